From an optimization exercise on the open Yosys and OpenROAD flow, aimed at small area; shortcuts taken in it are not production practice. In this exercise RTL edits were held to simulation tests only and were not proved equivalent to the original. Runs are listed by start time; runs that overlapped did not see each other's results, and the first one shown may already differ from the original design. Some runs may be left out. An edit can pass the tests and still lose a function that they never use. Power figures rest on the tool's default switching activity, not on a simulated workload.

==> design/flow/design.v <==
module conv_neuron
  #
  (
   parameter FEATURE_WIDTH    = 8,
   parameter WEIGHT_WIDTH     = 8,
   parameter WEIGHT_MEM_ORDER = 5,
   parameter OUTPUT_WIDTH     = 8,
   parameter OUTPUT_SHIFT     = 0,
   parameter BIAS_SHIFT       = 0,
   parameter ReLU             = "TRUE"
   )   
  (
   input logic                     clk,
   input logic [FEATURE_WIDTH-1:0] feature_stream,
   input logic                     feature_first,
   input logic                     feature_last,
   input logic [WEIGHT_WIDTH-1:0]  weight_stream,
   input logic                     weight_first,
   input logic                     weight_last,
   output logic [OUTPUT_WIDTH-1:0] output_stream,
   output logic                    output_valid
   );
   localparam WEIGHT_MEM_SIZE = 2**WEIGHT_MEM_ORDER;
   localparam ACC_SIZE        = FEATURE_WIDTH + WEIGHT_WIDTH + WEIGHT_MEM_ORDER;
   localparam P_SIZE          = FEATURE_WIDTH + WEIGHT_WIDTH + 1;
   logic [WEIGHT_MEM_SIZE-1:0][WEIGHT_WIDTH-1:0] wmem;
   logic [WEIGHT_MEM_ORDER-1:0] 		 wmem_waddr;
   logic [WEIGHT_MEM_ORDER-1:0] 		 wmem_raddr;
   logic [WEIGHT_WIDTH-1:0] 			 bias;
   logic 					 wmem_writing;
   logic signed [P_SIZE-1:0] 			 p;
   logic [3:0][FEATURE_WIDTH-1:0] 		 feature_stream_reg;
   logic [2:0][WEIGHT_WIDTH-1:0] 		 weight_reg;
   logic signed [ACC_SIZE-1:0] 			 acc;
   logic [4:0] 					 feature_first_reg;
   logic [6:0] 					 feature_last_reg;
   logic signed [ACC_SIZE-1:0] 			 acc_slv;
   always @(posedge clk) begin
      if (weight_first) begin
         wmem_writing <= '1;
         wmem_waddr   <= '0;
         bias         <= weight_stream;
      end else if (wmem_writing) begin
         if (weight_last) wmem_writing <= '0;
         wmem[wmem_waddr] <= weight_stream;
         wmem_waddr       <= wmem_waddr + 1'b1;
      end
      for (int i = 0; i < 3; i++) begin
	 if (i == 0) weight_reg[i] <= wmem[wmem_raddr];
	 else        weight_reg[i] <= weight_reg[i-1];
      end
      if (feature_first) 
        wmem_raddr <= '0;
      else
        wmem_raddr <= wmem_raddr + 1'b1;  
      for (int i = 0; i < 4; i++) begin
	 if (i == 0) feature_stream_reg[i] <= feature_stream;
	 else        feature_stream_reg[i] <= feature_stream_reg[i-1];
      end
      for (int i = 0; i < 5; i++) begin
	 if (i == 0) feature_first_reg[i] <= feature_first;
	 else        feature_first_reg[i] <= feature_first_reg[i-1];
      end
      for (int i = 0; i < 7; i++) begin
	 if (i == 0) feature_last_reg[i] <= feature_last;
	 else        feature_last_reg[i] <= feature_last_reg[i-1];
      end
      p <= $signed(weight_reg[2]) * $signed({1'b0, feature_stream_reg[3]});  
      if (feature_first_reg[4])      
        acc <= ($signed(bias) << BIAS_SHIFT) + $signed(p);
      else        
        acc <= acc + p;
      acc_slv <= acc;
      if (feature_last_reg[6]) begin
         if (ReLU == "TRUE") begin
            if (acc_slv[ACC_SIZE-1]) begin
               output_stream <= '0;
            end else begin
               if (ACC_SIZE == OUTPUT_WIDTH+OUTPUT_SHIFT) begin
		  output_stream <= acc_slv[ACC_SIZE-1:OUTPUT_SHIFT];
               end else begin
		  if (|acc_slv[ACC_SIZE-1:OUTPUT_WIDTH+OUTPUT_SHIFT-1]) begin
                     output_stream[OUTPUT_WIDTH-1] <= '0;
                     output_stream[OUTPUT_WIDTH-2:0] <= '1;
                  end else begin
                     output_stream <= acc_slv[OUTPUT_WIDTH+OUTPUT_SHIFT-1:OUTPUT_SHIFT];
		  end
               end
            end 
	 end else begin
            output_stream <= acc_slv[OUTPUT_WIDTH+OUTPUT_SHIFT-1:OUTPUT_SHIFT];
	 end  
         output_valid <= '1;
      end else begin
         output_valid <= '0;
      end  
   end  
endmodule  
module conv_neuron_layer_ffanout
  #
  (
   parameter LAYER_SIZE       = 10,
   parameter LAYER_SIZE_ORDER = 4,
   parameter FEATURE_WIDTH    = 8,
   parameter WEIGHT_WIDTH     = 8,
   parameter WEIGHT_MEM_ORDER = 5,
   parameter OUTPUT_WIDTH     = 8,
   parameter OUTPUT_SHIFT     = 0,
   parameter BIAS_SHIFT       = 0,
   parameter ReLU             = "TRUE"
   )
  (
   input logic                         clk,
   input logic [FEATURE_WIDTH-1:0]     feature_stream,
   input logic                         feature_first,
   input logic                         feature_last,
   input logic [WEIGHT_WIDTH-1:0]      weight_stream,
   input logic [LAYER_SIZE_ORDER-1:0]  weight_id,
   input logic                         weight_first,
   input logic                         weight_last,
   output logic [OUTPUT_WIDTH-1:0]     output_stream,
   output logic [LAYER_SIZE_ORDER-1:0] output_id,
   output logic                        output_valid
   );
  logic [0:LAYER_SIZE][FEATURE_WIDTH-1:0]    feature_fanout_sr;
  logic [0:LAYER_SIZE][WEIGHT_WIDTH-1:0]     weight_fanout_sr;
  logic [0:LAYER_SIZE][LAYER_SIZE_ORDER-1:0] weight_id_fanout_sr;
  logic [0:LAYER_SIZE][LAYER_SIZE_ORDER-1:0] output_id_fanin_sr;
  logic [0:LAYER_SIZE][OUTPUT_WIDTH-1:0]     output_fanin_sr;
  logic [0:LAYER_SIZE][OUTPUT_WIDTH-1:0]     output_sig;
  logic [LAYER_SIZE:0]                       feature_first_sr;
  logic [LAYER_SIZE:0]                       feature_last_sr;
  logic [LAYER_SIZE:0]                       weight_first_sr;
  logic [LAYER_SIZE:0]                       weight_last_sr;
  logic [LAYER_SIZE:0]                       output_valid_sr;
  logic [LAYER_SIZE:0]                       weight_first_valid;
  logic [LAYER_SIZE:0]                       weight_last_valid;
  logic [LAYER_SIZE:0]                       output_valid_sig;
  always_ff @(posedge clk) begin
    feature_fanout_sr[0]   <= feature_stream;
    feature_first_sr[0]    <= feature_first;
    feature_last_sr[0]     <= feature_last;
    weight_fanout_sr[0]    <= weight_stream;
    weight_id_fanout_sr[0] <= weight_id;
    weight_first_sr[0]     <= weight_first;
    weight_last_sr[0]      <= weight_last;
    output_valid_sr[LAYER_SIZE]    <= '0;
    output_fanin_sr[LAYER_SIZE]    <= '0;
    output_id_fanin_sr[LAYER_SIZE] <= '0;
    for (int i=1; i <= LAYER_SIZE; i++) begin
      feature_fanout_sr[i]   <= feature_fanout_sr[0];
      feature_first_sr[i]    <= feature_first_sr[0];
      feature_last_sr[i]     <= feature_last_sr[0];
      weight_fanout_sr[i]    <= weight_fanout_sr[i-1];
      weight_first_sr[i]     <= weight_first_sr[i-1];
      weight_last_sr[i]      <= weight_last_sr[i-1];
      weight_id_fanout_sr[i] <= weight_id_fanout_sr[i-1];
      if (weight_id_fanout_sr[i-1] == i) begin
        weight_first_valid[i] <= weight_first_sr[i-1];
        weight_last_valid[i]  <= weight_last_sr[i-1];
      end else begin
        weight_first_valid[i] <= '0;
        weight_last_valid[i]  <= '0;
      end
      if (output_valid_sig[i]) begin
        output_valid_sr[i-1]    <= '1;
        output_fanin_sr[i-1]    <= output_sig[i];
        output_id_fanin_sr[i-1] <= i;
      end else begin
        output_valid_sr[i-1]    <= output_valid_sr[i];
        output_fanin_sr[i-1]    <= output_fanin_sr[i];
        output_id_fanin_sr[i-1] <= output_id_fanin_sr[i];
      end
    end  
  end  
  assign output_valid  = output_valid_sr[0];
  assign output_id     = output_id_fanin_sr[0];
  assign output_stream = output_fanin_sr[0];
  generate
    for (genvar i_g = 1; i_g <= LAYER_SIZE; i_g++) begin : g_NEURONS
      conv_neuron
        #
        (
         .FEATURE_WIDTH    (FEATURE_WIDTH),
         .WEIGHT_WIDTH     (WEIGHT_WIDTH),
         .WEIGHT_MEM_ORDER (WEIGHT_MEM_ORDER),
         .OUTPUT_WIDTH     (OUTPUT_WIDTH),
         .OUTPUT_SHIFT     (OUTPUT_SHIFT),
         .BIAS_SHIFT       (BIAS_SHIFT),
         .ReLU             (ReLU)
         )
      u_conv_neuron
        (
         .clk              (clk),
         .feature_stream   (feature_fanout_sr[i_g]),
         .feature_first    (feature_first_sr[i_g]),
         .feature_last     (feature_last_sr[i_g]),
         .weight_stream    (weight_fanout_sr[i_g]),
         .weight_first     (weight_first_valid[i_g]),
         .weight_last      (weight_last_valid[i_g]),
         .output_stream    (output_sig[i_g]),
         .output_valid     (output_valid_sig[i_g])
         );
    end  
  endgenerate
endmodule  
==> design/flow/run.sh <==
#!/bin/bash
# synth_recipe.tcl (not shown) runs the flow's synth.tcl, then flattens the netlist and writes it again
# the make line also repeats each setting of config.mk as NAME=value (left out here)
make -C /OpenROAD-flow-scripts/flow DESIGN_CONFIG=/design/flow/config.mk WORK_HOME=/design/flow/orfs CLKGATE_MAP_FILE= SYNTH_SCRIPT=/design/flow/synth_recipe.tcl finish
==> design/flow/config.mk <==
export PLATFORM = sky130hd
export DESIGN_NAME = conv_neuron_layer_ffanout
export DESIGN_NICKNAME = conv_neuron_layer_ffanout
export VERILOG_FILES = /design/flow/design.v
export SDC_FILE = /design/flow/constraint.sdc
export NUM_CORES = 4
export LEC_CHECK = 0
export CAP_MARGIN = 20
export CORE_MARGIN = 2
export CORE_UTILIZATION = 40
export SLEW_MARGIN = 20
==> design/flow/constraint.sdc <==
create_clock -name core_clock -period 6.0 [get_ports {clk}]
set_input_delay 1.2000 -clock core_clock [delete_from_list [all_inputs] [get_ports {clk}]]
set_output_delay 1.2000 -clock core_clock [all_outputs]
set_load 0.01 [all_outputs]
==> results_dict.tcl, run 1 <==
set metrics [dict create \
    outcome "finished clean" \
    layout.nets 15700 \
    reg2reg_depth 17 \
    start_kind "flop" \
    ant_nets 0 \
    yosysTopAreaCell "edfxtp_1" \
    fmax_mhz 186 \
    grt_max_degree 191 \
    layout_setup_ws_ns 0.629 \
    cts_hold_buffers 0 \
    clk_pin_slew_ns 0.06 \
    synth.top_cell.area_share 0.397 \
    worstSkewPairLatency_ns 1.00 \
    place_hpwl_um 296000 \
    synth_edf_count 2720 \
    topRoutingLayerUsed "met5" \
    drt_iter0_markers 7691 \
    avgSynthCellArea_um2 14.2 \
    die-area_um2 520000 \
    crit_slowest_cell "dfxtp_4" \
    maxSlewHeadroom 0.154 \
    peakVddDrop_mv 0.391 \
    drive_gt1_frac 0.316 \
    maxSlewViolCount 0 \
    clock-sinks 4014 \
    final.fill_count 45500 \
    wl_met1_um 215000 \
    start_util 0.401 \
    grt_pass1_vias 117000 \
    htreeDepth 5 \
    path_class "flop to flop" \
    path_delay_family "adder cells" \
    path_common_cell "fa_1" \
    synth_async_sr_flop_share 0 \
    track_usage 0.171 \
    cts_setup_buffers 0 \
    r2r_start "g_NEURONS[10].u_conv_neuron.feature_stream_reg[24]$_DFF_P_" \
    post_cts_resize_count 0 \
    final_util 0.445 \
    tritoncts "done" \
    final_common_cell "mux2_2" \
    period_needed_ns 5.37 \
    synth_seq_cells 4014 \
    wl_met2_um 213000 \
    cts_buffers 433 \
    synthesis.area_um2 206000 \
    end_kind "flop" \
    rows 263 \
    startpoint "g_NEURONS[10].u_conv_neuron.feature_stream_reg[24]$_DFF_P_" \
    path_max_fanout 54 \
    viasPerCell 5.37 \
    r2r_setup_slack_ns 0.63 \
    synth-warning-count 2 \
    syn_to_final_growth_pct 10.9 \
    crit_arrival_ns 6.22 \
    syn_inst 14500 \
    finalClockSkew_ns 0.100 \
    worstPathRequired_ns 6.85 \
    vias 116000 \
    hold_viol 0 \
    antenna_found_initial 11 \
    root_buffer "clkbuf_16" \
    largest_reg_flops 2560 \
    worst-path-stages 17 \
    drc 0 \
    critical_path_buf_inv_count 3 \
    die_y_um 721 \
    grt_pass1_wl_um 709000 \
    core-area_um2 512000 \
    overflow 0 \
    seqCellArea_um2 108000 \
    rsz0062_at_grt "no" \
    multi_input_area_um2 92500 \
    p_per_area_nw_per_um2 555 \
    leakage_nw 83.8 \
    worst_slew_pin_slew_ns 1.27 \
    path_cells "nand2b_1, fa_1, fa_1, inv_1, fa_1, inv_1, fa_1, inv_1, ha_1, o21ai_0, a21boi_0, o21ai_0, a21boi_0, o21bai_1, a21boi_0, nor4_1, a311oi_1" \
    endpoint "g_NEURONS[9].u_conv_neuron.p[16]$_DFF_P_" \
    synth-seq-area-share 0.523 \
    finalCritPeriodShare 0.895 \
    wl_um 455000 \
    port_buffers 37 \
    r2r_end "g_NEURONS[9].u_conv_neuron.p[16]$_DFF_P_" \
    met3_wirelength_um 17200 \
    layout_common_cells "2723 x mux2_2, 2720 x edfxtp_1, 1262 x dfxtp_1" \
    wire_per_inst_um 21.1 \
    clock_path_buffers 4 \
    yosys-top-cells-area "edfxtp_1 40%, mux2_2 15%, dfxtp_1 13%" \
    setup_viol 0 \
    pre_cts_ws_ns 0.660 \
    drv_cap 0 \
    hold_path.class "flop to flop" \
    die_w_um 721 \
    ios 38 \
    gp_congestion 0.822 \
    drt_pass1_iterations 6 \
    synth-main-ff-cell "edfxtp_1" \
    ys_types 106 \
    cp_slowest_stage_delay_ns 0.88 \
    p_total_mw 126 \
]
==> per-layer routing <==
layer | global-route usage | vias to the layer above
li1 | - | 53900
met5 | 0 | -
met2 | 0.281 | 1972
met1 | 0.245 | 59200
met3 | 0.0192 | 578
met4 | 0.0380 | 2
==> worst register-to-register path, cell delays in order, from the launching register on <==
cell and delay [ns]:
dfxtp_4 0.88, nand2b_1 0.33, fa_1 0.43, fa_1 0.49, inv_1 0.05, fa_1 0.47
inv_1 0.05, fa_1 0.47, inv_1 0.04, ha_1 0.31, o21ai_0 0.13, a21boi_0 0.27
o21ai_0 0.15, a21boi_0 0.33, o21bai_1 0.12, a21boi_0 0.35, nor4_1 0.09, a311oi_1 0.25
==> cells by family after synthesis <==
logic type                 share of synthesized area
muxes                                          0.239
AOI/OAI and AO/OA                             0.0380
adders and majority gates                     0.0891
and+or+nand+nor                               0.0638
buffers and inverters                         0.0271
DFF                                            0.523
xor gates and xnor gates                      0.0195
other                                      0.0000182
==> metrics by stage <==
| stage | std cells | hold WS (ns) | cell area (um2) | setup TNS (ns) |
|---|---|---|---|---|
| final | 21600 | 0.274 | 228000 | 0 |
| after global routing | 21600 | 0.277 | 228000 | 0 |
| after CTS | 21600 | 0.265 | 228000 | 0 |
| after detailed placement | 20700 | 0.312 | 213000 | 0 |
| after global placement | 20700 | 0.310 | 213000 | 0 |
| after floorplan | 14500 | 0.310 | 206000 | -1758.74 |
==> worst min path at each step <==
stage	from	end	slack (ns)	cells after the start
CTS	g_NEURONS[10].u_conv_neuron.feature_stream_reg[18]$_DFF_P_	g_NEURONS[10].u_conv_neuron.feature_stream_reg[26]$_DFF_P_	0.27	0
global placement	g_NEURONS[10].u_conv_neuron.feature_stream_reg[17]$_DFF_P_	g_NEURONS[10].u_conv_neuron.feature_stream_reg[25]$_DFF_P_	0.31	0
detailed placement	g_NEURONS[10].u_conv_neuron.weight_reg[9]$_DFF_P_	g_NEURONS[10].u_conv_neuron.weight_reg[17]$_DFF_P_	0.31	0
finish	g_NEURONS[10].u_conv_neuron.feature_stream_reg[18]$_DFF_P_	g_NEURONS[10].u_conv_neuron.feature_stream_reg[26]$_DFF_P_	0.27	0
global route	g_NEURONS[10].u_conv_neuron.feature_stream_reg[18]$_DFF_P_	g_NEURONS[10].u_conv_neuron.feature_stream_reg[26]$_DFF_P_	0.28	0
floorplan	feature_fanout_sr[80]$_DFF_P_	feature_fanout_sr[72]$_DFF_P_	0.31	0
==> where the power goes <==
group,internal [mW],total [mW],leakage [nW],switching [mW]
clock,16.0,27.5,7.30,11.5
sequential,41.2,46.4,37.1,5.22
combinational,25.2,52.6,39.4,27.4
total,82.4,126,83.8,44.1
==> synthesized netlist by cell type (13+ instances only) <==
library cell     n
mux2_2        2723
edfxtp_1      2720
dfxtp_1       1294
ha_1           840
mux4_2         800
inv_1          699
nand2_1        621
nor2_1         569
clkbuf_1       528
fa_1           390
and2_1         379
a21oi_1        338
o21ai_0        276
xnor2_1        253
xor2_1         205
nand2b_1       169
a21o_1         162
nor2b_1        142
nand3_1        132
buf_2          130
nor3_1         108
nor2_2         106
nand4_1         69
or2_2           52
buf_1           51
or3_1           50
mux2i_1         47
a211oi_1        46
nor4_1          46
o21a_1          46
a31oi_1         42
and3_1          38
a21boi_0        35
o21bai_1        35
o21ai_1         28
o31ai_1         25
a211o_1         23
nor3b_1         14
o2111ai_1       14
buf_4           13
nand3b_1        13
==> cell type report <==
cell class / count / area share
timing repair buffer: 221 / 0.00834
clock buffer: 630 / 0.0568
inverter: 699 / 0.0115
multi-input combinational: 9057 / 0.406
clock inverter: 188 / 0.00839
antenna: 4 / 0.0000439
sequential: 4014 / 0.472
tap: 6757 / 0.0371
==> inputs of run 2 (changes only) <==
==> design/flow/design.v (replaced) <==
module conv_neuron
  (
   input  logic        clk,
   input  logic [7:0]  wdx,         
   input  logic [7:0]  wdy,         
   input  logic [7:0]  ins_x,       
   input  logic [7:0]  ins_y,       
   input  logic [7:0]  ins_k,       
   input  logic [7:0]  bdata,       
   input  logic        bias_we,     
   input  logic [31:0] rsel,        
   input  logic        rpol,        
   input  logic [7:0]  feat,        
   input  logic        first,       
   output logic [6:0]  result       
   );
   logic [31:0][7:0] ring;      
   logic [7:0]       bias;
   logic [7:0]       w, w_r;
   logic [20:0]      acc, ain, sum;
   logic [1:0]       cr, cin, cout;
   logic [13:0]      acc_hi;
   always_ff @(posedge clk)
      if (bias_we) bias <= bdata;
   genvar gr;
   generate
      for (gr = 0; gr < 8; gr++) begin : g_RING
         always_ff @(posedge clk) begin
            ring[4*gr+0] <= ring[4*gr+1];
            ring[4*gr+1] <= ring[4*gr+2];
            ring[4*gr+2] <= ring[4*gr+3];
            ring[4*gr+3] <= ~(({8{ins_x[gr]}} & wdx) | ({8{ins_y[gr]}} & wdy) |
                             ({8{ins_k[gr]}} & ring[4*gr+0]));
         end
      end
   endgenerate
   always_comb begin
      w = '0;
      for (int k = 0; k < 32; k++)
        w = w | (ring[k] & {8{rsel[k]}});
   end
   assign ain = first ? {{13{bias[7]}}, bias} : acc;
   assign cin = first ? 2'b00 : cr;
   conv_mac u_mac (.w(w_r), .f(feat), .ain(ain), .cin(cin), .sum(sum), .cout(cout));
   always_ff @(posedge clk) begin
      w_r <= w ^ {8{rpol}};
      acc <= sum;
      cr  <= cout;
   end
   assign acc_hi = acc[20:7] + {cr[1], 4'd0, cr[0], 1'b0};
   assign result = acc_hi[13] ? 7'd0 : (|acc_hi) ? 7'h7f : acc[6:0];
endmodule  
module conv_mac (
  input  logic [7:0]  w,
  input  logic [7:0]  f,
  input  logic [20:0] ain,
  input  logic [1:0]  cin,
  output logic [20:0] sum,
  output logic [1:0]  cout);
  logic t1;
  logic t2;
  logic t3;
  logic t4;
  logic t5;
  logic t6;
  logic t7;
  logic t8;
  logic t9;
  logic t10;
  logic t11;
  logic t12;
  logic t13;
  logic t14;
  logic t15;
  logic t16;
  logic t17;
  logic t18;
  logic t19;
  logic t20;
  logic t21;
  logic t22;
  logic t23;
  logic t24;
  logic t25;
  logic t26;
  logic t27;
  logic t28;
  logic t29;
  logic t30;
  logic t31;
  logic t32;
  logic t33;
  logic t34;
  logic t35;
  logic t36;
  logic t37;
  logic t38;
  logic t39;
  logic t40;
  logic t41;
  logic t42;
  logic t43;
  logic t44;
  logic t45;
  logic t46;
  logic t47;
  logic t48;
  logic t49;
  logic t50;
  logic t51;
  logic t52;
  logic t53;
  logic t54;
  logic t55;
  logic t56;
  logic t57;
  logic t58;
  logic t59;
  logic t60;
  logic t61;
  logic t62;
  logic t63;
  logic t64;
  logic t65;
  logic t66;
  logic t67;
  logic t68;
  logic t69;
  logic t70;
  logic t71;
  logic t72;
  logic t73;
  logic t74;
  logic t75;
  logic t76;
  logic t77;
  logic t78;
  logic t79;
  logic t80;
  logic t81;
  logic t82;
  logic t83;
  logic t84;
  logic t85;
  logic t86;
  logic t87;
  logic t88;
  logic t89;
  logic t90;
  logic t91;
  logic t92;
  logic t93;
  logic t94;
  logic t95;
  logic t96;
  logic t97;
  logic t98;
  logic t99;
  logic t100;
  logic t101;
  logic t102;
  logic t103;
  logic t104;
  logic t105;
  logic t106;
  logic t107;
  logic t108;
  logic t109;
  logic t110;
  logic t111;
  logic t112;
  logic t113;
  logic t114;
  logic t115;
  logic t116;
  logic t117;
  logic t118;
  logic t119;
  logic t120;
  logic t121;
  logic t122;
  logic t123;
  logic t124;
  logic t125;
  logic t126;
  logic t127;
  logic t128;
  logic t129;
  logic t130;
  logic t131;
  logic t132;
  logic t133;
  logic t134;
  logic t135;
  logic t136;
  logic t137;
  logic t138;
  logic t139;
  logic t140;
  logic t141;
  logic t142;
  logic t143;
  logic t144;
  logic t145;
  logic t146;
  logic t147;
  logic t148;
  logic t149;
  logic t150;
  logic t151;
  logic t152;
  logic t153;
  logic t154;
  logic t155;
  logic t156;
  logic t157;
  logic t158;
  logic t159;
  logic t160;
  logic t161;
  logic t162;
  logic t163;
  logic t164;
  logic t165;
  logic t166;
  conv_ha u_t1 (.a(ain[0]), .b((w[0] & f[0])), .s(t1), .co(t2));
  assign sum[0] = t1;
  conv_fa u_t3 (.a(ain[1]), .b((w[0] & f[1])), .c((w[1] & f[0])), .s(t3), .co(t4));
  conv_ha u_t5 (.a(t2), .b(t3), .s(t5), .co(t6));
  assign sum[1] = t5;
  conv_fa u_t7 (.a(ain[2]), .b((w[0] & f[2])), .c((w[1] & f[1])), .s(t7), .co(t8));
  conv_fa u_t9 (.a((w[2] & f[0])), .b(t4), .c(t7), .s(t9), .co(t10));
  conv_ha u_t11 (.a(t6), .b(t9), .s(t11), .co(t12));
  assign sum[2] = t11;
  conv_fa u_t13 (.a(ain[3]), .b((w[0] & f[3])), .c((w[1] & f[2])), .s(t13), .co(t14));
  conv_fa u_t15 (.a((w[2] & f[1])), .b((w[3] & f[0])), .c(t8), .s(t15), .co(t16));
  conv_fa u_t17 (.a(t13), .b(t10), .c(t15), .s(t17), .co(t18));
  conv_ha u_t19 (.a(t12), .b(t17), .s(t19), .co(t20));
  assign sum[3] = t19;
  conv_fa u_t21 (.a(ain[4]), .b((w[0] & f[4])), .c((w[1] & f[3])), .s(t21), .co(t22));
  conv_fa u_t23 (.a((w[2] & f[2])), .b((w[3] & f[1])), .c((w[4] & f[0])), .s(t23), .co(t24));
  conv_fa u_t25 (.a(t14), .b(t21), .c(t23), .s(t25), .co(t26));
  conv_fa u_t27 (.a(t16), .b(t25), .c(t18), .s(t27), .co(t28));
  conv_ha u_t29 (.a(t20), .b(t27), .s(t29), .co(t30));
  assign sum[4] = t29;
  conv_fa u_t31 (.a(ain[5]), .b((w[0] & f[5])), .c((w[1] & f[4])), .s(t31), .co(t32));
  conv_fa u_t33 (.a((w[2] & f[3])), .b((w[3] & f[2])), .c((w[4] & f[1])), .s(t33), .co(t34));
  conv_fa u_t35 (.a((w[5] & f[0])), .b(t22), .c(t24), .s(t35), .co(t36));
  conv_fa u_t37 (.a(t31), .b(t33), .c(t26), .s(t37), .co(t38));
  conv_fa u_t39 (.a(t35), .b(t37), .c(t28), .s(t39), .co(t40));
  conv_ha u_t41 (.a(t30), .b(t39), .s(t41), .co(t42));
  assign sum[5] = t41;
  conv_fa u_t43 (.a(ain[6]), .b((w[0] & f[6])), .c((w[1] & f[5])), .s(t43), .co(t44));
  conv_fa u_t45 (.a((w[2] & f[4])), .b((w[3] & f[3])), .c((w[4] & f[2])), .s(t45), .co(t46));
  conv_fa u_t47 (.a((w[5] & f[1])), .b((w[6] & f[0])), .c(t32), .s(t47), .co(t48));
  conv_fa u_t49 (.a(t34), .b(t43), .c(t45), .s(t49), .co(t50));
  conv_fa u_t51 (.a(t36), .b(t47), .c(t49), .s(t51), .co(t52));
  conv_fa u_t53 (.a(t38), .b(t51), .c(t40), .s(t53), .co(t54));
  conv_ha u_t55 (.a(t42), .b(t53), .s(t55), .co(t56));
  assign sum[6] = t55;
  conv_fa u_t57 (.a(ain[7]), .b(w[7]), .c((w[0] & f[7])), .s(t57), .co(t58));
  conv_fa u_t59 (.a((w[1] & f[6])), .b((w[2] & f[5])), .c((w[3] & f[4])), .s(t59), .co(t60));
  conv_fa u_t61 (.a((w[4] & f[3])), .b((w[5] & f[2])), .c((w[6] & f[1])), .s(t61), .co(t62));
  conv_fa u_t63 (.a((w[7] & ~f[0])), .b(t44), .c(t46), .s(t63), .co(t64));
  conv_fa u_t65 (.a(t57), .b(t59), .c(t61), .s(t65), .co(t66));
  conv_fa u_t67 (.a(t48), .b(t50), .c(t63), .s(t67), .co(t68));
  conv_fa u_t69 (.a(t65), .b(t52), .c(t67), .s(t69), .co(t70));
  conv_fa u_t71 (.a(t69), .b(t54), .c(t56), .s(t71), .co(t72));
  assign sum[7] = t71;
  conv_fa u_t73 (.a(cin[0]), .b(ain[8]), .c((w[1] & f[7])), .s(t73), .co(t74));
  conv_fa u_t75 (.a((w[2] & f[6])), .b((w[3] & f[5])), .c((w[4] & f[4])), .s(t75), .co(t76));
  conv_fa u_t77 (.a((w[5] & f[3])), .b((w[6] & f[2])), .c((w[7] & ~f[1])), .s(t77), .co(t78));
  conv_fa u_t79 (.a(t58), .b(t60), .c(t62), .s(t79), .co(t80));
  conv_fa u_t81 (.a(t73), .b(t75), .c(t77), .s(t81), .co(t82));
  conv_fa u_t83 (.a(t64), .b(t66), .c(t79), .s(t83), .co(t84));
  conv_fa u_t85 (.a(t81), .b(t68), .c(t83), .s(t85), .co(t86));
  conv_ha u_t87 (.a(t70), .b(t85), .s(t87), .co(t88));
  assign sum[8] = t87;
  conv_fa u_t89 (.a(ain[9]), .b((w[2] & f[7])), .c((w[3] & f[6])), .s(t89), .co(t90));
  conv_fa u_t91 (.a((w[4] & f[5])), .b((w[5] & f[4])), .c((w[6] & f[3])), .s(t91), .co(t92));
  conv_fa u_t93 (.a((w[7] & ~f[2])), .b(t74), .c(t76), .s(t93), .co(t94));
  conv_fa u_t95 (.a(t78), .b(t89), .c(t91), .s(t95), .co(t96));
  conv_fa u_t97 (.a(t80), .b(t82), .c(t93), .s(t97), .co(t98));
  conv_fa u_t99 (.a(t95), .b(t84), .c(t97), .s(t99), .co(t100));
  conv_fa u_t101 (.a(t86), .b(t99), .c(t88), .s(t101), .co(t102));
  assign sum[9] = t101;
  conv_fa u_t103 (.a(ain[10]), .b((w[3] & f[7])), .c((w[4] & f[6])), .s(t103), .co(t104));
  conv_fa u_t105 (.a((w[5] & f[5])), .b((w[6] & f[4])), .c((w[7] & ~f[3])), .s(t105), .co(t106));
  conv_fa u_t107 (.a(t90), .b(t92), .c(t103), .s(t107), .co(t108));
  conv_fa u_t109 (.a(t105), .b(t94), .c(t96), .s(t109), .co(t110));
  conv_fa u_t111 (.a(t107), .b(t98), .c(t109), .s(t111), .co(t112));
  conv_fa u_t113 (.a(t100), .b(t111), .c(t102), .s(t113), .co(t114));
  assign sum[10] = t113;
  conv_fa u_t115 (.a(ain[11]), .b((w[4] & f[7])), .c((w[5] & f[6])), .s(t115), .co(t116));
  conv_fa u_t117 (.a((w[6] & f[5])), .b((w[7] & ~f[4])), .c(t104), .s(t117), .co(t118));
  conv_fa u_t119 (.a(t106), .b(t115), .c(t108), .s(t119), .co(t120));
  conv_fa u_t121 (.a(t117), .b(t110), .c(t119), .s(t121), .co(t122));
  conv_fa u_t123 (.a(t112), .b(t121), .c(t114), .s(t123), .co(t124));
  assign sum[11] = t123;
  conv_fa u_t125 (.a(ain[12]), .b((w[5] & f[7])), .c((w[6] & f[6])), .s(t125), .co(t126));
  conv_fa u_t127 (.a((w[7] & ~f[5])), .b(t116), .c(t125), .s(t127), .co(t128));
  conv_fa u_t129 (.a(t118), .b(t127), .c(t120), .s(t129), .co(t130));
  conv_fa u_t131 (.a(t122), .b(t129), .c(t124), .s(t131), .co(t132));
  assign sum[12] = t131;
  conv_fa u_t133 (.a(cin[1]), .b(ain[13]), .c((w[6] & f[7])), .s(t133), .co(t134));
  conv_fa u_t135 (.a((w[7] & ~f[6])), .b(t126), .c(t133), .s(t135), .co(t136));
  conv_fa u_t137 (.a(t128), .b(t135), .c(t130), .s(t137), .co(t138));
  assign sum[13] = t137;
  conv_fa u_t139 (.a(ain[14]), .b((w[7] & ~f[7])), .c(t134), .s(t139), .co(t140));
  conv_fa u_t141 (.a(t136), .b(t139), .c(t138), .s(t141), .co(t142));
  assign sum[14] = t141;
  conv_fa u_t143 (.a(ain[15]), .b(w[7]), .c(t140), .s(t143), .co(t144));
  conv_ha u_t145 (.a(t143), .b(t142), .s(t145), .co(t146));
  assign sum[15] = t145;
  conv_fa u_t147 (.a(ain[16]), .b(w[7]), .c(t144), .s(t147), .co(t148));
  conv_ha u_t149 (.a(t147), .b(t146), .s(t149), .co(t150));
  assign sum[16] = t149;
  conv_fa u_t151 (.a(ain[17]), .b(w[7]), .c(t148), .s(t151), .co(t152));
  conv_ha u_t153 (.a(t151), .b(t150), .s(t153), .co(t154));
  assign sum[17] = t153;
  conv_fa u_t155 (.a(ain[18]), .b(w[7]), .c(t152), .s(t155), .co(t156));
  conv_ha u_t157 (.a(t155), .b(t154), .s(t157), .co(t158));
  assign sum[18] = t157;
  conv_fa u_t159 (.a(ain[19]), .b(w[7]), .c(t156), .s(t159), .co(t160));
  conv_ha u_t161 (.a(t159), .b(t158), .s(t161), .co(t162));
  assign sum[19] = t161;
  conv_fa u_t163 (.a(ain[20]), .b(w[7]), .c(t160), .s(t163), .co(t164));
  conv_ha u_t165 (.a(t163), .b(t162), .s(t165), .co(t166));
  assign sum[20] = t165;
  assign cout[0] = t72;
  assign cout[1] = t132;
endmodule
module conv_fa (input logic a, b, c, output logic s, co);
  assign s  = a ^ b ^ c;
  assign co = (a & b) | (a & c) | (b & c);
endmodule
module conv_ha (input logic a, b, output logic s, co);
  assign s  = a ^ b;
  assign co = a & b;
endmodule
module conv_neuron_layer_ffanout
  #
  (
   parameter LAYER_SIZE       = 10,
   parameter LAYER_SIZE_ORDER = 4,
   parameter FEATURE_WIDTH    = 8,
   parameter WEIGHT_WIDTH     = 8,
   parameter WEIGHT_MEM_ORDER = 5,
   parameter OUTPUT_WIDTH     = 8,
   parameter OUTPUT_SHIFT     = 0,
   parameter BIAS_SHIFT       = 0,
   parameter ReLU             = "TRUE"
   )
  (
   input logic                         clk,
   input logic [FEATURE_WIDTH-1:0]     feature_stream,
   input logic                         feature_first,
   input logic                         feature_last,
   input logic [WEIGHT_WIDTH-1:0]      weight_stream,
   input logic [LAYER_SIZE_ORDER-1:0]  weight_id,
   input logic                         weight_first,
   input logic                         weight_last,
   output logic [OUTPUT_WIDTH-1:0]     output_stream,
   output logic [LAYER_SIZE_ORDER-1:0] output_id,
   output logic                        output_valid
   );
  logic [2:0]  tc;                    
  logic [1:0]  ph;
  logic        ld_active;
  logic        word_v;
  logic        bcur;                  
  logic [3:0]  tv, tb;                
  logic [3:0][7:0] td;                
  logic [1:0]  xd, yd;                
  logic [3:0]  xid, yid;              
  logic [4:0]  xk, yk;                
  logic        xv, yv;                
  logic [7:0]  xdat, ydat;
  logic [LAYER_SIZE:1] xn, yn;        
  logic [7:0]  xr, yr;                
  logic        yfirst;                
  logic        clash;                 
  logic        xw, yw;                
  assign ph     = tc[1:0];
  assign word_v = ld_active && !weight_first;
  always_comb begin
    tv[0] = word_v;
    tb[0] = bcur;
    td[0] = weight_stream;
  end
  always_ff @(posedge clk) begin
    tc <= tc + 1'b1;
    if (weight_first) begin
      ld_active <= 1'b1;
      bcur      <= !bcur;
      if (bcur) begin
        xd  <= 2'd3 - ph;
        xid <= weight_id;
      end else begin
        yd  <= 2'd3 - ph;
        yid <= weight_id;
      end
    end else if (ld_active && weight_last) begin
      ld_active <= 1'b0;
    end
    for (int i = 1; i < 4; i++) begin
      tv[i] <= tv[i-1];
      tb[i] <= tb[i-1];
      td[i] <= td[i-1];
    end
    if (weight_first && bcur) xk <= '0;
    else if (xv)              xk <= xk + 1'b1;
    if (weight_first && !bcur) yk <= '0;
    else if (yv)               yk <= yk + 1'b1;
  end
  assign xv   = tv[xd] && !tb[xd];
  assign yv   = tv[yd] &&  tb[yd];
  assign xdat = td[xd] ^ {8{tc[2]}};
  assign ydat = td[yd] ^ {8{tc[2]}};
  assign yfirst = bcur;
  assign clash = xv && yv && (xid == yid) && (xk[4:2] == yk[4:2]);
  assign xw = xv && !(clash && yfirst);
  assign yw = yv && !(clash && !yfirst);
  always_comb begin
    for (int n = 1; n <= LAYER_SIZE; n++) begin
      xn[n] = xw && (xid == n);
      yn[n] = yw && (yid == n);
    end
    for (int r = 0; r < 8; r++) begin
      xr[r] = (xk[4:2] == r);
      yr[r] = (yk[4:2] == r);
    end
  end
  logic [7:0]  feat_r;
  logic        first_r, last_r, last_r2;
  logic [4:0]  rcnt, raddr;
  logic [1:0]  rpos;
  logic [2:0]  rpt;
  logic        rpol;
  logic [31:0] rsel;
  assign raddr = feature_first ? 5'd0 : rcnt;
  assign rpos  = raddr[1:0] - ph;
  assign rpt   = tc + {1'b0, rpos};
  assign rpol  = rpt[2];
  always_ff @(posedge clk) begin
    feat_r  <= feature_stream;
    first_r <= feature_first;
    last_r  <= feature_last;
    last_r2 <= last_r;
    rcnt    <= raddr + 1'b1;
  end
  always_comb
    for (int r = 0; r < 8; r++)
      for (int p = 0; p < 4; p++)
        rsel[4*r+p] = (raddr[4:2] == r) && (rpos == p);
  logic [7*LAYER_SIZE-1:0] result;
  genvar gi;
  generate
    for (gi = 1; gi <= LAYER_SIZE; gi++) begin : g_NEURONS
      logic [7:0] hx, hy;
      assign hx = {8{xn[gi]}} & xr;
      assign hy = {8{yn[gi]}} & yr;
      conv_neuron u_conv_neuron
        (
         .clk     (clk),
         .wdx     (xdat),
         .wdy     (ydat),
         .ins_x   (hx),
         .ins_y   (hy),
         .ins_k   (~(hx | hy)),
         .bdata   (weight_stream),
         .bias_we (weight_first && weight_id == gi),
         .rsel    (rsel),
         .rpol    (rpol),
         .feat    (feat_r),
         .first   (first_r),
         .result  (result[7*(gi-1) +: 7])
         );
    end
  endgenerate
  logic [6:0] out_sr [1:LAYER_SIZE];
  logic [3:0]               out_id;
  logic                     out_valid;
  always_ff @(posedge clk) begin
    if (last_r2) begin
      for (int j = 1; j <= LAYER_SIZE; j++) out_sr[j] <= result[7*(j-1) +: 7];
      out_id    <= 4'd1;
      out_valid <= 1'b1;
    end else begin
      for (int j = 1; j < LAYER_SIZE; j++) out_sr[j] <= out_sr[j+1];
      out_sr[LAYER_SIZE] <= result[7*(LAYER_SIZE-1) +: 7];
      if (out_valid) begin
        out_id <= out_id + 1'b1;
        if (out_id == LAYER_SIZE) out_valid <= 1'b0;
      end
    end
  end
  assign output_stream = {1'b0, out_sr[1]};
  assign output_id     = out_id;
  assign output_valid  = out_valid;
endmodule  
--- a/design/flow/config.mk
+++ b/design/flow/config.mk
@@ -10,2 +10,7 @@
 export CORE_UTILIZATION = 40
+export CTS_BUF_LIST = sky130_fd_sc_hd__clkbuf_16
+export CTS_CLUSTER_DIAMETER = 80
+export CTS_CLUSTER_SIZE = 30
 export SLEW_MARGIN = 20
+export SYNTH_HIERARCHICAL = 1
+export SYNTH_MINIMUM_KEEP_SIZE = 0
==> run 2 against run 1 <==
Synthesized area decreased by 43%. Combinational power decreased by about 80%. Highest routed layer unchanged. Largest cell class unchanged. Non-clock buffer count increased by 335. Largest power group is now sequential cells.
==> results_dict.tcl, run 2 <==
set metrics [dict create \
    grt_max_degree 81 \
    p_per_area_nw_per_um2 368 \
    worst_slew_pin_slew_ns 1.32 \
    crit_arrival_ns 6.14 \
    grt_pass1_wl_um 613000 \
    p_total_mw 47.0 \
    port_buffers 36 \
    track_usage 0.283 \
    pre_cts_ws_ns 0.640 \
    gp_congestion 0.945 \
    layout_setup_ws_ns 0.566 \
    ys_types 66 \
    synth_common_cells "3005 x dfxtp_1, 744 x clkbuf_1, 690 x fa_1" \
    path_class "flop to flop" \
    wl_um 428000 \
    clk_pin_slew_ns 0.11 \
    final_common_cell "dfxtp_1" \
    maxSlewHeadroom 0.117 \
    outcome "finished clean" \
    largest-register "g_NEURONS.u_conv_neuron.ring" \
    antenna_found_initial 24 \
    clock_path_buffers 3 \
    drt_iter0_markers 14200 \
    ant_nets 0 \
    period_needed_ns 5.43 \
    hold_path.class "flop to flop" \
    start_util 0.401 \
    layout_common_cells "2994 x dfxtp_1, 690 x fa_1, 640 x a222oi_1, 640 x a22oi_1, 523 x and2_1" \
    synth-main-ff-cell "dfxtp_1" \
    cts_setup_buffers 0 \
    peakVddDrop_mv 0.319 \
    clock-sinks 3098 \
    yosys-top-cells-area "dfxtp_1 52%, fa_1 12%, a222oi_1 5.5%" \
    drt_pass1_iterations 11 \
    synthesis.area_um2 117000 \
    critical_path_buf_inv_count 1 \
    drive_gt1_frac 0.131 \
    synth_async_sr_flop_share 0 \
    die_w_um 544 \
    crit_slowest_cell "dfxtp_4" \
    fmax_mhz 184 \
    die-area_um2 296000 \
    overflow 0 \
    vias 84000 \
    drv_cap 0 \
    hold_viol 0 \
    cp_slowest_stage_delay_ns 0.62 \
    die_y_um 544 \
    core-area_um2 290000 \
    syn_to_final_growth_pct 9.54 \
    finalClockSkew_ns 0.0735 \
    start_kind "flop" \
    avgSynthCellArea_um2 12.5 \
    synth-warning-count 9 \
    yosysMostFrequentCell "dfxtp_1" \
    synth_seq_cells 3098 \
    viasPerCell 6.49 \
    post_cts_resize_count 0 \
    maxSlewViolCount 0 \
    path_cells "buf_4, nand2_1, o21ai_0, fa_1, fa_1, fa_1, fa_1, ha_1, fa_1, fa_1, fa_1, fa_1" \
    finalCritPeriodShare 0.906 \
    syn_inst 9333 \
    cts_buffers 143 \
    grt_pass1_vias 86300 \
    rows 198 \
    htreeDepth 4 \
    path_max_fanout 25 \
    end_kind "flop" \
    place_hpwl_um 275000 \
    drc 0 \
    tritoncts "done" \
    cts_hold_buffers 0 \
    path_common_cell "fa_1" \
    layout.nets 9854 \
    path_delay_family "adder cells" \
    worstPathRequired_ns 6.70 \
    worstSkewPairLatency_ns 0.88 \
    wire_per_inst_um 33.1 \
    setup_viol 0 \
    rsz0062_at_grt "no" \
    root_buffer "clkbuf_16" \
    synth.top_cell.area_share 0.516 \
    synth-seq-area-share 0.540 \
    largest_reg_flops 2560 \
    yosysTopAreaCell "dfxtp_1" \
    leakage_nw 48.5 \
    finalSetupTns_ns 0 \
    synth_edf_count 93 \
    ios 38 \
]
==> run 2: cell types whose count changed after synthesis, sizes merged, moves of 304 or more <==
cell	delta
a21oi	-304
a221oi	+317
a222oi	+640
a22o	+318
a22oi	+639
dfxtp	+1711
edfxtp	-2627
ha	-661
inv	-540
mux2	-2580
mux4	-784
nand2	-571
nor2	-515
==> run 2: cell type report <==
cell class / instances / area [um2]
multi-input cells: 5002 / 49600
well taps: 3900 / 4880
clock inverters: 70 / 957
flip-flops and latches: 3098 / 63000
fillers: 26300 / 163000
diodes: 8 / 20.0
inverters: 159 / 597
clock buffers: 145 / 3630
repair buffers: 556 / 5000
==> run 2: path summary, 6_finish.rpt <==
kind,to,from,cells after the start,slack [ns]
setup / recovery,g_NEURONS[5].u_conv_neuron.acc[12]$_DFF_P_,first_r$_DFF_P_,12,0.57
hold / removal,g_NEURONS[4].u_conv_neuron.ring[230]$_DFF_P_,g_NEURONS[4].u_conv_neuron.ring[238]$_DFF_P_,0,0.33
setup reg to reg,g_NEURONS[5].u_conv_neuron.acc[12]$_DFF_P_,first_r$_DFF_P_,12,0.57
hold reg to reg,g_NEURONS[4].u_conv_neuron.ring[230]$_DFF_P_,g_NEURONS[4].u_conv_neuron.ring[238]$_DFF_P_,0,0.33
==> run 2: metrics by stage <==
stage	cells	instance area, um2	util	hold slack, ns
after global placement	12700	123000	0.424	0.320
after floorplan	9333	117000	-	0.310
final	12900	128000	0.440	0.326
after CTS	12900	128000	0.440	0.328
after detailed placement	12700	123000	0.424	0.319
after global routing	12900	128000	0.440	0.322
==> run 2: layer usage <==
metal,GRT usage,share of wire,up-vias
li1,-,-,33900
met4,0.137,0.058,6
met1,0.374,0.38,42300
met5,0,0.00011,-
met2,0.425,0.42,6265
met3,0.0818,0.13,1504
==> run 2: logic make-up after synthesis <==
group | synth area share
flops | 0.540
compound gates | 0.166
simple gates | 0.0778
buf+inv | 0.0479
fa+ha+maj | 0.138
xor+xnor | 0.0129
mux | 0.0172
other cells | 0.0000322
==> run 2: worst register-to-register path: cells and delay by family (launching register included) <==
kind            cells  cell delay (ns)
compound gates      1             0.21
fa+ha+maj           9             3.75
buf+inv             1             0.38
flops               1             0.62
simple gates        1             0.30
==> run 2: power by group <==
group          leakage (nW)  switching (mW)  total, mW  internal, mW
combinational          20.2            5.75       10.7          4.99
clock                  2.25            7.15       11.9          4.78
sequential             26.0            1.86       24.3          22.5
==> run 2: Yosys stat by module, one instance, submodules excluded <==
module                     cells inside  cell area, um2  flip-flops and latches  copies in the design
conv_neuron_layer_ffanout           793            7410                     148                     1
conv_mac                             87             579                       0                    10
conv_fa                               1            20.0                       0                   690
conv_neuron                         684            8780                     295                    10
conv_ha                               1            12.5                       0                   140
==> inputs of run 3 (changes only) <==
--- a/design/flow/config.mk
+++ b/design/flow/config.mk
@@ -10,5 +10,5 @@
 export CORE_UTILIZATION = 40
-export CTS_BUF_LIST = sky130_fd_sc_hd__clkbuf_16
-export CTS_CLUSTER_DIAMETER = 80
-export CTS_CLUSTER_SIZE = 30
+export CTS_BUF_LIST = sky130_fd_sc_hd__clkbuf_8
+export CTS_CLUSTER_DIAMETER = 50
+export CTS_CLUSTER_SIZE = 16
 export SLEW_MARGIN = 20
==> run 3 against run 2 <==
Global-route usage increased by 0.24 points. Sequential share of layout area down 0.76 points. Clock skew increased by 0.058 ns. Flip-flop and latch count is the same. Die area is the same. Total power is 5.4% higher. Sequential power is essentially flat. Still clean on timing, DRC and antenna. Non-clock buffer count stayed put. Critical path depth stayed put. Combinational power about the same.
==> results_dict.tcl, run 3 <==
set metrics [dict create \
    largest_reg_flops 2560 \
    clk_pin_slew_ns 0.10 \
    tritoncts "done" \
    final_util 0.447 \
    peakVddDrop_mv 0.254 \
    r2r_setup_slack_ns 0.53 \
    avgSynthCellArea_um2 12.5 \
    grt_pass1_vias 88200 \
    place_hpwl_um 275000 \
    clock_path_buffers 4 \
    layout_common_cells "2993 x dfxtp_1, 690 x fa_1, 640 x a222oi_1, 640 x a22oi_1, 523 x and2_1" \
    hold_viol 0 \
    startpoint "first_r$_DFF_P_" \
    cts_buffers 307 \
    post_cts_resize_count 0 \
    finalCritPeriodShare 0.912 \
    worstPathRequired_ns 6.83 \
    worst-path-stages 12 \
    layout.nets 10000 \
    final_common_cell "dfxtp_1" \
    ys_types 66 \
    path_class "flop to flop" \
    path_delay_family "adder cells" \
    crit_arrival_ns 6.30 \
    maxSlewHeadroom 0.121 \
    rows 198 \
    drc 0 \
    die_y_um 544 \
    overflow 0 \
    yosys-top-cells-area "dfxtp_1 52%, fa_1 12%, a222oi_1 5.5%" \
    maxSlewViolCount 0 \
    final.fill_count 26300 \
    setup_viol 0 \
    holdWs_ns 0.284 \
    die_w_um 544 \
    synthesis.area_um2 117000 \
    grt_pass1_wl_um 620000 \
    synth-seq-area-share 0.540 \
    root_buffer "clkbuf_8" \
    cts_hold_buffers 0 \
    synth-main-ff-cell "dfxtp_1" \
    ios 38 \
    start_util 0.401 \
    die-area_um2 296000 \
    viasPerCell 6.43 \
    critical_path_buf_inv_count 1 \
    drt_iter0_markers 14500 \
    crit_slowest_cell "dfxtp_4" \
    path_max_fanout 25 \
    end_kind "flop" \
    worstSkewPairLatency_ns 1.06 \
    r2r_start "first_r$_DFF_P_" \
    r2r_end "g_NEURONS[5].u_conv_neuron.acc[12]$_DFF_P_" \
    cts_setup_buffers 0 \
    path_common_cell "fa_1" \
    drv_cap 0 \
    clock-sinks 3098 \
    wl_um 433000 \
    synth.top_cell.area_share 0.516 \
    p_per_area_nw_per_um2 382 \
    hp-start "g_NEURONS[9].u_conv_neuron.ring[237]$_DFF_P_" \
    yosysTopAreaCell "dfxtp_1" \
    syn_inst 9333 \
    cp_slowest_stage_delay_ns 0.61 \
    endpoint "g_NEURONS[5].u_conv_neuron.acc[12]$_DFF_P_" \
    fmax_mhz 183 \
    vias 85100 \
    synth_common_cells "3005 x dfxtp_1, 744 x clkbuf_1, 690 x fa_1" \
    seqCellArea_um2 63000 \
    syn_to_final_growth_pct 11.2 \
    yosysMostFrequentCell "dfxtp_1" \
    port_buffers 36 \
    period_needed_ns 5.47 \
    drive_gt1_frac 0.157 \
    largest-register "g_NEURONS.u_conv_neuron.ring" \
    outcome "finished clean" \
    finalSetupTns_ns 0 \
    synth_edf_count 93 \
    grt_max_degree 81 \
    wire_per_inst_um 32.7 \
    multi_input_area_um2 49600 \
    rsz0062_at_grt "no" \
    track_usage 0.286 \
    antenna_found_initial 22 \
    synth-warning-count 9 \
    gp_congestion 0.945 \
    path_cells "buf_4, nand2_1, o21ai_0, fa_1, fa_1, fa_1, fa_1, ha_1, fa_1, fa_1, fa_1, fa_1" \
    leakage_nw 49.7 \
    finalClockSkew_ns 0.132 \
    drt_pass1_iterations 14 \
    synth_seq_cells 3098 \
    ant_nets 0 \
    core-area_um2 290000 \
    reg2reg_depth 12 \
    synth_async_sr_flop_share 0 \
    start_kind "flop" \
    worst_slew_pin_slew_ns 1.31 \
    hold_path.class "flop to flop" \
    htreeDepth 5 \
]
## run 3: changes by cell type in the layout (fill, tap and decap cells not counted), moves of 2 or more
cell and delta:
clkbuf_8 +328, clkbuf_16 -145, inv_6 +27, bufinv_16 +23
clkinvlp_4 +20, inv_1 +19, clkinv_4 +15, clkinv_2 +14
clkinv_16 -9, inv_16 -9, inv_8 +9, clkinv_8 +6
clkinv_1 -3, diode_2 +2
## run 3: per-module statistics from Yosys, one instance, submodules excluded
module                     cell area, um2  flip-flops and latches  cells inside  times used
conv_neuron                          8780                     295           684          10
conv_mac                              579                       0            87          10
conv_fa                              20.0                       0             1         690
conv_neuron_layer_ffanout            7410                     148           793           1
conv_ha                              12.5                       0             1         140
## run 3: metal layers
metal | vias to the layer above | track usage | part of all wire
li1 | 34300 | - | -
met1 | 42600 | 0.371 | 0.38
met2 | 6473 | 0.425 | 0.42
met3 | 1697 | 0.0878 | 0.14
met4 | 8 | 0.152 | 0.063
met5 | - | 0 | 0.00014
## run 3: report_power, final
| group | internal [mW] | total, mW | switching [mW] |
|---|---|---|---|
| sequential | 22.5 | 24.3 | 1.86 |
| combinational | 4.99 | 10.8 | 5.77 |
| clock | 6.44 | 14.5 | 8.01 |
## run 3: cell type report
class                   instances  area share
well taps                    3900      0.0376
clock buffers                 328      0.0348
clock inverters               182      0.0158
repair buffers                556      0.0386
multi-input cells            5002       0.383
flip-flops and latches       3098       0.486
inverters                     159     0.00460
diodes                         10    0.000193
## run 3: through the flow
stage                     setup slack [ns]  total power [mW]  std cells  area, um2
after floorplan                      0.807              35.7       9333     117000
after global placement               0.595              35.2      12700     123000
after detailed placement             0.640              35.6      12700     123000
after CTS                            0.551              49.7      13200     130000
after global routing                 0.289              52.3      13200     130000
final                                0.528              49.6      13200     130000
## run 3: kinds of logic after synthesis
| kind of cell | Yosys count | synth area share |
|---|---|---|
| compound gates | 2274 | 0.166 |
| xor+xnor | 171 | 0.0129 |
| fa+ha+maj | 869 | 0.138 |
| buf+inv | 1233 | 0.0479 |
| flops | 3098 | 0.540 |
| mux | 161 | 0.0172 |
| other cells | 1 | 0.0000322 |
| simple gates | 1526 | 0.0778 |
## run 3: how the worst min path moves through the flow
stage / end / depth (start not counted)
final: g_NEURONS[9].u_conv_neuron.ring[229]$_DFF_P_ / 0
after global routing: g_NEURONS[4].u_conv_neuron.ring[79]$_DFF_P_ / 0
after CTS: g_NEURONS[2].u_conv_neuron.ring[16]$_DFF_P_ / 0
after detailed placement: last_r2$_DFF_P_ / 0
after global placement: last_r2$_DFF_P_ / 0
after floorplan: last_r2$_DFF_P_ / 0
==> inputs of run 4 (changes only) <==
--- a/design/flow/design.v
+++ b/design/flow/design.v
@@ -13,2 +13,3 @@
    input  logic [7:0]  feat,        
+   input  logic [7:0]  feat_n,      
    input  logic        first,       
@@ -18,3 +19,3 @@
    logic [7:0]       bias;
-   logic [7:0]       w, w_r;
+   logic [7:0]       w, w_rn;
    logic [20:0]      acc, ain, sum;
@@ -43,5 +44,5 @@
    assign cin = first ? 2'b00 : cr;
-   conv_mac u_mac (.w(w_r), .f(feat), .ain(ain), .cin(cin), .sum(sum), .cout(cout));
+   conv_mac u_mac (.wn(w_rn), .f(feat), .fn(feat_n), .ain(ain), .cin(cin), .sum(sum), .cout(cout));
    always_ff @(posedge clk) begin
-      w_r <= w ^ {8{rpol}};
+      w_rn <= ~(w ^ {8{rpol}});
       acc <= sum;
@@ -53,4 +54,5 @@
 module conv_mac (
-  input  logic [7:0]  w,
-  input  logic [7:0]  f,
+  input  logic [7:0]  wn,      
+  input  logic [7:0]  f,       
+  input  logic [7:0]  fn,      
   input  logic [20:0] ain,
@@ -59,2 +61,3 @@
   output logic [1:0]  cout);
+  logic w7;
   logic t1;
@@ -225,13 +228,14 @@
   logic t166;
-  conv_ha u_t1 (.a(ain[0]), .b((w[0] & f[0])), .s(t1), .co(t2));
+  assign w7 = ~wn[7];
+  conv_ha u_t1 (.a(ain[0]), .b(~(wn[0] | fn[0])), .s(t1), .co(t2));
   assign sum[0] = t1;
-  conv_fa u_t3 (.a(ain[1]), .b((w[0] & f[1])), .c((w[1] & f[0])), .s(t3), .co(t4));
+  conv_fa u_t3 (.a(ain[1]), .b(~(wn[0] | fn[1])), .c(~(wn[1] | fn[0])), .s(t3), .co(t4));
   conv_ha u_t5 (.a(t2), .b(t3), .s(t5), .co(t6));
   assign sum[1] = t5;
-  conv_fa u_t7 (.a(ain[2]), .b((w[0] & f[2])), .c((w[1] & f[1])), .s(t7), .co(t8));
-  conv_fa u_t9 (.a((w[2] & f[0])), .b(t4), .c(t7), .s(t9), .co(t10));
+  conv_fa u_t7 (.a(ain[2]), .b(~(wn[0] | fn[2])), .c(~(wn[1] | fn[1])), .s(t7), .co(t8));
+  conv_fa u_t9 (.a(~(wn[2] | fn[0])), .b(t4), .c(t7), .s(t9), .co(t10));
   conv_ha u_t11 (.a(t6), .b(t9), .s(t11), .co(t12));
   assign sum[2] = t11;
-  conv_fa u_t13 (.a(ain[3]), .b((w[0] & f[3])), .c((w[1] & f[2])), .s(t13), .co(t14));
-  conv_fa u_t15 (.a((w[2] & f[1])), .b((w[3] & f[0])), .c(t8), .s(t15), .co(t16));
+  conv_fa u_t13 (.a(ain[3]), .b(~(wn[0] | fn[3])), .c(~(wn[1] | fn[2])), .s(t13), .co(t14));
+  conv_fa u_t15 (.a(~(wn[2] | fn[1])), .b(~(wn[3] | fn[0])), .c(t8), .s(t15), .co(t16));
   conv_fa u_t17 (.a(t13), .b(t10), .c(t15), .s(t17), .co(t18));
@@ -239,4 +243,4 @@
   assign sum[3] = t19;
-  conv_fa u_t21 (.a(ain[4]), .b((w[0] & f[4])), .c((w[1] & f[3])), .s(t21), .co(t22));
-  conv_fa u_t23 (.a((w[2] & f[2])), .b((w[3] & f[1])), .c((w[4] & f[0])), .s(t23), .co(t24));
+  conv_fa u_t21 (.a(ain[4]), .b(~(wn[0] | fn[4])), .c(~(wn[1] | fn[3])), .s(t21), .co(t22));
+  conv_fa u_t23 (.a(~(wn[2] | fn[2])), .b(~(wn[3] | fn[1])), .c(~(wn[4] | fn[0])), .s(t23), .co(t24));
   conv_fa u_t25 (.a(t14), .b(t21), .c(t23), .s(t25), .co(t26));
@@ -245,5 +249,5 @@
   assign sum[4] = t29;
-  conv_fa u_t31 (.a(ain[5]), .b((w[0] & f[5])), .c((w[1] & f[4])), .s(t31), .co(t32));
-  conv_fa u_t33 (.a((w[2] & f[3])), .b((w[3] & f[2])), .c((w[4] & f[1])), .s(t33), .co(t34));
-  conv_fa u_t35 (.a((w[5] & f[0])), .b(t22), .c(t24), .s(t35), .co(t36));
+  conv_fa u_t31 (.a(ain[5]), .b(~(wn[0] | fn[5])), .c(~(wn[1] | fn[4])), .s(t31), .co(t32));
+  conv_fa u_t33 (.a(~(wn[2] | fn[3])), .b(~(wn[3] | fn[2])), .c(~(wn[4] | fn[1])), .s(t33), .co(t34));
+  conv_fa u_t35 (.a(~(wn[5] | fn[0])), .b(t22), .c(t24), .s(t35), .co(t36));
   conv_fa u_t37 (.a(t31), .b(t33), .c(t26), .s(t37), .co(t38));
@@ -252,5 +256,5 @@
   assign sum[5] = t41;
-  conv_fa u_t43 (.a(ain[6]), .b((w[0] & f[6])), .c((w[1] & f[5])), .s(t43), .co(t44));
-  conv_fa u_t45 (.a((w[2] & f[4])), .b((w[3] & f[3])), .c((w[4] & f[2])), .s(t45), .co(t46));
-  conv_fa u_t47 (.a((w[5] & f[1])), .b((w[6] & f[0])), .c(t32), .s(t47), .co(t48));
+  conv_fa u_t43 (.a(ain[6]), .b(~(wn[0] | fn[6])), .c(~(wn[1] | fn[5])), .s(t43), .co(t44));
+  conv_fa u_t45 (.a(~(wn[2] | fn[4])), .b(~(wn[3] | fn[3])), .c(~(wn[4] | fn[2])), .s(t45), .co(t46));
+  conv_fa u_t47 (.a(~(wn[5] | fn[1])), .b(~(wn[6] | fn[0])), .c(t32), .s(t47), .co(t48));
   conv_fa u_t49 (.a(t34), .b(t43), .c(t45), .s(t49), .co(t50));
@@ -260,6 +264,6 @@
   assign sum[6] = t55;
-  conv_fa u_t57 (.a(ain[7]), .b(w[7]), .c((w[0] & f[7])), .s(t57), .co(t58));
-  conv_fa u_t59 (.a((w[1] & f[6])), .b((w[2] & f[5])), .c((w[3] & f[4])), .s(t59), .co(t60));
-  conv_fa u_t61 (.a((w[4] & f[3])), .b((w[5] & f[2])), .c((w[6] & f[1])), .s(t61), .co(t62));
-  conv_fa u_t63 (.a((w[7] & ~f[0])), .b(t44), .c(t46), .s(t63), .co(t64));
+  conv_fa u_t57 (.a(ain[7]), .b(w7), .c(~(wn[0] | fn[7])), .s(t57), .co(t58));
+  conv_fa u_t59 (.a(~(wn[1] | fn[6])), .b(~(wn[2] | fn[5])), .c(~(wn[3] | fn[4])), .s(t59), .co(t60));
+  conv_fa u_t61 (.a(~(wn[4] | fn[3])), .b(~(wn[5] | fn[2])), .c(~(wn[6] | fn[1])), .s(t61), .co(t62));
+  conv_fa u_t63 (.a(~(wn[7] | f[0])), .b(t44), .c(t46), .s(t63), .co(t64));
   conv_fa u_t65 (.a(t57), .b(t59), .c(t61), .s(t65), .co(t66));
@@ -269,5 +273,5 @@
   assign sum[7] = t71;
-  conv_fa u_t73 (.a(cin[0]), .b(ain[8]), .c((w[1] & f[7])), .s(t73), .co(t74));
-  conv_fa u_t75 (.a((w[2] & f[6])), .b((w[3] & f[5])), .c((w[4] & f[4])), .s(t75), .co(t76));
-  conv_fa u_t77 (.a((w[5] & f[3])), .b((w[6] & f[2])), .c((w[7] & ~f[1])), .s(t77), .co(t78));
+  conv_fa u_t73 (.a(cin[0]), .b(ain[8]), .c(~(wn[1] | fn[7])), .s(t73), .co(t74));
+  conv_fa u_t75 (.a(~(wn[2] | fn[6])), .b(~(wn[3] | fn[5])), .c(~(wn[4] | fn[4])), .s(t75), .co(t76));
+  conv_fa u_t77 (.a(~(wn[5] | fn[3])), .b(~(wn[6] | fn[2])), .c(~(wn[7] | f[1])), .s(t77), .co(t78));
   conv_fa u_t79 (.a(t58), .b(t60), .c(t62), .s(t79), .co(t80));
@@ -278,5 +282,5 @@
   assign sum[8] = t87;
-  conv_fa u_t89 (.a(ain[9]), .b((w[2] & f[7])), .c((w[3] & f[6])), .s(t89), .co(t90));
-  conv_fa u_t91 (.a((w[4] & f[5])), .b((w[5] & f[4])), .c((w[6] & f[3])), .s(t91), .co(t92));
-  conv_fa u_t93 (.a((w[7] & ~f[2])), .b(t74), .c(t76), .s(t93), .co(t94));
+  conv_fa u_t89 (.a(ain[9]), .b(~(wn[2] | fn[7])), .c(~(wn[3] | fn[6])), .s(t89), .co(t90));
+  conv_fa u_t91 (.a(~(wn[4] | fn[5])), .b(~(wn[5] | fn[4])), .c(~(wn[6] | fn[3])), .s(t91), .co(t92));
+  conv_fa u_t93 (.a(~(wn[7] | f[2])), .b(t74), .c(t76), .s(t93), .co(t94));
   conv_fa u_t95 (.a(t78), .b(t89), .c(t91), .s(t95), .co(t96));
@@ -286,4 +290,4 @@
   assign sum[9] = t101;
-  conv_fa u_t103 (.a(ain[10]), .b((w[3] & f[7])), .c((w[4] & f[6])), .s(t103), .co(t104));
-  conv_fa u_t105 (.a((w[5] & f[5])), .b((w[6] & f[4])), .c((w[7] & ~f[3])), .s(t105), .co(t106));
+  conv_fa u_t103 (.a(ain[10]), .b(~(wn[3] | fn[7])), .c(~(wn[4] | fn[6])), .s(t103), .co(t104));
+  conv_fa u_t105 (.a(~(wn[5] | fn[5])), .b(~(wn[6] | fn[4])), .c(~(wn[7] | f[3])), .s(t105), .co(t106));
   conv_fa u_t107 (.a(t90), .b(t92), .c(t103), .s(t107), .co(t108));
@@ -293,4 +297,4 @@
   assign sum[10] = t113;
-  conv_fa u_t115 (.a(ain[11]), .b((w[4] & f[7])), .c((w[5] & f[6])), .s(t115), .co(t116));
-  conv_fa u_t117 (.a((w[6] & f[5])), .b((w[7] & ~f[4])), .c(t104), .s(t117), .co(t118));
+  conv_fa u_t115 (.a(ain[11]), .b(~(wn[4] | fn[7])), .c(~(wn[5] | fn[6])), .s(t115), .co(t116));
+  conv_fa u_t117 (.a(~(wn[6] | fn[5])), .b(~(wn[7] | f[4])), .c(t104), .s(t117), .co(t118));
   conv_fa u_t119 (.a(t106), .b(t115), .c(t108), .s(t119), .co(t120));
@@ -299,4 +303,4 @@
   assign sum[11] = t123;
-  conv_fa u_t125 (.a(ain[12]), .b((w[5] & f[7])), .c((w[6] & f[6])), .s(t125), .co(t126));
-  conv_fa u_t127 (.a((w[7] & ~f[5])), .b(t116), .c(t125), .s(t127), .co(t128));
+  conv_fa u_t125 (.a(ain[12]), .b(~(wn[5] | fn[7])), .c(~(wn[6] | fn[6])), .s(t125), .co(t126));
+  conv_fa u_t127 (.a(~(wn[7] | f[5])), .b(t116), .c(t125), .s(t127), .co(t128));
   conv_fa u_t129 (.a(t118), .b(t127), .c(t120), .s(t129), .co(t130));
@@ -304,25 +308,25 @@
   assign sum[12] = t131;
-  conv_fa u_t133 (.a(cin[1]), .b(ain[13]), .c((w[6] & f[7])), .s(t133), .co(t134));
-  conv_fa u_t135 (.a((w[7] & ~f[6])), .b(t126), .c(t133), .s(t135), .co(t136));
+  conv_fa u_t133 (.a(cin[1]), .b(ain[13]), .c(~(wn[6] | fn[7])), .s(t133), .co(t134));
+  conv_fa u_t135 (.a(~(wn[7] | f[6])), .b(t126), .c(t133), .s(t135), .co(t136));
   conv_fa u_t137 (.a(t128), .b(t135), .c(t130), .s(t137), .co(t138));
   assign sum[13] = t137;
-  conv_fa u_t139 (.a(ain[14]), .b((w[7] & ~f[7])), .c(t134), .s(t139), .co(t140));
+  conv_fa u_t139 (.a(ain[14]), .b(~(wn[7] | f[7])), .c(t134), .s(t139), .co(t140));
   conv_fa u_t141 (.a(t136), .b(t139), .c(t138), .s(t141), .co(t142));
   assign sum[14] = t141;
-  conv_fa u_t143 (.a(ain[15]), .b(w[7]), .c(t140), .s(t143), .co(t144));
+  conv_fa u_t143 (.a(ain[15]), .b(w7), .c(t140), .s(t143), .co(t144));
   conv_ha u_t145 (.a(t143), .b(t142), .s(t145), .co(t146));
   assign sum[15] = t145;
-  conv_fa u_t147 (.a(ain[16]), .b(w[7]), .c(t144), .s(t147), .co(t148));
+  conv_fa u_t147 (.a(ain[16]), .b(w7), .c(t144), .s(t147), .co(t148));
   conv_ha u_t149 (.a(t147), .b(t146), .s(t149), .co(t150));
   assign sum[16] = t149;
-  conv_fa u_t151 (.a(ain[17]), .b(w[7]), .c(t148), .s(t151), .co(t152));
+  conv_fa u_t151 (.a(ain[17]), .b(w7), .c(t148), .s(t151), .co(t152));
   conv_ha u_t153 (.a(t151), .b(t150), .s(t153), .co(t154));
   assign sum[17] = t153;
-  conv_fa u_t155 (.a(ain[18]), .b(w[7]), .c(t152), .s(t155), .co(t156));
+  conv_fa u_t155 (.a(ain[18]), .b(w7), .c(t152), .s(t155), .co(t156));
   conv_ha u_t157 (.a(t155), .b(t154), .s(t157), .co(t158));
   assign sum[18] = t157;
-  conv_fa u_t159 (.a(ain[19]), .b(w[7]), .c(t156), .s(t159), .co(t160));
+  conv_fa u_t159 (.a(ain[19]), .b(w7), .c(t156), .s(t159), .co(t160));
   conv_ha u_t161 (.a(t159), .b(t158), .s(t161), .co(t162));
   assign sum[19] = t161;
-  conv_fa u_t163 (.a(ain[20]), .b(w[7]), .c(t160), .s(t163), .co(t164));
+  conv_fa u_t163 (.a(ain[20]), .b(w7), .c(t160), .s(t163), .co(t164));
   conv_ha u_t165 (.a(t163), .b(t162), .s(t165), .co(t166));
@@ -433,3 +437,3 @@
   end
-  logic [7:0]  feat_r;
+  logic [7:0]  feat_r, feat_rn;
   logic        first_r, last_r, last_r2;
@@ -446,2 +450,3 @@
     feat_r  <= feature_stream;
+    feat_rn <= ~feature_stream;
     first_r <= feature_first;
@@ -475,2 +480,3 @@
          .feat    (feat_r),
+         .feat_n  (feat_rn),
          .first   (first_r),
--- a/design/flow/config.mk
+++ b/design/flow/config.mk
@@ -10,5 +10,5 @@
 export CORE_UTILIZATION = 40
-export CTS_BUF_LIST = sky130_fd_sc_hd__clkbuf_8
-export CTS_CLUSTER_DIAMETER = 50
-export CTS_CLUSTER_SIZE = 16
+export CTS_BUF_LIST = sky130_fd_sc_hd__clkbuf_16
+export CTS_CLUSTER_DIAMETER = 80
+export CTS_CLUSTER_SIZE = 30
 export SLEW_MARGIN = 20
==> run 4 against run 3 <==
Still clean on timing, DRC and antenna. Setup slack better by 0.19 ns. Sequential power is 2% lower. Synthesized cell count is 1.2% higher. Register-to-register slack better by 0.19 ns. Clock-buffer cell count is 182 lower. Routed wire length is 0.57% higher. Clock skew is 0.052 ns lower. Via count is 0.60% lower. Critical path type unchanged. Highest routed layer unchanged.
==> results_dict.tcl, run 4 <==
set metrics [dict create \
    die_w_um 542 \
    largest-register "g_NEURONS.u_conv_neuron.ring" \
    syn_to_final_growth_pct 8.57 \
    yosysMostFrequentCell "dfxtp_1" \
    post_cts_resize_count 0 \
    final_common_cell "dfxtp_1" \
    tritoncts "done" \
    wire_per_inst_um 34.0 \
    finalCritPeriodShare 0.881 \
    finalInstanceArea_um2 126000 \
    layout_setup_ws_ns 0.715 \
    start_util 0.402 \
    post_dp_cell_area_um2 122000 \
    end_kind "flop" \
    place_hpwl_um 272000 \
    seqCellArea_um2 63100 \
    synthesis.area_um2 116000 \
    endpoint "g_NEURONS[5].u_conv_neuron.acc[20]$_DFF_P_" \
    synth.top_cell.area_share 0.520 \
    outcome "finished clean" \
    worstSkewPairLatency_ns 0.91 \
    drv_cap 0 \
    die_y_um 542 \
    yosys-top-cells-area "dfxtp_1 52%, fa_1 12%, a222oi_1 5.5%" \
    swShare 0.309 \
    clockPowerShare 0.261 \
    path_max_fanout 19 \
    crit_arrival_ns 6.03 \
    cts_hold_buffers 0 \
    viasPerCell 6.60 \
    finalClockSkew_ns 0.0803 \
    place_inst 12600 \
    avgSynthCellArea_um2 12.3 \
    maxSlewHeadroom 0.142 \
    overflow 0 \
    antenna_found_initial 14 \
    grt_pass1_wl_um 619000 \
    synth_edf_count 93 \
    ios 38 \
    fmax_mhz 189 \
    r2r_setup_slack_ns 0.71 \
    layout.nets 9871 \
    die-area_um2 294000 \
    largest_reg_flops 2560 \
    power.internal_mw 31.3 \
    startpoint "first_r$_DFF_P_" \
    synth_seq_cells 3106 \
    switching_power_mw 14.0 \
    r2r_start "first_r$_DFF_P_" \
    ys_types 55 \
    final_util 0.437 \
    port_buffers 36 \
    multi_input_area_um2 47800 \
    p_seq_frac 0.527 \
    pre_cts_ws_ns 0.649 \
    synth_common_cells "3013 x dfxtp_1, 802 x nor2_1, 770 x clkbuf_1" \
    start_kind "flop" \
    reg2reg_depth 15 \
    synth_async_sr_flop_share 0 \
    core-area_um2 288000 \
    comb_power_share 0.213 \
    holdWs_ns 0.306 \
    ant_nets 0 \
    track_usage 0.288 \
    r2r_end "g_NEURONS[5].u_conv_neuron.acc[20]$_DFF_P_" \
    worst_slew_pin_slew_ns 1.28 \
    cts_buffers 145 \
    hold_viol 0 \
    final_cell_count_no_fill 12800 \
    setup_viol 0 \
    drive_gt1_frac 0.122 \
    p_total_mw 45.3 \
    final.fill_count 26000 \
    root_buffer "clkbuf_16" \
    hold_path.class "flop to flop" \
    vias 84600 \
    path_class "flop to flop" \
    clock_path_buffers 4 \
    peakVddDrop_mv 0.313 \
    htreeDepth 4 \
    worstPathRequired_ns 6.74 \
    drt_pass1_iterations 14 \
    finalSetupTns_ns 0 \
    wl_um 435000 \
    p_per_area_nw_per_um2 360 \
    rsz0062_at_grt "no" \
    drc 0 \
    synth-warning-count 9 \
    period_needed_ns 5.29 \
    grt_max_degree 88 \
    grt_pass1_vias 85700 \
    leakage_nw 48.2 \
    rows 197 \
    layout_common_cells "3001 x dfxtp_1, 768 x nor2_1, 690 x fa_1" \
    drt_iter0_markers 15400 \
    clock-sinks 3106 \
    yosysTopAreaCell "dfxtp_1" \
    syn_inst 9448 \
    clk_pin_slew_ns 0.12 \
    cts_setup_buffers 0 \
    maxSlewViolCount 0 \
    gp_congestion 0.935 \
    synth-seq-area-share 0.544 \
    synth-main-ff-cell "dfxtp_1" \
]
## run 4: final cells by class
type	count	area share
antenna	10	0.000199
multi-input combinational	5014	0.380
sequential	3106	0.502
inverter	176	0.00525
clock inverter	53	0.00563
clock buffer	146	0.0290
timing repair buffer	534	0.0407
tap	3781	0.0376
## run 4: power by group through the flow
stage / sequential (mW) / combinational, mW / clock, mW
after floorplan: 23.5 / 10.3 / 0
after global placement: 24.2 / 9.24 / 0
after detailed placement: 24.3 / 9.66 / 0
after CTS: 23.8 / 9.75 / 11.9
after global routing: 24.0 / 11.0 / 12.6
final: 23.9 / 9.65 / 11.8
## run 4: per-layer routing
layer | global-route usage | up-vias | wire, um
li1 | - | 33900 | -
met1 | 0.373 | 42600 | 163000
met2 | 0.436 | 6413 | 186000
met3 | 0.0879 | 1610 | 60500
met4 | 0.141 | 4 | 26200
met5 | 0 | - | 34
## run 4: critical path, stage by stage (launching register included)
cell	delay, ns
dfxtp_4	0.58
buf_12	0.25
nand2_1	0.30
o21ai_0	0.25
fa_1	0.47
fa_1	0.41
fa_1	0.40
fa_1	0.43
fa_1	0.41
fa_1	0.42
ha_1	0.21
ha_1	0.19
ha_1	0.19
ha_1	0.19
ha_1	0.19
ha_1	0.26
## run 4: cells by family after synthesis
| family | Yosys count | share of synthesized area |
|---|---|---|
| AO/OA/AOI/OAI | 2286 | 0.167 |
| XOR/XNOR | 169 | 0.0128 |
| adder cells (fa/ha/maj) | 869 | 0.138 |
| buffers and inverters | 1328 | 0.0562 |
| flip-flops | 3106 | 0.544 |
| multiplexers | 162 | 0.0174 |
| other | 1 | 0.0000323 |
| AND/OR/NAND/NOR | 1527 | 0.0636 |
## run 4: worst min path at each step
stage                                                             from                                           end  slack [ns]  depth (start not counted)
final                     g_NEURONS[6].u_conv_neuron.ring[209]$_DFF_P_  g_NEURONS[6].u_conv_neuron.ring[201]$_DFF_P_        0.31                          0
after global routing      g_NEURONS[1].u_conv_neuron.ring[126]$_DFF_P_  g_NEURONS[1].u_conv_neuron.ring[118]$_DFF_P_        0.33                          0
after CTS                  g_NEURONS[1].u_conv_neuron.ring[16]$_DFF_P_    g_NEURONS[1].u_conv_neuron.ring[8]$_DFF_P_        0.31                          0
after detailed placement                                last_r$_DFF_P_                               last_r2$_DFF_P_        0.32                          0
after global placement                                  last_r$_DFF_P_                               last_r2$_DFF_P_        0.32                          0
after floorplan                                         last_r$_DFF_P_                               last_r2$_DFF_P_        0.31                          0
## run 4: per-module statistics from Yosys, one instance, submodules excluded
module | copies in the design | cells inside | area, um2
conv_fa | 690 | 1 | 20.0
conv_ha | 140 | 1 | 12.5
conv_mac | 10 | 96 | 507
conv_neuron | 10 | 684 | 8780
conv_neuron_layer_ffanout | 1 | 818 | 7540
==> inputs of run 5 (changes only) <==
--- a/design/flow/config.mk
+++ b/design/flow/config.mk
@@ -7,3 +7,3 @@
 export LEC_CHECK = 0
-export CAP_MARGIN = 20
+export CAP_MARGIN = 0
 export CORE_MARGIN = 2
@@ -13,3 +13,3 @@
 export CTS_CLUSTER_SIZE = 30
-export SLEW_MARGIN = 20
+export SLEW_MARGIN = 0
 export SYNTH_HIERARCHICAL = 1
==> run 5 against run 4 <==
The layout now fails its checks (capacitance limit, slew limit). Register-to-register slack improved by 0.02 ns. Sequential power barely moved. Highest routed layer unchanged. Global-route usage rose by 0.064 points. First-iteration DRC count rose by 2.8%.
==> results_dict.tcl, run 5 <==
set metrics [dict create \
    outcome "failed layout checks" \
    check.faults "capacitance limit, slew limit" \
    start_kind "flop" \
    finalSetupTns_ns 0 \
    track_usage 0.289 \
    hold_path.class "flop to flop" \
    synth.top_cell.area_share 0.520 \
    cts_buffers 147 \
    end_kind "flop" \
    peakVddDrop_mv 0.236 \
    ys_types 55 \
    worstSkewPairLatency_ns 0.93 \
    ios 38 \
    fmax_mhz 190 \
    drc 0 \
    rows 197 \
    synth-main-ff-cell "dfxtp_1" \
    hold_viol 0 \
    yosysMostFrequentCell "dfxtp_1" \
    p_per_area_nw_per_um2 361 \
    place_hpwl_um 272000 \
    startpoint "first_r$_DFF_P_" \
    drive_gt1_frac 0.122 \
    largest-register "g_NEURONS.u_conv_neuron.ring" \
    gp_congestion 0.935 \
    drv_cap 1 \
    clock-sinks 3106 \
    setup_viol 0 \
    synth_common_cells "3013 x dfxtp_1, 802 x nor2_1, 770 x clkbuf_1" \
    ant_nets 0 \
    die_w_um 542 \
    path_class "flop to flop" \
    rsz0062_at_grt "no" \
    drt_iter0_markers 15800 \
    reg2reg_depth 15 \
    period_needed_ns 5.27 \
    r2r_end "g_NEURONS[5].u_conv_neuron.acc[20]$_DFF_P_" \
    maxSlewHeadroom -0.0165 \
    largest_reg_flops 2560 \
    final_common_cell "dfxtp_1" \
    viasPerCell 6.60 \
    finalCritPeriodShare 0.878 \
    grt_max_degree 88 \
    holdWs_ns 0.309 \
    antenna_found_initial 15 \
    hold-path-endpoint "g_NEURONS[1].u_conv_neuron.ring[205]$_DFF_P_" \
    start_util 0.402 \
    wl_um 436000 \
    worstPathRequired_ns 6.77 \
    cts_hold_buffers 0 \
    cts_setup_buffers 0 \
    crit_arrival_ns 6.03 \
    final.fill_count 26100 \
    synth-seq-area-share 0.544 \
    maxSlewViolCount 9 \
    post_dp_cell_area_um2 121000 \
    tritoncts "done" \
    drt_pass1_iterations 13 \
    avgSynthCellArea_um2 12.3 \
    finalClockSkew_ns 0.0797 \
    root_buffer "clkbuf_16" \
    syn_to_final_growth_pct 8.61 \
    overflow 0 \
    vias 84600 \
    leakage_nw 48.3 \
    htreeDepth 4 \
    yosys-top-cells-area "dfxtp_1 52%, fa_1 12%, a222oi_1 5.5%" \
    synth_seq_cells 3106 \
    core-area_um2 288000 \
    synthesis.area_um2 116000 \
    clk_pin_slew_ns 0.12 \
    yosysTopAreaCell "dfxtp_1" \
    syn_inst 9448 \
    worst_slew_pin_slew_ns 1.52 \
    hp-start "g_NEURONS[1].u_conv_neuron.ring[213]$_DFF_P_" \
    die_y_um 542 \
    grt_pass1_vias 85900 \
    post_cts_resize_count 0 \
    r2r_start "first_r$_DFF_P_" \
    layout_common_cells "3001 x dfxtp_1, 770 x nor2_1, 690 x fa_1" \
    grt_pass1_wl_um 620000 \
    layout.nets 9872 \
    finalInstanceArea_um2 126000 \
    synth_async_sr_flop_share 0 \
    synth_edf_count 93 \
    die-area_um2 294000 \
    wire_per_inst_um 34.0 \
    clock_path_buffers 4 \
    synth-warning-count 9 \
    port_buffers 36 \
    path_max_fanout 19 \
    r2r_setup_slack_ns 0.73 \
    min_path_cells 0 \
]
==> run 5: area by class of cell <==
class / instances / area [um2] / share of cell area
Tap cell: 3781 / 4730 / 0.0376
Timing Repair Buffer: 533 / 5120 / 0.0406
Inverter: 176 / 661 / 0.00525
Multi-Input combinational cell: 5014 / 47800 / 0.380
Clock buffer: 151 / 3780 / 0.0300
Sequential cell: 3106 / 63100 / 0.501
Clock inverter: 49 / 669 / 0.00532
Antenna cell: 7 / 17.5 / 0.000139
==> run 5: metrics by stage <==
step,std cells,setup WS (ns),total power [mW],util
final,12800,0.734,45.4,0.437
after floorplan,9448,0.551,33.8,-
after CTS,12800,0.754,45.5,0.437
after detailed placement,12600,0.629,33.9,0.422
after global routing,12800,0.539,47.7,0.437
after global placement,12600,0.588,33.5,0.422
==> run 5: worst max path at each step <==
| stage | end | slack [ns] | depth (start not counted) |
|---|---|---|---|
| CTS | g_NEURONS[5].u_conv_neuron.acc[20]$_DFF_P_ | 0.75 | 15 |
| global route | g_NEURONS[4].u_conv_neuron.acc[12]$_DFF_P_ | 0.54 | 12 |
| floorplan | g_NEURONS[10].u_conv_neuron.acc[12]$_DFF_P_ | 0.55 | 11 |
| detailed placement | g_NEURONS[7].u_conv_neuron.w_rn[3]$_DFF_P_ | 0.63 | 14 |
| finish | g_NEURONS[5].u_conv_neuron.acc[20]$_DFF_P_ | 0.73 | 15 |
| global placement | g_NEURONS[2].u_conv_neuron.w_rn[4]$_DFF_P_ | 0.59 | 13 |
==> run 5: power breakdown <==
part | total (mW) | leakage [nW] | switching (mW) | internal [mW]
combinational | 9.64 | 20.0 | 5.38 | 4.26
sequential | 23.9 | 26.1 | 1.55 | 22.3
clock | 11.9 | 2.18 | 7.13 | 4.81
==> run 5: modules after synthesis, one instance, submodules excluded <==
| module | flops+latches | area (um2) | copies in the design | cells |
|---|---|---|---|---|
| conv_fa | 0 | 20.0 | 690 | 1 |
| conv_neuron | 295 | 8780 | 10 | 684 |
| conv_mac | 0 | 507 | 10 | 96 |
| conv_neuron_layer_ffanout | 156 | 7540 | 1 | 818 |
| conv_ha | 0 | 12.5 | 140 | 1 |
==> run 5: cell families (layout without fill, tap and decap cells) <==
| group | count (synthesis) | after routing | share of synthesized area |
|---|---|---|---|
| DFF | 3106 | 3106 | 0.544 |
| buffers and inverters | 1328 | 909 | 0.0562 |
| AOI/OAI and AO/OA | 2286 | 2286 | 0.167 |
| and+or+nand+nor | 1527 | 1527 | 0.0636 |
| xor gates and xnor gates | 169 | 169 | 0.0128 |
| muxes | 162 | 162 | 0.0174 |
| adders and majority gates | 869 | 869 | 0.138 |
| other | 1 | 8 | 0.0000323 |
==> run 5: critical path: stages (launching register included) <==
cell     delay (ns)
dfxtp_4        0.57
buf_12         0.25
nand2_1        0.29
o21ai_0        0.25
fa_1           0.47
fa_1           0.41
fa_1           0.40
fa_1           0.43
fa_1           0.41
fa_1           0.42
ha_1           0.20
ha_1           0.18
ha_1           0.19
ha_1           0.18
ha_1           0.19
ha_1           0.27
==> run 5: routing by layer <==
metal	track usage	vias up	routed length, um	share of wire
li1	-	33800	-	-
met4	0.147	10	27900	0.064
met2	0.433	6576	184000	0.42
met3	0.0863	1673	60700	0.14
met1	0.375	42500	163000	0.37
met5	0	-	78	0.00018
==> inputs of run 6 (changes only) <==
--- a/design/flow/design.v
+++ b/design/flow/design.v
@@ -37,7 +37,20 @@
    endgenerate
-   always_comb begin
-      w = '0;
-      for (int k = 0; k < 32; k++)
-        w = w | (ring[k] & {8{rsel[k]}});
-   end
+   logic [7:0][10:0] grp_n;
+   genvar gb, gg;
+   generate
+      for (gb = 0; gb < 8; gb++) begin : g_RBIT
+         for (gg = 0; gg < 10; gg++) begin : g_RGRP
+            conv_aoi222 u_aoi
+              (.a1(rsel[3*gg]),   .b1(ring[3*gg][gb]),
+               .a2(rsel[3*gg+1]), .b2(ring[3*gg+1][gb]),
+               .a3(rsel[3*gg+2]), .b3(ring[3*gg+2][gb]),
+               .y(grp_n[gb][gg]));
+         end
+         conv_aoi22 u_aoi_last
+           (.a1(rsel[30]), .b1(ring[30][gb]),
+            .a2(rsel[31]), .b2(ring[31][gb]),
+            .y(grp_n[gb][10]));
+         assign w[gb] = ~&grp_n[gb];
+      end
+   endgenerate
    assign ain = first ? {{13{bias[7]}}, bias} : acc;
@@ -53,2 +66,8 @@
 endmodule  
+module conv_aoi222 (input logic a1, b1, a2, b2, a3, b3, output logic y);
+  assign y = ~((a1 & b1) | (a2 & b2) | (a3 & b3));
+endmodule
+module conv_aoi22 (input logic a1, b1, a2, b2, output logic y);
+  assign y = ~((a1 & b1) | (a2 & b2));
+endmodule
 module conv_mac (
@@ -384,2 +403,4 @@
   logic [7:0]  xr, yr;                
+  logic [LAYER_SIZE:1] xn_n, yn_n;
+  logic [7:0]  xr_n, yr_n;
   logic        yfirst;                
@@ -437,2 +458,6 @@
   end
+  assign xn_n = ~xn;
+  assign yn_n = ~yn;
+  assign xr_n = ~xr;
+  assign yr_n = ~yr;
   logic [7:0]  feat_r, feat_rn;
@@ -464,5 +489,8 @@
     for (gi = 1; gi <= LAYER_SIZE; gi++) begin : g_NEURONS
-      logic [7:0] hx, hy;
-      assign hx = {8{xn[gi]}} & xr;
-      assign hy = {8{yn[gi]}} & yr;
+      logic [7:0] hx, hy, hk;
+      for (genvar r = 0; r < 8; r++) begin : g_INS
+        conv_nor2 u_hx (.a(xn_n[gi]), .b(xr_n[r]), .y(hx[r]));
+        conv_nor2 u_hy (.a(yn_n[gi]), .b(yr_n[r]), .y(hy[r]));
+        conv_nor2 u_hk (.a(hx[r]),    .b(hy[r]),   .y(hk[r]));
+      end
       conv_neuron u_conv_neuron
@@ -474,3 +502,3 @@
          .ins_y   (hy),
-         .ins_k   (~(hx | hy)),
+         .ins_k   (hk),
          .bdata   (weight_stream),
@@ -507 +535,4 @@
 endmodule  
+module conv_nor2 (input logic a, b, output logic y);
+  assign y = ~(a | b);
+endmodule
--- a/design/flow/config.mk
+++ b/design/flow/config.mk
@@ -7,3 +7,3 @@
 export LEC_CHECK = 0
-export CAP_MARGIN = 0
+export CAP_MARGIN = 20
 export CORE_MARGIN = 2
@@ -13,3 +13,3 @@
 export CTS_CLUSTER_SIZE = 30
-export SLEW_MARGIN = 0
+export SLEW_MARGIN = 20
 export SYNTH_HIERARCHICAL = 1
==> run 6 against run 5 <==
Now clean on timing, DRC and antenna. Global-route usage is 3.4 points lower. Register-to-register slack worse by 0.31 ns. Clock power is 3% lower. Synthesized area is 2.8% lower. Sequential share of layout area is 1.7 points higher. Critical path type unchanged. Critical path depth is 1 lower. Routed wire length is 14% lower. Non-clock buffer count is 136 lower. First-iteration DRC count is 0.94% higher. Fmax is 5.6% lower.
==> results_dict.tcl, run 6 <==
set metrics [dict create \
    grt_pass1_wl_um 545000 \
    post_cts_resize_count 0 \
    fmax_mhz 179 \
    synth_common_cells "3013 x dfxtp_1, 1440 x a222oi_1, 944 x nor2_1" \
    setup_viol 0 \
    ios 38 \
    die_w_um 535 \
    hold_path.class "flop to flop" \
    end_kind "flop" \
    grt_max_degree 81 \
    drv_cap 0 \
    viasPerCell 6.41 \
    start_kind "flop" \
    antenna_found_initial 15 \
    maxSlewViolCount 0 \
    finalCritPeriodShare 0.929 \
    finalClockSkew_ns 0.0825 \
    clk_pin_slew_ns 0.11 \
    core-area_um2 280000 \
    period_needed_ns 5.58 \
    vias 79200 \
    hold_viol 0 \
    tritoncts "done" \
    root_buffer "clkbuf_16" \
    synth.top_cell.area_share 0.535 \
    yosysMostFrequentCell "dfxtp_1" \
    syn_inst 8821 \
    start_util 0.403 \
    leakage_nw 47.7 \
    rows 194 \
    final_common_cell "dfxtp_1" \
    port_buffers 36 \
    wire_per_inst_um 30.2 \
    use_met2 0.400 \
    synth_async_sr_flop_share 0 \
    ys_types 53 \
    clock-sinks 3106 \
    cts_setup_buffers 0 \
    track_usage 0.254 \
    power.internal_mw 30.8 \
    drc 0 \
    synth-seq-area-share 0.560 \
    synth-main-ff-cell "dfxtp_1" \
    maxSlewHeadroom 0.165 \
    avgSynthCellArea_um2 12.8 \
    place_hpwl_um 241000 \
    top_usage_layer "met2" \
    layout_common_cells "3001 x dfxtp_1, 1440 x a222oi_1, 910 x nor2_1" \
    worstSkewPairLatency_ns 0.89 \
    met1_usage 0.336 \
    wl_um 373000 \
    finalSetupTns_ns 0 \
    syn_to_final_growth_pct 8.02 \
    gp_congestion 0.888 \
    yosys-top-cells-area "dfxtp_1 54%, a222oi_1 13%, fa_1 12%" \
    drt_iter0_markers 16000 \
    drt_pass1_iterations 11 \
    rsz0062_at_grt "no" \
    grt_use_met3 0.0553 \
    worst_slew_pin_slew_ns 1.25 \
    switching_power_mw 13.6 \
    ant_nets 0 \
    htreeDepth 4 \
    synthesis.area_um2 113000 \
    worstPathRequired_ns 6.74 \
    outcome "finished clean" \
    comb_power_share 0.207 \
    crit_arrival_ns 6.32 \
    synth_seq_cells 3106 \
    drive_gt1_frac 0.0982 \
    largest_reg_flops 2560 \
    holdWs_ns 0.299 \
    p_per_area_nw_per_um2 365 \
    clock_path_buffers 3 \
    p_seq_frac 0.533 \
    place_inst 12200 \
    grt_pass1_vias 80500 \
    synth_edf_count 93 \
    final_cell_count_no_fill 12400 \
    cts_buffers 141 \
    layout.nets 9467 \
    peakVddDrop_mv 0.298 \
    path_max_fanout 61 \
    yosysTopAreaCell "dfxtp_1" \
    die_y_um 535 \
    path_class "flop to flop" \
    swShare 0.305 \
    cts_hold_buffers 0 \
    overflow 0 \
    clockPowerShare 0.260 \
    synth-warning-count 9 \
    die-area_um2 286000 \
    largest-register "g_NEURONS.u_conv_neuron.ring" \
]
[run 6: Yosys stat by module (local to each module, per instance), a selection]
module / cell area [um2] / times used
conv_neuron: 7610 / 10
conv_fa: 20.0 / 690
conv_nor2: 3.75 / 240
conv_aoi222: 10.0 / 800
conv_mac: 507 / 10
conv_neuron_layer_ffanout: 6030 / 1
[run 6: cell type report]
class	count	area (um2)
diodes	5	12.5
flip-flops and latches	3106	63100
inverters	251	942
clock inverters	65	783
multi-input cells	4676	44800
clock buffers	142	3550
well taps	3724	4660
repair buffers	397	3870
fillers	25200	158000
[run 6: worst paths after layout]
kind | to | slack [ns] | cells after the start | start
max | g_NEURONS[6].u_conv_neuron.acc[20]$_DFF_P_ | 0.42 | 14 | first_r$_DFF_P_
min | g_NEURONS[3].u_conv_neuron.ring[73]$_DFF_P_ | 0.30 | 0 | g_NEURONS[3].u_conv_neuron.ring[81]$_DFF_P_
max reg2reg | g_NEURONS[6].u_conv_neuron.acc[20]$_DFF_P_ | 0.42 | 14 | first_r$_DFF_P_
min reg2reg | g_NEURONS[3].u_conv_neuron.ring[73]$_DFF_P_ | 0.30 | 0 | g_NEURONS[3].u_conv_neuron.ring[81]$_DFF_P_
[run 6: cells by family (layout without fill, tap and decap cells)]
group	Yosys count	in the layout	share of synthesized area
multiplexers	90	90	0.0106
AND/OR/NAND/NOR	1639	1639	0.0664
adder cells (fa/ha/maj)	869	869	0.142
buffers and inverters	1039	855	0.0477
flip-flops	3106	3106	0.560
XOR/XNOR	143	143	0.0111
other	1	6	0.0000333
AO/OA/AOI/OAI	1934	1934	0.162
[run 6: worst max-delay path, stage by stage (launching register included)]
cell and delay (ns):
dfxtp_4 0.86, nand2_1 0.48, o21ai_0 0.31, fa_1 0.49, fa_1 0.40, fa_1 0.42, fa_1 0.43, fa_1 0.41
fa_1 0.40, ha_1 0.20, ha_1 0.19, ha_1 0.18, ha_1 0.18, ha_1 0.18, ha_1 0.27
[run 6: power by group through the flow]
stage | Clock [mW] | Combinational, mW | Sequential, mW
floorplan | 0 | 9.69 | 23.4
global placement | 0 | 8.91 | 24.0
detailed placement | 0 | 9.21 | 24.1
CTS | 11.7 | 9.29 | 23.6
global route | 12.4 | 10.6 | 23.8
finish | 11.5 | 9.19 | 23.7
[run 6: stage by stage]
stage	total power, mW	worst slack, ns	util	area (um2)
after floorplan	33.1	0.233	-	113000
final	44.4	0.424	0.435	122000
after CTS	44.6	0.417	0.435	122000
after detailed placement	33.3	0.472	0.419	117000
after global routing	46.7	0.173	0.435	122000
after global placement	32.9	0.509	0.419	117000
[run 6: metal layers]
metal  share of wire  vias to the layer above
met3            0.11                      847
met1            0.39                    40300
met4           0.046                        2
li1                -                    33000
met5        0.000054                        -
met2            0.45                     5079
==> inputs of run 7 (changes only) <==
--- a/design/flow/design.v
+++ b/design/flow/design.v
@@ -24,3 +24,3 @@
    always_ff @(posedge clk)
-      if (bias_we) bias <= bdata;
+      if (bias_we) bias <= bdata ^ 8'h80;    
    genvar gr;
@@ -55,3 +55,3 @@
    endgenerate
-   assign ain = first ? {{13{bias[7]}}, bias} : acc;
+   assign ain = first ? {13'd0, bias} : acc;
    assign cin = first ? 2'b00 : cr;
@@ -64,3 +64,4 @@
    assign acc_hi = acc[20:7] + {cr[1], 4'd0, cr[0], 1'b0};
-   assign result = acc_hi[13] ? 7'd0 : (|acc_hi) ? 7'h7f : acc[6:0];
+   assign result = (acc_hi[13] || acc_hi == 14'd0) ? 7'd0 :
+                   (acc_hi != 14'd1) ? 7'h7f : acc[6:0];
 endmodule  
==> run 7 against run 6 <==
Still clean. Total power is 0.50% lower. Sequential share of layout area about the same. Cell count decreased by 1.8%. Critical path depth decreased by 3. Combinational power down 5.8%. First-iteration DRC count shrank 2.6%. Routed wire length up 1.4%. Synthesized cell count is 2.7% lower. Flip-flop and latch count stayed put. Setup slack better by 0.28 ns. Register-to-register slack better by 0.28 ns. Synthesized area decreased by 0.26%. Critical path type unchanged. Largest cell class unchanged.
==> results_dict.tcl, run 7 <==
set metrics [dict create \
    maxSlewViolCount 0 \
    synth_seq_cells 3106 \
    port_buffers 36 \
    rows 194 \
    path_delay_family "adder cells" \
    root_buffer "clkbuf_16" \
    drv_cap 0 \
    synth-seq-area-share 0.561 \
    ios 38 \
    path_max_fanout 35 \
    synth_common_cells "3013 x dfxtp_1, 1440 x a222oi_1, 944 x nor2_1" \
    gp_congestion 0.883 \
    yosys-top-cells-area "dfxtp_1 54%, a222oi_1 13%, fa_1 12%" \
    yosysTopAreaCell "dfxtp_1" \
    leakage_nw 47.3 \
    antenna_found_initial 16 \
    track_usage 0.258 \
    yosysMostFrequentCell "dfxtp_1" \
    finalCritPeriodShare 0.883 \
    setup_viol 0 \
    end_kind "flop" \
    min_path_cells 0 \
    syn_inst 8582 \
    vias 78300 \
    worstPathRequired_ns 6.69 \
    outcome "finished clean" \
    grt_pass1_vias 79800 \
    place_hpwl_um 240000 \
    peakVddDrop_mv 0.283 \
    r2r_end "g_NEURONS[2].u_conv_neuron.acc[12]$_DFF_P_" \
    layout_common_cells "3002 x dfxtp_1, 1440 x a222oi_1, 911 x nor2_1" \
    grt_max_degree 81 \
    drt_iter0_markers 15600 \
    core-area_um2 279000 \
    worst_slew_pin_slew_ns 1.29 \
    final_common_cell "dfxtp_1" \
    swShare 0.301 \
    viasPerCell 6.45 \
    crit_slowest_cell "dfxtp_4" \
    layout.nets 9245 \
    comb_power_share 0.196 \
    grt_pass1_wl_um 550000 \
    hold-path-endpoint "g_NEURONS[4].u_conv_neuron.ring[43]$_DFF_P_" \
    cts_hold_buffers 0 \
    p_total_mw 44.2 \
    drc 0 \
    tritoncts "done" \
    clk_pin_slew_ns 0.11 \
    finalClockSkew_ns 0.0650 \
    rsz0062_at_grt "no" \
    syn_to_final_growth_pct 8.24 \
    maxSlewHeadroom 0.139 \
    hp-start "g_NEURONS[4].u_conv_neuron.ring[51]$_DFF_P_" \
    finalSetupTns_ns 0 \
    post_cts_resize_count 0 \
    htreeDepth 4 \
    fmax_mhz 189 \
    synth-main-ff-cell "dfxtp_1" \
    r2r_start "first_r$_DFF_P_" \
    r2r_setup_slack_ns 0.70 \
    power.internal_mw 30.9 \
    hold_viol 0 \
    reg2reg_depth 11 \
    drive_gt1_frac 0.109 \
    ant_nets 0 \
    period_needed_ns 5.30 \
    synth.top_cell.area_share 0.537 \
    path_class "flop to flop" \
    largest_reg_flops 2560 \
    start_kind "flop" \
    wl_um 379000 \
    synth_edf_count 93 \
    die_w_um 534 \
    switching_power_mw 13.3 \
    p_per_area_nw_per_um2 363 \
    avgSynthCellArea_um2 13.1 \
    final_util 0.435 \
    path_cells "buf_12, mux2_1, fa_1, fa_1, fa_1, fa_1, ha_1, fa_1, fa_1, fa_1, fa_1" \
    cts_buffers 141 \
    crit_arrival_ns 5.99 \
    overflow 0 \
    start_util 0.402 \
    hold_path.class "flop to flop" \
    ys_types 62 \
    path_common_cell "fa_1" \
    p_seq_frac 0.540 \
    synth-warning-count 9 \
    largest-register "g_NEURONS.u_conv_neuron.ring" \
    die-area_um2 285000 \
    cp_slowest_stage_delay_ns 0.61 \
    critical_path_buf_inv_count 1 \
    synth_async_sr_flop_share 0 \
    drt_pass1_iterations 14 \
    clock_path_buffers 3 \
    worstSkewPairLatency_ns 0.87 \
    clockPowerShare 0.264 \
    cts_setup_buffers 0 \
    clock-sinks 3106 \
    synthesis.area_um2 112000 \
    wire_per_inst_um 31.2 \
    die_y_um 534 \
]
[run 7: cell types whose count changed in the layout (fill, tap and decap cells not counted), moves of 22 or more]
cell and delta:
nand3_1 -33, mux2_1 +50, o21ai_0 -209, inv_1 -205
nor2b_1 +120, nand2_1 -22, a41oi_1 -60, a21oi_1 +50
or3_1 -22
[run 7: worst max-delay path by stage]
| stage | startpoint | end | slack, ns | cells after the start |
|---|---|---|---|---|
| global placement | feature_first | g_NEURONS[2].u_conv_neuron.w_rn[7]$_DFF_P_ | 0.56 | 12 |
| finish | first_r$_DFF_P_ | g_NEURONS[2].u_conv_neuron.acc[12]$_DFF_P_ | 0.70 | 11 |
| CTS | first_r$_DFF_P_ | g_NEURONS[2].u_conv_neuron.acc[12]$_DFF_P_ | 0.69 | 11 |
| floorplan | first_r$_DFF_P_ | g_NEURONS[10].u_conv_neuron.acc[12]$_DFF_P_ | 0.15 | 12 |
| detailed placement | weight_first | g_NEURONS[9].u_conv_neuron.ring[124]$_DFF_P_ | 0.52 | 8 |
| global route | first_r$_DFF_P_ | g_NEURONS[4].u_conv_neuron.acc[12]$_DFF_P_ | 0.53 | 12 |
[run 7: cells by family (layout without fill, tap and decap cells)]
kind of cell             count (synthesis)  count (layout)  share of synthesized area
flip-flops                            3106            3106                      0.561
AND/OR/NAND/NOR                       1749            1749                     0.0747
AO/OA/AOI/OAI                         1724            1724                      0.151
adder cells (fa/ha/maj)                869             869                      0.143
buffers and inverters                  830             659                     0.0408
multiplexers                           160             160                     0.0176
XOR/XNOR                               143             143                     0.0111
other                                    1               8                  0.0000334
[run 7: modules after synthesis, one instance, submodules excluded]
module | flip-flops and latches | area, um2 | cells inside | copies in the design
conv_ha | 0 | 12.5 | 1 | 140
conv_neuron_layer_ffanout | 156 | 6020 | 532 | 1
conv_aoi22 | 0 | 12.5 | 1 | 80
conv_mac | 0 | 507 | 96 | 10
conv_aoi222 | 0 | 10.0 | 1 | 800
conv_neuron | 295 | 7580 | 514 | 10
conv_nor2 | 0 | 3.75 | 1 | 240
conv_fa | 0 | 20.0 | 1 | 690
[run 7: final cells by class]
type | count | area [um2]
Antenna cell | 7 | 17.5
Clock buffer | 142 | 3550
Clock inverter | 61 | 876
Fill cell | 25100 | 158000
Inverter | 51 | 191
Multi-Input combinational cell | 4646 | 45300
Sequential cell | 3106 | 63100
Tap cell | 3724 | 4660
Timing Repair Buffer | 405 | 3930
[run 7: metal layers]
metal  up-vias  routed length, um  GRT usage
met3      1005              44700     0.0676
li1      32200                  -          -
met5         -                113    0.00183
met1     39900             147000      0.339
met2      5176             168000      0.399
met4        12              18200      0.117
[run 7: power groups by stage]
stage | combinational [mW] | clock, mW | sequential (mW)
after floorplan | 9.50 | 0 | 23.4
after global placement | 8.36 | 0 | 24.2
after detailed placement | 8.73 | 0 | 24.2
after CTS | 8.77 | 11.8 | 23.8
after global routing | 9.91 | 12.5 | 24.0
final | 8.66 | 11.7 | 23.8
[run 7: per-stage QoR]
step | hold slack (ns) | area, um2 | cells | worst slack (ns)
6_report | 0.306 | 122000 | 12100 | 0.703
5_1_grt | 0.321 | 122000 | 12100 | 0.529
4_1_cts | 0.311 | 122000 | 12100 | 0.692
3_5_place_dp | 0.320 | 117000 | 11900 | 0.517
3_3_place_gp | 0.318 | 117000 | 11900 | 0.556
2_1_floorplan | 0.310 | 112000 | 8582 | 0.146
==> inputs of run 8 (changes only) <==
--- a/design/flow/design.v
+++ b/design/flow/design.v
@@ -48,5 +48,6 @@
          end
-         conv_aoi22 u_aoi_last
+         conv_aoi222 u_aoi_last
            (.a1(rsel[30]), .b1(ring[30][gb]),
             .a2(rsel[31]), .b2(ring[31][gb]),
+            .a3(rsel[31]), .b3(ring[31][gb]),
             .y(grp_n[gb][10]));
@@ -70,5 +71,2 @@
 endmodule
-module conv_aoi22 (input logic a1, b1, a2, b2, output logic y);
-  assign y = ~((a1 & b1) | (a2 & b2));
-endmodule
 module conv_mac (
@@ -404,4 +402,2 @@
   logic [7:0]  xr, yr;                
-  logic [LAYER_SIZE:1] xn_n, yn_n;
-  logic [7:0]  xr_n, yr_n;
   logic        yfirst;                
@@ -459,6 +455,2 @@
   end
-  assign xn_n = ~xn;
-  assign yn_n = ~yn;
-  assign xr_n = ~xr;
-  assign yr_n = ~yr;
   logic [7:0]  feat_r, feat_rn;
@@ -492,5 +484,5 @@
       for (genvar r = 0; r < 8; r++) begin : g_INS
-        conv_nor2 u_hx (.a(xn_n[gi]), .b(xr_n[r]), .y(hx[r]));
-        conv_nor2 u_hy (.a(yn_n[gi]), .b(yr_n[r]), .y(hy[r]));
-        conv_nor2 u_hk (.a(hx[r]),    .b(hy[r]),   .y(hk[r]));
+        conv_and2 u_hx (.a(xn[gi]), .b(xr[r]), .y(hx[r]));
+        conv_and2 u_hy (.a(yn[gi]), .b(yr[r]), .y(hy[r]));
+        conv_nor2 u_hk (.a(hx[r]),  .b(hy[r]), .y(hk[r]));
       end
@@ -539 +531,4 @@
 endmodule
+module conv_and2 (input logic a, b, output logic y);
+  assign y = a & b;
+endmodule
--- a/design/flow/config.mk
+++ b/design/flow/config.mk
@@ -13,2 +13,3 @@
 export CTS_CLUSTER_SIZE = 30
+export PLACE_DENSITY = 0.7
 export SLEW_MARGIN = 20
==> run 8 against run 7 <==
Still clean on timing, DRC and antenna. Total power fell by 0.27%. Sequential power about the same. Core utilization fell by 0.30 points. Via count up 2.4%. First-iteration DRC count increased by 14%.
==> results_dict.tcl, run 8 <==
set metrics [dict create \
    wl_um 378000 \
    drive_gt1_frac 0.0883 \
    hold_viol 0 \
    worst_slew_pin_slew_ns 1.37 \
    synth_edf_count 93 \
    post_dp_cell_area_um2 117000 \
    die_y_um 535 \
    finalCritPeriodShare 0.874 \
    yosys-top-cells-area "dfxtp_1 54%, a222oi_1 14%, fa_1 12%" \
    grt_max_degree 99 \
    place_hpwl_um 238000 \
    track_usage 0.255 \
    synth_async_sr_flop_share 0 \
    finalSetupTns_ns 0 \
    hold_path.class "flop to flop" \
    start_kind "flop" \
    critical_path_buf_inv_count 1 \
    crit_arrival_ns 5.96 \
    port_buffers 36 \
    grt_pass1_vias 81700 \
    maxSlewHeadroom 0.0862 \
    p_total_mw 44.1 \
    synth_common_cells "3013 x dfxtp_1, 1520 x a222oi_1, 793 x nor2_1" \
    outcome "finished clean" \
    clockPowerShare 0.249 \
    core-area_um2 280000 \
    synth-main-ff-cell "dfxtp_1" \
    htreeDepth 4 \
    rsz0062_at_grt "no" \
    final_common_cell "dfxtp_1" \
    root_buffer "clkbuf_16" \
    grt_pass1_wl_um 549000 \
    switching_power_mw 13.3 \
    clk_pin_slew_ns 0.11 \
    drc 0 \
    largest_reg_flops 2560 \
    path_delay_family "adder cells" \
    clock_path_buffers 3 \
    final.fill_count 24800 \
    layout_common_cells "3002 x dfxtp_1, 1520 x a222oi_1, 759 x nor2_1" \
    leakage_nw 47.2 \
    antenna_found_initial 20 \
    syn_inst 8581 \
    finalInstanceArea_um2 121000 \
    worstPathRequired_ns 6.71 \
    path_max_fanout 9 \
    viasPerCell 6.65 \
    setup_viol 0 \
    tritoncts "done" \
    comb_power_share 0.209 \
    cts_buffers 132 \
    power.internal_mw 30.8 \
    start_util 0.403 \
    vias 80200 \
    drt_iter0_markers 17800 \
    post_cts_resize_count 0 \
    finalClockSkew_ns 0.0729 \
    path_common_cell "fa_1" \
    fmax_mhz 191 \
    rows 194 \
    yosysMostFrequentCell "dfxtp_1" \
    wire_per_inst_um 31.3 \
    synth-warning-count 9 \
    worstSkewPairLatency_ns 0.86 \
    drv_cap 0 \
    period_needed_ns 5.24 \
    clock-sinks 3106 \
    ant_nets 0 \
    drt_pass1_iterations 13 \
    synth_seq_cells 3106 \
    syn_to_final_growth_pct 7.45 \
    path_cells "inv_1, fa_1, fa_1, fa_1, fa_1, ha_1, fa_1, fa_1, fa_1, fa_1" \
    cts_setup_buffers 0 \
    avgSynthCellArea_um2 13.1 \
    p_per_area_nw_per_um2 364 \
    largest-register "g_NEURONS.u_conv_neuron.ring" \
    swShare 0.301 \
    gp_congestion 0.942 \
    synth.top_cell.area_share 0.535 \
    p_seq_frac 0.542 \
    die_w_um 535 \
    end_kind "flop" \
    overflow 0 \
    maxSlewViolCount 0 \
    crit_slowest_cell "dfxtp_1" \
    cp_slowest_stage_delay_ns 0.77 \
    synthesis.area_um2 113000 \
    die-area_um2 286000 \
    cts_hold_buffers 0 \
    layout.nets 9161 \
    yosysTopAreaCell "dfxtp_1" \
    peakVddDrop_mv 0.344 \
    ios 38 \
    path_class "flop to flop" \
    synth-seq-area-share 0.560 \
    ys_types 61 \
]
==> run 8: changes by cell type in the layout (fill, tap and decap cells not counted), moves of 7 or more <==
| cell | change |
|---|---|
| xnor2_1 | +8 |
| a222oi_1 | +80 |
| diode_2 | +20 |
| nor2_1 | -152 |
| clkbuf_16 | -7 |
| a22oi_2 | -80 |
| clkinv_8 | -10 |
| nand4_1 | -20 |
| xor2_1 | -7 |
| nand2b_1 | +7 |
| buf_4 | -82 |
| buf_12 | +9 |
| nor4_1 | +9 |
| and2_1 | +159 |
==> run 8: layer usage <==
layer | GRT usage | part of all wire | up-vias
met5 | 0.00266 | 0.00040 | -
met4 | 0.141 | 0.061 | 10
met3 | 0.0830 | 0.15 | 1375
met2 | 0.384 | 0.43 | 6651
met1 | 0.324 | 0.36 | 40000
li1 | - | - | 32200
==> run 8: final cells by class <==
class,count,area [um2],area share
Inverter,49,184,0.00152
Timing Repair Buffer,331,3470,0.0287
Antenna cell,27,67.6,0.000558
Tap cell,3724,4660,0.0385
Clock buffer,135,3380,0.0279
Multi-Input combinational cell,4647,45600,0.377
Sequential cell,3106,63100,0.522
Clock inverter,44,564,0.00466
==> run 8: cell families after synthesis <==
logic type / after synthesis / share of synthesized area
flip-flops: 3106 / 0.560
AND/OR/NAND/NOR: 1754 / 0.0785
AO/OA/AOI/OAI: 1715 / 0.149
adder cells (fa/ha/maj): 869 / 0.142
buffers and inverters: 828 / 0.0408
multiplexers: 164 / 0.0180
XOR/XNOR: 144 / 0.0112
other: 1 / 0.0000333
==> run 8: Yosys stat by module (local to each module, per instance) <==
module | flops+latches | copies in the design | cells inside | area [um2]
conv_ha | 0 | 140 | 1 | 12.5
conv_and2 | 0 | 160 | 1 | 6.26
conv_mac | 0 | 10 | 96 | 507
conv_nor2 | 0 | 80 | 1 | 3.75
conv_neuron | 295 | 10 | 514 | 7580
conv_neuron_layer_ffanout | 156 | 1 | 531 | 6070
conv_fa | 0 | 690 | 1 | 20.0
conv_aoi222 | 0 | 880 | 1 | 10.0
==> run 8: power groups by stage <==
stage	sequential (mW)	combinational [mW]	clock, mW
detailed placement	24.2	9.23	0
CTS	23.8	9.28	11.0
floorplan	23.4	9.95	0
global route	24.0	10.5	11.7
global placement	24.2	8.64	0
finish	23.9	9.22	11.0
==> run 8: path summary, 6_finish.rpt <==
check	from	to	slack [ns]	depth (start not counted)
setup / recovery	g_NEURONS[4].u_conv_neuron.w_rn[7]$_DFF_P_	g_NEURONS[4].u_conv_neuron.acc[12]$_DFF_P_	0.76	10
hold / removal	g_NEURONS[2].u_conv_neuron.ring[239]$_DFF_P_	g_NEURONS[2].u_conv_neuron.ring[231]$_DFF_P_	0.33	0
setup reg to reg	g_NEURONS[4].u_conv_neuron.w_rn[7]$_DFF_P_	g_NEURONS[4].u_conv_neuron.acc[12]$_DFF_P_	0.76	10
hold reg to reg	g_NEURONS[2].u_conv_neuron.ring[239]$_DFF_P_	g_NEURONS[2].u_conv_neuron.ring[231]$_DFF_P_	0.33	0
==> run 8: per-stage QoR <==
stage | utilization | std cells | setup slack (ns) | hold WS [ns]
2_1_floorplan | - | 8581 | 0.146 | 0.310
3_3_place_gp | 0.418 | 11900 | 0.870 | 0.319
3_5_place_dp | 0.418 | 11900 | 0.803 | 0.319
4_1_cts | 0.432 | 12000 | 0.822 | 0.336
5_1_grt | 0.432 | 12100 | 0.642 | 0.343
6_report | 0.433 | 12100 | 0.758 | 0.332
==> inputs of run 9 (changes only) <==
--- a/design/flow/config.mk
+++ b/design/flow/config.mk
@@ -13,3 +13,3 @@
 export CTS_CLUSTER_SIZE = 30
-export PLACE_DENSITY = 0.7
+export PLACE_DENSITY = 0.8
 export SLEW_MARGIN = 20
==> run 9 against run 8 <==
Routed wire length shrank 8.0%. Register-to-register slack lost 0.12 ns. Final area is essentially flat. Clock skew shrank 0.0076 ns. Core utilization is essentially flat. Critical path type unchanged.
==> results_dict.tcl, run 9 <==
set metrics [dict create \
    worstPathRequired_ns 6.73 \
    layout_setup_ws_ns 0.638 \
    leakage_nw 47.2 \
    synth_common_cells "3013 x dfxtp_1, 1520 x a222oi_1, 793 x nor2_1" \
    viasPerCell 6.57 \
    layout.nets 9150 \
    period_needed_ns 5.36 \
    cts_buffers 136 \
    outcome "finished clean" \
    core-area_um2 280000 \
    crit_slowest_cell "dfxtp_1" \
    die-area_um2 286000 \
    worstSkewPairLatency_ns 0.88 \
    cts_setup_buffers 0 \
    holdWs_ns 0.330 \
    path_class "flop to flop" \
    drv_cap 0 \
    hold_path.class "flop to flop" \
    wire_per_inst_um 28.8 \
    maxSlewViolCount 0 \
    drive_gt1_frac 0.0880 \
    start_kind "flop" \
    p_total_mw 44.4 \
    rows 194 \
    largest-register "g_NEURONS.u_conv_neuron.ring" \
    port_buffers 36 \
    yosysTopAreaCell "dfxtp_1" \
    clock-sinks 3106 \
    crit_arrival_ns 6.10 \
    clk_pin_slew_ns 0.10 \
    start_util 0.403 \
    pre_cts_ws_ns 0.510 \
    place_inst 11800 \
    avgSynthCellArea_um2 13.1 \
    place_hpwl_um 227000 \
    yosysMostFrequentCell "dfxtp_1" \
    synthesis.area_um2 113000 \
    worst_slew_pin_slew_ns 1.41 \
    layout_common_cells "3002 x dfxtp_1, 1520 x a222oi_1, 760 x nor2_1" \
    synth_async_sr_flop_share 0 \
    rsz0062_at_grt "no" \
    drc 0 \
    ys_types 61 \
    clock_path_buffers 3 \
    die_w_um 535 \
    grt_pass1_wl_um 515000 \
    synth.top_cell.area_share 0.535 \
    tritoncts "done" \
    yosys-top-cells-area "dfxtp_1 54%, a222oi_1 14%, fa_1 12%" \
    die_y_um 535 \
    overflow 0 \
    root_buffer "clkbuf_16" \
    track_usage 0.234 \
    htreeDepth 4 \
    fmax_mhz 186 \
    synth-seq-area-share 0.560 \
    final_cell_count_no_fill 12100 \
    drt_iter0_markers 17800 \
    ant_nets 0 \
    gp_congestion 0.931 \
    antenna_found_initial 23 \
    peakVddDrop_mv 0.353 \
    vias 79300 \
    path_max_fanout 9 \
    finalCritPeriodShare 0.894 \
    grt_max_degree 81 \
    syn_inst 8581 \
    synth_seq_cells 3106 \
    final_common_cell "dfxtp_1" \
    wl_um 348000 \
    p_per_area_nw_per_um2 367 \
    end_kind "flop" \
    synth-warning-count 9 \
    finalClockSkew_ns 0.0653 \
    post_cts_resize_count 0 \
    grt_pass1_vias 81200 \
    cts_hold_buffers 0 \
    synth-main-ff-cell "dfxtp_1" \
    synth_edf_count 93 \
    drt_pass1_iterations 12 \
    hold_viol 0 \
    ios 38 \
    maxSlewHeadroom 0.0599 \
    finalSetupTns_ns 0 \
    cp_slowest_stage_delay_ns 0.88 \
    syn_to_final_growth_pct 7.47 \
    path_cells "inv_1, fa_1, fa_1, fa_1, fa_1, ha_1, fa_1, fa_1, fa_1, fa_1" \
    path_common_cell "fa_1" \
    setup_viol 0 \
    largest_reg_flops 2560 \
]
## run 9: final cells by class
class                      instances  area (um2)
clock inverter                    48         777
clock buffer                     137        3430
sequential                      3106       63100
inverter                          49         184
multi-input combinational       4647       45600
tap                             3724        4660
antenna                           42         105
timing repair buffer             316        3150
fill                           24400      159000
## run 9: modules after synthesis, one instance, submodules excluded
module                     cells inside  flops+latches  times used
conv_and2                             1              0         160
conv_aoi222                           1              0         880
conv_fa                               1              0         690
conv_ha                               1              0         140
conv_mac                             96              0          10
conv_neuron                         514            295          10
conv_neuron_layer_ffanout           531            156           1
conv_nor2                             1              0          80
## run 9: worst max-delay path: cells and delay by family, from the launching register on
| kind | cells | cell delay, ns |
|---|---|---|
| fa+ha+maj | 9 | 3.83 |
| flops | 1 | 0.88 |
| buf+inv | 1 | 0.48 |
## run 9: path summary, 6_finish.rpt
kind / startpoint / to / slack [ns] / cells after the start
setup reg to reg: g_NEURONS[6].u_conv_neuron.w_rn[7]$_DFF_P_ / g_NEURONS[6].u_conv_neuron.acc[12]$_DFF_P_ / 0.64 / 10
setup / recovery: g_NEURONS[6].u_conv_neuron.w_rn[7]$_DFF_P_ / g_NEURONS[6].u_conv_neuron.acc[12]$_DFF_P_ / 0.64 / 10
hold / removal: last_r$_DFF_P_ / last_r2$_DFF_P_ / 0.33 / 0
hold reg to reg: last_r$_DFF_P_ / last_r2$_DFF_P_ / 0.33 / 0
## run 9: cell families (layout without fill, tap and decap cells)
kind of cell / Yosys count / count (layout) / share of synthesized area
multiplexers: 164 / 164 / 0.0180
AO/OA/AOI/OAI: 1715 / 1715 / 0.149
AND/OR/NAND/NOR: 1754 / 1754 / 0.0785
flip-flops: 3106 / 3106 / 0.560
adder cells (fa/ha/maj): 869 / 869 / 0.142
other: 1 / 43 / 0.0000333
buffers and inverters: 828 / 550 / 0.0408
XOR/XNOR: 144 / 144 / 0.0112
## run 9: per-stage QoR
stage,utilization,instance area [um2]
2_1_floorplan,-,113000
3_3_place_gp,0.417,117000
3_5_place_dp,0.417,117000
4_1_cts,0.432,121000
5_1_grt,0.432,121000
6_report,0.433,121000
## run 9: report_power, final
group,switching [mW],internal [mW],total (mW)
combinational,5.12,4.22,9.34
clock,6.84,4.41,11.2
sequential,1.55,22.3,23.8
## run 9: metal layers
layer  part of all wire  routed length (um)  track usage  vias to the layer above
met5           0.000063                  22            0                        -
met4              0.056               19500        0.129                        4
met3               0.15               52300       0.0795                     1255
met2               0.44              152000        0.357                     6691
met1               0.36              124000        0.291                    39100
li1                   -                   -            -                    32200

## separate check: timing with driven ports
No port has a modelled driver above. Below, the same layouts with a new extraction and two added sets of constraints. Step 1: set_driving_cell puts a clkbuf_16 on clk and a buf_2 on each other input, an assumption about the parent block. Step 2 adds t to the input delays and takes it off the output delays; t is the mean of the earliest and latest rising clock arrival at the registers after step 1. Input paths then give back, and output paths get back, about the clock's delay inside the block. a / b / c = no drivers / after step 1 / after step 2; a / b = the first two.
| run | t (ns) | slack for setup (ns) | hold WS [ns] | latest minus earliest clock arrival (ns) | pins driven straight from the clock port |
|---|---|---|---|---|---|
| run 1 | 1.081 | 0.629 / 0.629 / 0.629 | 0.274 / 0.274 / 0.274 | 0.122 / 0.122 | 1 |
| run 2 | 0.939 | 0.566 / 0.566 / 0.389 | 0.326 / 0.326 / 0.326 | 0.079 / 0.079 | 1 |
| run 3 | 1.083 | 0.528 / 0.528 / 0.343 | 0.284 / 0.284 / 0.284 | 0.145 / 0.145 | 1 |
| run 4 | 0.966 | 0.715 / 0.715 / 0.453 | 0.306 / 0.306 / 0.306 | 0.088 / 0.088 | 1 |
| run 5 | 0.994 | 0.734 / 0.734 / 0.426 | 0.309 / 0.309 / 0.309 | 0.087 / 0.087 | 1 |
| run 6 | 0.941 | 0.424 / 0.424 / 0.188 | 0.299 / 0.299 / 0.299 | 0.085 / 0.085 | 1 |
| run 7 | 0.944 | 0.703 / 0.703 / 0.299 | 0.306 / 0.306 / 0.306 | 0.086 / 0.086 | 1 |
| run 8 | 0.928 | 0.758 / 0.758 / 0.429 | 0.332 / 0.332 / 0.332 | 0.083 / 0.083 | 1 |
| run 9 | 0.933 | 0.638 / 0.638 / 0.370 | 0.330 / 0.330 / 0.330 | 0.071 / 0.071 | 1 |
For run 7, which loses most, drivers alone change the setup slack by 0.000 ns; drivers and shift together by -0.404 ns.
